From an optimization exercise on the open Yosys and OpenROAD flow, aimed at small area; shortcuts taken in it are not production practice.
RTL that was checked went through simulation tests only; none was proved equivalent to the original.
Runs are listed by start time; runs that overlapped did not see each other's results, and the first one shown may already differ from the original design.
Some runs may be left out. An edit can pass the tests and still lose a function that they never use.
For runs 3 to 6, only the layout was checked, not whether the RTL still works.
The flow treats the clock pin as an ideal source, which a real chip does not have.
Power figures rest on the tool's default switching activity, not on a simulated workload.

==> flow/design.v <==
`timescale 1ns / 1ps
module task2 (clock, reset_neg, PS2_clock, PS2_data, finish_flag, neg_edge, overflow, bit_counter, output_data, output_data_2, Seven_Segment_display, Seven_Segment_display_1);
input clock, reset_neg, PS2_clock, PS2_data;
output logic finish_flag, neg_edge, overflow; output logic [3:0] bit_counter; output logic [6:0] Seven_Segment_display, Seven_Segment_display_1; output logic [7:0] output_data, output_data_2;
logic PS2_clock_delay, packet_detect, filter_PS2_clock_current, filter_PS2_clock_next, first_digit_detect, second_digit_detect, enter_detect_1, enter_detect_2, sum_detected; 
logic [1:0] current_state, next_state; 
logic [7:0] filter_current, filter_next, first_digit_temp, second_digit_temp, first_digit, second_digit, first_digit_converted, second_digit_converted, decimal_0_output, 
decimal_1_output, final_sum;
logic [10:0] current_register, next_register;
parameter IDLE_STATE = 2'b00; parameter RX_STATE = 2'b01;
always_ff @ (posedge clock, negedge reset_neg)
begin
if (!reset_neg)
begin
filter_current <= 8'b0;
filter_PS2_clock_current <= 1'b0;
end
else
begin
filter_current <= filter_next;
filter_PS2_clock_current <= filter_PS2_clock_next;
end
end
assign filter_next = {PS2_clock, filter_current[7:1]};
assign filter_PS2_clock_next = (filter_current == 8'b11111111) ? 1'b1 : ((filter_current == 8'b00000000) ? 1'b0 : filter_PS2_clock_current);
assign neg_edge = (~filter_PS2_clock_next) & (filter_PS2_clock_current);
always_ff @ (posedge clock, negedge reset_neg)
begin
if (!reset_neg)
bit_counter <= 4'b0;
else if (bit_counter == 4'b1010)
bit_counter <= 4'b0;
else if ((current_state == RX_STATE) & (neg_edge))
bit_counter <= bit_counter + 4'b1;
end
assign overflow = (bit_counter == 4'b1010) ? 1'b1 : 1'b0;
always_ff @ (posedge clock, negedge reset_neg)
begin
if (!reset_neg)
begin
current_state <= IDLE_STATE;
current_register <= 11'b0;
end
else
begin
current_state <= next_state;
current_register <= next_register;
end
end
always_comb
begin
next_state = current_state;
next_register = current_register;
finish_flag = 1'b0;
case (current_state)
IDLE_STATE:
if (neg_edge)
begin
next_state = RX_STATE;
end
RX_STATE:
begin
if (neg_edge)
begin
next_register = {PS2_data, current_register[10:1]};
end
if (overflow)
begin
finish_flag = 1'b1;
next_state = IDLE_STATE;
end
end
endcase
end
always_ff @ (posedge clock, negedge reset_neg)
begin
if (!reset_neg)
begin
output_data <= 8'b0;
output_data_2 <= 8'b0;
packet_detect <= 1'b0;
first_digit_detect <= 1'b0;
second_digit_detect <= 1'b0;
first_digit_temp <= 8'b0;
second_digit_temp <= 8'b0;
first_digit <= 8'b0;
second_digit <= 8'b0;
enter_detect_1 <= 1'b0;
enter_detect_2 <= 1'b0;
sum_detected <= 1'b0;
final_sum <= 8'b0;
end
else if ((overflow) & (current_register[8:1] == 8'hF0))
begin
packet_detect <= 1'b1;
sum_detected <= 1'b0;
end
else if ((overflow) & ((current_register[8:1] == 8'h45) || (current_register[8:1] == 8'h16) || (current_register[8:1] == 8'h1E) || (current_register[8:1] == 8'h26) ||
(current_register[8:1] == 8'h25) || (current_register[8:1] == 8'h2E) || (current_register[8:1] == 8'h36) || (current_register[8:1] == 8'h3D) || (current_register[8:1] == 8'h3E) ||
(current_register[8:1] == 8'h46)) & (packet_detect) & (!second_digit_detect) & (!enter_detect_1) & (!enter_detect_2))
begin
output_data <= current_register[8:1];
packet_detect <= 1'b0;
first_digit_detect <= 1'b1;
first_digit_temp <= current_register[8:1];
sum_detected <= 1'b0;
output_data_2 <= 8'h45;
end
else if ((overflow) & (current_register[8:1] == 8'h5A) & (packet_detect) & (first_digit_detect) & (!second_digit_detect) & (!enter_detect_2))
begin
packet_detect <= 1'b0;
first_digit_detect <= 1'b0;
first_digit <= first_digit_temp;
enter_detect_1 <= 1'b1;
sum_detected <= 1'b0;
end
else if ((overflow) & ((current_register[8:1] == 8'h45) || (current_register[8:1] == 8'h16) || (current_register[8:1] == 8'h1E) || (current_register[8:1] == 8'h26) ||
(current_register[8:1] == 8'h25) || (current_register[8:1] == 8'h2E) || (current_register[8:1] == 8'h36) || (current_register[8:1] == 8'h3D) || (current_register[8:1] == 8'h3E) ||
(current_register[8:1] == 8'h46)) & (packet_detect) & (!first_digit_detect) & (enter_detect_1) & (!enter_detect_2))
begin
output_data <= current_register[8:1];
packet_detect <= 1'b0;
second_digit_detect <= 1'b1;
second_digit_temp <= current_register[8:1];
enter_detect_1 <= 1'b0;
sum_detected <= 1'b0;
output_data_2 <= 8'h45;
end
else if ((overflow) & (current_register[8:1] == 8'h5A) & (packet_detect) & (!first_digit_detect) & (second_digit_detect) & (!enter_detect_1))
begin
packet_detect <= 1'b0;
second_digit_detect <= 1'b0;
second_digit <= second_digit_temp;
enter_detect_2 <= 1'b1;
sum_detected <= 1'b0;
end
else if (enter_detect_2)
begin
enter_detect_2 <= 1'b0;
sum_detected <= 1'b1;
end
else if (sum_detected)
begin
final_sum <= first_digit_converted + second_digit_converted;
output_data <= decimal_0_output;
output_data_2 <= decimal_1_output;
end
end
Seven_Segment_display digit (.output_data (output_data), .Seven_Segment_display_output (Seven_Segment_display), .sum_detected_flag (sum_detected));
Seven_Segment_display digit_1 (.output_data (output_data_2), .Seven_Segment_display_output (Seven_Segment_display_1), .sum_detected_flag (sum_detected));
PS2_Binary sum_digit_1 (.output_data_conversion (first_digit), .binary_output (first_digit_converted));
PS2_Binary sum_digit_2 (.output_data_conversion (second_digit), .binary_output (second_digit_converted));
Binary_Decimal sum_to_digits (.sum_input (final_sum), .decimal_0 (decimal_0_output), .decimal_1 (decimal_1_output));
endmodule
module Seven_Segment_display (output_data, Seven_Segment_display_output, sum_detected_flag);
input logic sum_detected_flag; input logic [7:0] output_data;
output logic [6:0] Seven_Segment_display_output;
always_comb
begin
if (sum_detected_flag)
begin
case (output_data)
8'd0: Seven_Segment_display_output = 7'b1000000;
8'd1: Seven_Segment_display_output = 7'b1111001;
8'd2: Seven_Segment_display_output = 7'b0100100;
8'd3: Seven_Segment_display_output = 7'b0110000;
8'd4: Seven_Segment_display_output = 7'b0011001;
8'd5: Seven_Segment_display_output = 7'b0010010;
8'd6: Seven_Segment_display_output = 7'b0000010;
8'd7: Seven_Segment_display_output = 7'b1111000;
8'd8: Seven_Segment_display_output = 7'b0000000;
8'd9: Seven_Segment_display_output = 7'b0010000;
default: Seven_Segment_display_output = 7'b1000000;
endcase
end
else 
begin
case (output_data)
8'h45: Seven_Segment_display_output = 7'b1000000;
8'h16: Seven_Segment_display_output = 7'b1111001;
8'h1E: Seven_Segment_display_output = 7'b0100100;
8'h26: Seven_Segment_display_output = 7'b0110000;
8'h25: Seven_Segment_display_output = 7'b0011001;
8'h2E: Seven_Segment_display_output = 7'b0010010;
8'h36: Seven_Segment_display_output = 7'b0000010;
8'h3D: Seven_Segment_display_output = 7'b1111000;
8'h3E: Seven_Segment_display_output = 7'b0000000;
8'h46: Seven_Segment_display_output = 7'b0010000;
default: Seven_Segment_display_output = 7'b1000000;
endcase
end
end
endmodule
module PS2_Binary (output_data_conversion, binary_output);
input logic [7:0] output_data_conversion;
output logic [7:0] binary_output;
always_comb
begin
case (output_data_conversion)
8'h45: binary_output = 8'b00000000;
8'h16: binary_output = 8'b00000001;
8'h1E: binary_output = 8'b00000010;
8'h26: binary_output = 8'b00000011;
8'h25: binary_output = 8'b00000100;
8'h2E: binary_output = 8'b00000101;
8'h36: binary_output = 8'b00000110;
8'h3D: binary_output = 8'b00000111;
8'h3E: binary_output = 8'b00001000;
8'h46: binary_output = 8'b00001001;
default: binary_output = 8'b11111111;
endcase
end
endmodule
module Binary_Decimal (sum_input, decimal_0, decimal_1);
input logic [7:0] sum_input;
output logic [7:0] decimal_0, decimal_1;
always_comb
begin
case (sum_input)
8'b00000000:
begin
decimal_0 = 8'd0;
decimal_1 = 8'd0;
end
8'b00000001:
begin
decimal_0 = 8'd1;
decimal_1 = 8'd0;
end
8'b00000010:
begin
decimal_0 = 8'd2;
decimal_1 = 8'd0;
end
8'b00000011:
begin
decimal_0 = 8'd3;
decimal_1 = 8'd0;
end
8'b00000100:
begin
decimal_0 = 8'd4;
decimal_1 = 8'd0;
end
8'b00000101:
begin
decimal_0 = 8'd5;
decimal_1 = 8'd0;
end
8'b00000110:
begin
decimal_0 = 8'd6;
decimal_1 = 8'd0;
end
8'b00000111:
begin
decimal_0 = 8'd7;
decimal_1 = 8'd0;
end
8'b00001000:
begin
decimal_0 = 8'd8;
decimal_1 = 8'd0;
end
8'b00001001:
begin
decimal_0 = 8'd9;
decimal_1 = 8'd0;
end
8'b00001010:
begin
decimal_0 = 8'd0;
decimal_1 = 8'd1;
end
8'b00001011:
begin
decimal_0 = 8'd1;
decimal_1 = 8'd1;
end
8'b00001100:
begin
decimal_0 = 8'd2;
decimal_1 = 8'd1;
end
8'b00001101:
begin
decimal_0 = 8'd3;
decimal_1 = 8'd1;
end
8'b00001110:
begin
decimal_0 = 8'd4;
decimal_1 = 8'd1;
end
8'b00001111:
begin
decimal_0 = 8'd5;
decimal_1 = 8'd1;
end
8'b00010000:
begin
decimal_0 = 8'd6;
decimal_1 = 8'd1;
end
8'b00010001:
begin
decimal_0 = 8'd7;
decimal_1 = 8'd1;
end
8'b00010010:
begin
decimal_0 = 8'd8;
decimal_1 = 8'd1;
end
default: 
begin
decimal_0 = 8'd0;
decimal_1 = 8'd0;
end
endcase
end
endmodule
==> flow/run.sh <==
#!/bin/bash
# synth_recipe.tcl (not shown) runs the flow's synth.tcl, then flattens the netlist and writes it again
# the make line also repeats each setting of config.mk as NAME=value (left out here)
make -C /OpenROAD-flow-scripts/flow DESIGN_CONFIG=/design/flow/config.mk WORK_HOME=/design/flow/orfs CLKGATE_MAP_FILE= SYNTH_SCRIPT=/design/flow/synth_recipe.tcl finish
==> flow/config.mk <==
export PLATFORM = sky130hd
export DESIGN_NAME = task2
export DESIGN_NICKNAME = task2
export VERILOG_FILES = /design/flow/design.v
export SDC_FILE = /design/flow/constraint.sdc
export NUM_CORES = 4
export LEC_CHECK = 0
export CAP_MARGIN = 20
export CORE_MARGIN = 2
export CORE_UTILIZATION = 40
export SLEW_MARGIN = 20
==> flow/constraint.sdc <==
create_clock -name core_clock -period 10.0 [get_ports {clock}]
set_input_delay 2.0000 -clock core_clock [delete_from_list [all_inputs] [get_ports {clock}]]
set_output_delay 2.0000 -clock core_clock [all_outputs]
set_load 0.01 [all_outputs]
==> flow_summary.ini, run 1 <==
[timing]
setup_viol = 0
max_freq_mhz = 223
min_period_ps = 4470
hold_violations = 0
fin_setup_tns_ps = 0
tightestPinTransition_ps = 1070
rsz0062_at_grt = false
slew_viol_final = 0
final.period_utilization = 0.447
skew_ps = 7.83
slew_headroom = 0.276

[synth]
yosysSeqAreaShare = 0.431
synth-seq-cells = 80
synth_largest_area_cell = dfrtp_1
synth_top_area_frac = 0.431
synth-edff-count = 0
synth_warnings = 4
syn_area_per_cell_um2 = 10.4
synth_area_leaders = dfrtp_1 43%, mux2_1 4.6%, mux2_2 3.9%, ha_1 2.7%, mux2_4 2.6%
synthArstFlopShare = 1.00
netlist_area_um2 = 4640
synth_cells = 444
ys.flop_type = dfrtp_1
yosysUniqueCellTypes = 73

[detailed_routing]
vias_per_cell = 5.37
vias = 3264
wl_per_cell_um = 15.2
drt_pass1_iterations = 4
routed_wl_um = 9260
drc = 0
drt_iter0_drc = 226
antenna_left = 0

[critical_path]
cp_num_buf_inv = 3
cp_slowest_cell = clkdlybuf4s50_1
reg2reg_from = first_digit[3]
worst-setup-path-type = register to output pin
crit_path_start_kind = register
cp_cell_sequence = inv_1 -> ha_1 -> inv_1 -> nor3_1 -> a31o_2 -> a31oi_1 -> a21oi_1 -> clkdlybuf4s50_1
crit_family = buffers and inverters
slowest_delay_ps = 550
cpMostUsedCell = inv_1
arrival_ps = 2470
worstSetupEndpointType = output pin
worst_ep_required_time_ps = 8000
worst-r2r-setup-slack_ps = 6210
reg2reg_to = final_sum[4]
ff2ff_path_depth = 13
worstPathMaxFanout = 6

[power_and_ir_drop]
combPwrFrac = 0.017
intPower_mw = 0.549
netSwitchingPower_mw = 0.143
clkPwrFrac = 0.510
ir_worst_vdd_v = 0.0000950
p_leak_nw = 2.30
power.density_nw_per_um2 = 130
switching_share = 0.206
seq_power_share = 0.473

[grt]
grt.met1_usage = 0.200
grt_overflow = 0
antenna_found_initial = 0
grt_usage = 0.154
use_met2 = 0.253
grt_max_degree = 81
grt_pass1_vias = 3148
grt-busiest-layer = met2
grt_use_met3 = 0.0414
grt_pass1_wl_um = 15500

[placement]
place_area_um2 = 4950
hpwlAfterDp_um = 6330
place.gp.congestion = 0.846
dp_cells = 591
portBuffers = 32

[final_layout]
stdcell_area_um2 = 5300
fillers = 1074
fin_nets = 475
multiInputGateArea_um2 = 2350
seqCellArea_um2 = 2000
drive_above_1_share = 0.125
diodes = 0
syn2layout_area_growth_pct = 14.3
fin_cells = 608

[min_path]
hold_end = filter_current[0]
hold_depth = 0
hp-class = register to register
min_from = filter_current[1]

[floorplan]
top_level_ports = 41
core_um2 = 11400
fp-row-count = 39
start_util = 0.408
die_x_um = 112
die_h_um = 112
die_area_um2 = 12500

[clock_network]
path_clk_slew_ps = 60
clock_sinks = 80
clkLatencyLatePin_ps = 340
ctsHoldBuffers = 0
post_cts_buffers = 0
cts-resized-gates = 0
cts_tree = yes
numCtsBuffers = 9
clockBufferDepth = 2
htree_levels = 3
ctsRootBufferMaster = clkbuf_16

[run_status]
status = complete, no violations

[flow_run]
drv_cap = 0
-- registers in the layout, indices dropped and copies added, names as in the netlist --
| signal | count |
|---|---|
| first_digit_temp | 8 |
| second_digit_detect | 1 |
| current_state | 1 |
| filter_current | 8 |
| first_digit | 8 |
| final_sum | 8 |
| enter_detect_2 | 1 |
| bit_counter | 4 |
| sum_detected | 1 |
| output_data | 8 |
| packet_detect | 1 |
| filter_PS2_clock_current | 1 |
| second_digit_temp | 8 |
| current_register | 10 |
| enter_detect_1 | 1 |
| second_digit | 8 |
| output_data_2 | 2 |
| first_digit_detect | 1 |
-- Yosys cell counts, drive strengths merged (3+ instances only) --
| library cell | count |
|---|---|
| a21oi | 22 |
| dfrtp | 80 |
| o32ai | 3 |
| nor2b | 16 |
| nand2b | 6 |
| o21ai | 19 |
| nand3b | 4 |
| a22o | 5 |
| a31oi | 7 |
| nor3 | 7 |
| xnor2 | 9 |
| or3 | 7 |
| inv | 25 |
| and2 | 8 |
| mux2i | 10 |
| nor2 | 27 |
| nor3b | 5 |
| ha | 10 |
| nand4 | 8 |
| or3b | 3 |
| xor2 | 3 |
| o2bb2ai | 3 |
| nand2 | 21 |
| nand3 | 5 |
| o31ai | 3 |
| clkbuf | 13 |
| a21boi | 4 |
| mux2 | 43 |
| or4 | 4 |
| buf | 22 |
-- area by class of cell --
type / instances / area share
Clock buffer: 10 / 0.0432
Clock inverter: 6 / 0.0175
Inverter: 25 / 0.0177
Multi-Input combinational cell: 310 / 0.444
Sequential cell: 80 / 0.377
Tap cell: 143 / 0.0337
Timing Repair Buffer: 34 / 0.0665
-- cell families after synthesis --
| group | count (synthesis) | share of synthesized area |
|---|---|---|
| and+or+nand+nor | 138 | 0.179 |
| AOI/OAI and AO/OA | 88 | 0.135 |
| DFF | 80 | 0.431 |
| buffers and inverters | 60 | 0.0658 |
| muxes | 53 | 0.132 |
| xor gates and xnor gates | 12 | 0.0227 |
| adders and majority gates | 11 | 0.0313 |
| other | 2 | 0.00162 |
-- routing by layer --
layer  share of wire  vias to the layer above  wire length (um)
li1                -                     1604                 -
met1            0.47                     1579              4350
met2            0.48                       70              4460
met3           0.037                       11               341
met4           0.012                        0               108
met5               0                        -                 0
-- power groups by stage --
stage | Combinational (mW) | Sequential, mW | Clock [mW]
2_1_floorplan | 0.00502 | 0.333 | 0
3_3_place_gp | 0.0103 | 0.333 | 0
3_5_place_dp | 0.0107 | 0.334 | 0
4_1_cts | 0.0107 | 0.328 | 0.362
5_1_grt | 0.0132 | 0.328 | 0.377
6_report | 0.0115 | 0.328 | 0.353
-- worst register-to-register path, stage by stage (launching register included) --
cell and delay, ps:
dfrtp_1 560, nor4b_1 130, and2_1 190, and2_1 170
nor4b_1 920, a311o_1 280, ha_1 180, inv_1 50
fa_1 390, nor2b_1 140, o21ai_0 100, nor2b_1 150
xnor2_1 110, mux2_1 280
-- how the worst max path moves through the flow --
stage | startpoint | end | slack [ps] | cells after the start
after floorplan | output_data[0] | Seven_Segment_display[6] | 6470 | 7
after global placement | output_data[0] | Seven_Segment_display[6] | 5970 | 8
after detailed placement | output_data[0] | Seven_Segment_display[6] | 5900 | 8
after CTS | output_data[1] | Seven_Segment_display[4] | 5530 | 8
after global routing | output_data[0] | Seven_Segment_display[6] | 5350 | 8
final | output_data[0] | Seven_Segment_display[6] | 5530 | 8
-- stage by stage --
step | power, mW | hold slack [ps] | util | worst slack, ps
6_report | 0.692 | 392 | 0.466 | 5530
5_1_grt | 0.718 | 418 | 0.466 | 5350
4_1_cts | 0.701 | 397 | 0.464 | 5530
3_5_place_dp | 0.344 | 388 | 0.436 | 5900
3_3_place_gp | 0.344 | 375 | 0.436 | 5970
2_1_floorplan | 0.338 | 366 | - | 6470
-- cells in the final DEF (no fill, tap or decap), types with 6 or more instances in the layout --
| cell | n |
|---|---|
| dfrtp_1 | 80 |
| clkdlybuf4s50_1 | 31 |
| nor2_1 | 26 |
| inv_1 | 25 |
| a21oi_1 | 22 |
| nand2_1 | 20 |
| mux2_1 | 19 |
| o21ai_0 | 17 |
| nor2b_1 | 16 |
| mux2_2 | 16 |
| mux2i_1 | 10 |
| ha_1 | 10 |
| xnor2_1 | 9 |
| clkbuf_16 | 9 |
| and2_1 | 8 |
| nand4_1 | 8 |
| mux2_4 | 8 |
| conb_1 | 8 |
| or3_1 | 7 |
| nand2b_1 | 6 |
| nor3_1 | 6 |
| a31oi_1 | 6 |
==> inputs of run 2 (changes only) <==
==> flow/design.v (replaced) <==
`timescale 1ns / 1ps
module task2 (clock, reset_neg, PS2_clock, PS2_data, finish_flag, neg_edge, overflow, bit_counter, output_data, output_data_2, Seven_Segment_display, Seven_Segment_display_1);
input clock, reset_neg, PS2_clock, PS2_data;
output logic finish_flag, neg_edge, overflow;
output logic [3:0] bit_counter;
output logic [6:0] Seven_Segment_display, Seven_Segment_display_1;
output logic [7:0] output_data, output_data_2;
logic filt;
logic [3:0] run;
logic run_inc;
assign run_inc = PS2_clock ^ filt ^ run[3];
always_ff @(posedge clock, negedge reset_neg)
if (!reset_neg) begin
  filt <= 1'b0;
  run <= 4'd0;
end else begin
  filt <= filt ^ run[3];
  run[2:0] <= run_inc ? run[2:0] + 3'd1 : 3'd0;
  run[3] <= run_inc & (&run[2:0]);
end
assign neg_edge = filt & run[3];
localparam [3:0] CS_IDLE = 4'b1100;
logic [3:0] cs;
logic idle;
assign idle = cs[3] & cs[2];
assign bit_counter = {cs[3] & ~cs[2], cs[2] & ~cs[3], cs[1:0]};
assign overflow = cs[3] & ~cs[2] & cs[1] & ~cs[0];
assign finish_flag = overflow;
always_ff @(posedge clock, negedge reset_neg)
if (!reset_neg)
  cs <= CS_IDLE;
else if (overflow)
  cs <= CS_IDLE;
else if (neg_edge)
  cs <= idle ? 4'd0 : cs + 4'd1;
logic [7:0] rx;
always_ff @(posedge clock)
if (neg_edge & ~cs[3])
  rx <= {PS2_data, rx[7:1]};
logic is_f0, is_5a, is_dig;
logic [3:0] dig;
always_comb begin
  is_dig = 1'b1;
  dig = 4'd0;
  case (rx)
    8'h45: dig = 4'd0;
    8'h16: dig = 4'd1;
    8'h1E: dig = 4'd2;
    8'h26: dig = 4'd3;
    8'h25: dig = 4'd4;
    8'h2E: dig = 4'd5;
    8'h36: dig = 4'd6;
    8'h3D: dig = 4'd7;
    8'h3E: dig = 4'd8;
    8'h46: dig = 4'd9;
    default: begin is_dig = 1'b0; dig = 4'bxxxx; end
  endcase
end
assign is_f0 = rx == 8'hF0;
assign is_5a = rx == 8'h5A;
localparam [2:0] ST_N  = 3'd0;   
localparam [2:0] ST_F1 = 3'd1;   
localparam [2:0] ST_E1 = 3'd2;   
localparam [2:0] ST_F2 = 3'd3;   
localparam [2:0] ST_E2 = 3'd4;   
localparam [2:0] ST_S1 = 3'd5;   
localparam [2:0] ST_S2 = 3'd6;   
localparam [2:0] ST_S3 = 3'd7;   
logic [2:0] st;
logic pd;
logic [3:0] d1, d2;
logic [3:0] ones;
logic tens;
logic sd;
assign sd = (st == ST_S1) | (st == ST_S2) | (st == ST_S3);
logic [4:0] bsum;
logic [3:0] s_ones;
logic s_tens;
assign bsum = d1 + d2;
assign s_tens = bsum >= 5'd10;
assign s_ones = s_tens ? bsum[3:0] - 4'd10 : bsum[3:0];
always_ff @(posedge clock, negedge reset_neg)
if (!reset_neg) begin
  st <= ST_N;
  pd <= 1'b0;
  ones <= 4'd0;
  tens <= 1'b0;
end else if (overflow & is_f0) begin
  pd <= 1'b1;
  if (sd) st <= ST_N;
end else if (overflow & is_dig & pd & ((st == ST_N) | (st == ST_F1) | sd)) begin
  pd <= 1'b0;
  st <= ST_F1;
end else if (overflow & is_5a & pd & (st == ST_F1)) begin
  pd <= 1'b0;
  st <= ST_E1;
end else if (overflow & is_dig & pd & (st == ST_E1)) begin
  pd <= 1'b0;
  st <= ST_F2;
end else if (overflow & is_5a & pd & (st == ST_F2)) begin
  pd <= 1'b0;
  st <= ST_E2;
end else if (st == ST_E2) begin
  st <= ST_S1;
end else if (st == ST_S1) begin
  st <= ST_S2;
end else if (st == ST_S2) begin
  st <= ST_S3;
  ones <= s_ones;
  tens <= s_tens;
end
always_ff @(posedge clock)
if (overflow & ~is_f0 & is_dig & pd & ((st == ST_N) | (st == ST_F1) | sd))
  d1 <= dig;
always_ff @(posedge clock)
if (overflow & ~is_f0 & is_dig & pd & (st == ST_E1))
  d2 <= dig;
logic show1, show2, showsum;
assign show1 = (st == ST_F1) | (st == ST_E1);
assign show2 = (st == ST_F2) | (st == ST_E2) | (st == ST_S1);
assign showsum = (st == ST_S2) | (st == ST_S3);
logic [3:0] dsel;
assign dsel = show1 ? d1 : d2;
logic [7:0] scan;
always_comb
case (dsel)
  4'd0: scan = 8'h45;
  4'd1: scan = 8'h16;
  4'd2: scan = 8'h1E;
  4'd3: scan = 8'h26;
  4'd4: scan = 8'h25;
  4'd5: scan = 8'h2E;
  4'd6: scan = 8'h36;
  4'd7: scan = 8'h3D;
  4'd8: scan = 8'h3E;
  4'd9: scan = 8'h46;
  default: scan = 8'hxx;
endcase
assign output_data = (show1 | show2) ? scan : {4'd0, ones};
assign output_data_2 = (show1 | show2) ? 8'h45 : {7'd0, tens};
logic [3:0] segv;
assign segv = (show1 | (show2 & ~sd)) ? dsel : showsum ? ones : 4'd0;
always_comb
case (segv)
  4'd0: Seven_Segment_display = 7'b1000000;
  4'd1: Seven_Segment_display = 7'b1111001;
  4'd2: Seven_Segment_display = 7'b0100100;
  4'd3: Seven_Segment_display = 7'b0110000;
  4'd4: Seven_Segment_display = 7'b0011001;
  4'd5: Seven_Segment_display = 7'b0010010;
  4'd6: Seven_Segment_display = 7'b0000010;
  4'd7: Seven_Segment_display = 7'b1111000;
  4'd8: Seven_Segment_display = 7'b0000000;
  4'd9: Seven_Segment_display = 7'b0010000;
  default: Seven_Segment_display = 7'bxxxxxxx;
endcase
assign Seven_Segment_display_1 = (showsum & tens) ? 7'b1111001 : 7'b1000000;
endmodule
==> run 2 against run 1 <==
Compared with the run above: still clean on timing, DRC and antenna; clock-buffer cell count down 2; final cell count decreased by 38%; sequential share of layout area shrank 6.4 points; area after synthesis down 43%; sequential cell count fell by 46; worst setup slack worse by 770 ps; utilization about the same; register-to-register slack gained 1100 ps; sequential power down 52%; die area down 42%; critical path type unchanged; highest routed layer unchanged.
==> flow_summary.ini, run 2 <==
[min_path]
hp-class = register to register
hold_depth = 1
min_from = run[0]

[power_and_ir_drop]
clkPwrFrac = 0.369
power.density_nw_per_um2 = 92.3
ir_worst_vdd_v = 0.0000825
combPwrFrac = 0.064
p_leak_nw = 1.22
netSwitchingPower_mw = 0.0586
seq_power_share = 0.567
intPower_mw = 0.217
switching_share = 0.213

[synth]
yosysMostFrequentCell = nand2_1
netlist_area_um2 = 2650
yosysSeqAreaShare = 0.352
synth-edff-count = 16
synth_area_leaders = edfxtp_1 18%, dfrtp_1 15%, ha_1 8.5%, buf_4 4.5%, nand2_1 3.5%
ys.flop_type = edfxtp_1
synth_cells = 280
syn_area_per_cell_um2 = 9.47
synth_common_cells = 25 x nand2_1, 18 x ha_1, 17 x a21oi_1
yosysUniqueCellTypes = 65
synth_top_area_frac = 0.181
synth_largest_area_cell = edfxtp_1
synthArstFlopShare = 0.529
synth-seq-cells = 34
synth_warnings = 1

[critical_path]
slowest_delay_ps = 710
worst-r2r-setup-slack_ps = 7300
crit_path_start_kind = register
cp-startpoint = st[1]
arrival_ps = 3250
reg2reg_from = d1[0]
worst-setup-path-type = register to output pin
crit_family = compound AO/OA/AOI/OAI gates
worstPathMaxFanout = 19
cp_cell_sequence = xor2_1 -> a21boi_0 -> a21oi_1 -> o22a_1 -> ha_1 -> a211oi_1 -> clkdlybuf4s50_1
cp_num_buf_inv = 1
ff2ff_path_depth = 9
worstSetupEndpointType = output pin
worst_ep_required_time_ps = 8000
crit_cells = 7
cp_slowest_cell = dfrtp_1

[floorplan]
die_h_um = 85.4
core_um2 = 6390
top_level_ports = 41
fp-row-count = 29
start_util = 0.415
die_area_um2 = 7300
die_x_um = 85.4

[grt]
grt_overflow = 0
grt_max_degree = 20
grt_pass1_vias = 2012
grt_pass1_wl_um = 9220
grt_usage = 0.153
antenna_found_initial = 0

[clock_network]
clock_sinks = 34
clkLatencyLatePin_ps = 280
path_clk_slew_ps = 60
post_cts_buffers = 0
numCtsBuffers = 5
cts-resized-gates = 0
htree_levels = 2
clockBufferDepth = 2
ctsRootBufferMaster = clkbuf_8
ctsHoldBuffers = 0
cts_tree = yes

[final_layout]
syn2layout_area_growth_pct = 12.4
diodes = 0
mostFrequentLayoutCells = 31 x clkdlybuf4s50_1, 25 x nand2_1, 18 x ha_1
fin_util = 0.467
largest_register_ffs = 8
drive_above_1_share = 0.0833
final_common_cell = clkdlybuf4s50_1
fin_cells = 377
fin_nets = 322
largest_register = rx

[timing]
hold_violations = 0
tightestPinTransition_ps = 778
skew_ps = 4.18
slew_viol_final = 0
slew_headroom = 0.479
final.period_utilization = 0.525
rsz0062_at_grt = false
hold_ws_ps = 444
max_freq_mhz = 191
fin_setup_tns_ps = 0
min_period_ps = 5250
setup_viol = 0

[detailed_routing]
drt_iter0_drc = 93
vias_per_cell = 5.49
antenna_left = 0
wl_per_cell_um = 13.9
vias = 2068
routed_wl_um = 5230
drc = 0
drt_pass1_iterations = 4

[placement]
place.gp.congestion = 0.870
portBuffers = 31
hpwlAfterDp_um = 3960
dp_cells = 369

[run_status]
status = complete, no violations

[flow_run]
drv_cap = 0
run 2: metrics by stage:
step / setup slack, ps / area [um2] / power [mW]
6_report: 4750 / 2980 / 0.275
5_1_grt: 4480 / 2980 / 0.288
4_1_cts: 4760 / 2980 / 0.279
3_5_place_dp: 5080 / 2890 / 0.177
3_3_place_gp: 5160 / 2890 / 0.177
2_1_floorplan: 5800 / 2680 / 0.174
run 2: kinds of logic (layout without fill, tap and decap cells):
group / count (synthesis) / count (layout) / share of synthesized area
buffers and inverters: 42 / 55 / 0.0958
adder cells (fa/ha/maj): 19 / 19 / 0.0925
multiplexers: 16 / 16 / 0.0698
other: 2 / 9 / 0.00283
AND/OR/NAND/NOR: 96 / 96 / 0.201
AO/OA/AOI/OAI: 63 / 63 / 0.160
XOR/XNOR: 8 / 8 / 0.0264
flip-flops: 34 / 34 / 0.352
run 2: area by class of cell:
class	count	area [um2]
Fill cell	651	3410
Multi-Input combinational cell	211	1490
Sequential cell	34	933
Timing Repair Buffer	31	310
Tap cell	77	96.3
Clock buffer	8	90.1
Inverter	16	60.1
run 2: final timing paths:
check                                           endpoint
worst min register to register                    run[0]
worst min-delay path                              run[0]
worst max-delay path            Seven_Segment_display[3]
worst max register to register                   ones[2]
min in group asynchronous                         run[2]
max in group asynchronous                          st[0]
run 2: metal layers:
layer / up-vias / track usage / share of wire
met3: 16 / 0.0243 / 0.038
met4: 0 / 0.0592 / 0.028
met1: 972 / 0.205 / 0.48
met2: 59 / 0.248 / 0.46
met5: - / 0 / 0
li1: 1021 / - / -
run 2: power by group through the flow:
stage | Clock [mW] | Sequential [mW] | Combinational, mW
finish | 0.102 | 0.156 | 0.0175
global route | 0.110 | 0.157 | 0.0206
CTS | 0.105 | 0.156 | 0.0181
detailed placement | 0 | 0.159 | 0.0180
global placement | 0 | 0.159 | 0.0179
floorplan | 0 | 0.158 | 0.0157
==> inputs of run 3 (changes only) <==
==> flow/design.v (replaced) <==
`timescale 1ns / 1ps
module task2 (clock, reset_neg, PS2_clock, PS2_data, finish_flag, neg_edge, overflow, bit_counter, output_data, output_data_2, Seven_Segment_display, Seven_Segment_display_1);
input clock, reset_neg, PS2_clock, PS2_data;
output logic finish_flag, neg_edge, overflow;
output logic [3:0] bit_counter;
output logic [6:0] Seven_Segment_display, Seven_Segment_display_1;
output logic [7:0] output_data, output_data_2;
logic filt;
logic [3:0] run;
logic run_inc;
assign run_inc = PS2_clock ^ filt ^ run[3];
always_ff @(posedge clock, negedge reset_neg)
if (!reset_neg) begin
  filt <= 1'b0;
  run <= 4'd0;
end else begin
  filt <= filt ^ run[3];
  run[0] <= run_inc & ~run[0];
  run[1] <= run_inc & (run[1] ^ run[0]);
  run[2] <= run_inc & (run[2] ^ (run[1] & run[0]));
  run[3] <= run_inc & run[2] & run[1] & run[0];
end
assign neg_edge = filt & run[3];
logic [3:0] cs;
logic idle;
assign idle = cs[3] & cs[2];
assign bit_counter = {cs[3] & ~cs[2], cs[2] & ~cs[3], cs[1:0]};
assign overflow = cs[3] & cs[1];
assign finish_flag = overflow;
always_ff @(posedge clock, negedge reset_neg)
if (!reset_neg)
  cs <= 4'b1100;
else if (overflow)
  cs <= 4'b1100;
else if (neg_edge)
  cs <= idle ? 4'd0 : cs + 4'd1;
logic [7:0] rx;
always_ff @(posedge clock)
if (neg_edge & ~cs[3])
  rx <= {PS2_data, rx[7:1]};
logic is_f0, is_5a, is_dig;
logic [3:0] dig;
assign is_f0 = rx == 8'hF0;
assign is_5a = rx == 8'h5A;
assign is_dig = (rx == 8'h45) | (rx == 8'h16) | (rx == 8'h1E) | (rx == 8'h26) | (rx == 8'h25) |
                (rx == 8'h2E) | (rx == 8'h36) | (rx == 8'h3D) | (rx == 8'h3E) | (rx == 8'h46);
localparam [2:0] ST_N  = 3'b000;   
localparam [2:0] ST_S1 = 3'b001;   
localparam [2:0] ST_S2 = 3'b010;   
localparam [2:0] ST_S3 = 3'b011;   
localparam [2:0] ST_F2 = 3'b100;   
localparam [2:0] ST_E2 = 3'b101;   
localparam [2:0] ST_F1 = 3'b110;   
localparam [2:0] ST_E1 = 3'b111;   
logic [2:0] st;
logic pd;
logic [3:0] d1, d2;
logic [3:0] ones;
logic tens;
logic ev_f0, ev_dig, ev_5a;
assign ev_f0 = overflow & is_f0;
assign ev_dig = overflow & pd & is_dig;
assign ev_5a = overflow & pd & is_5a;
logic ld1, ld2;
assign ld1 = ev_dig & ((st == ST_N) | (st == ST_F1));
assign ld2 = ev_dig & (st == ST_E1);
logic [4:0] bsum;
logic s_c;
logic [3:0] s_ones;
assign bsum = d1 + d2;
assign s_c = bsum[4] | (bsum[3] & (bsum[2] | bsum[1]));
assign s_ones = {(bsum[3] & ~s_c) | (bsum[4] & bsum[1]), bsum[2] ^ (s_c & ~bsum[1]), bsum[1] ^ s_c, bsum[0]};
always_ff @(posedge clock, negedge reset_neg)
if (!reset_neg) begin
  st <= ST_N;
  pd <= 1'b0;
end else begin
  if (ev_f0)
    pd <= 1'b1;
  else if (ld1 | ld2 | (ev_5a & ((st == ST_F1) | (st == ST_F2))))
    pd <= 1'b0;
  case (st)
    ST_N:  if (ev_dig) st <= ST_F1;
    ST_F1: if (ev_5a) st <= ST_E1;
    ST_E1: if (ev_dig) st <= ST_F2;
    ST_F2: if (ev_5a) st <= ST_E2;
    ST_E2: st <= ST_S1;
    ST_S1: st <= ST_S2;
    ST_S2: st <= ST_S3;
    ST_S3: if (ev_f0) st <= ST_N;
  endcase
end
always_ff @(posedge clock, negedge reset_neg)
if (!reset_neg) begin
  ones <= 4'd0;
  tens <= 1'b0;
end else if (st == ST_S2) begin
  ones <= s_ones;
  tens <= s_c;
end
always_ff @(posedge clock)
if (ld1)
  d1 <= dig;
always_ff @(posedge clock)
if (ld2)
  d2 <= dig;
logic scanmode, showsum;
assign scanmode = st[2] | (~st[1] & st[0]);
assign showsum = ~st[2] & st[1];
logic [3:0] dsel, segv;
logic [6:0] scan, seg;
assign dsel = st[1] ? d1 : d2;
assign segv = st[2] ? dsel : (st[1] ? ones : 4'd0);
assign output_data = scanmode ? {1'b0, scan} : {4'd0, ones};
assign output_data_2 = {1'b0, scanmode, 3'b000, scanmode, 1'b0, scanmode | tens};
assign Seven_Segment_display = seg;
assign Seven_Segment_display_1 = {1'b1, {3{showsum & tens}}, 2'b00, showsum & tens};
assign dig[0] = (~rx[4] & rx[1]) | (rx[4] & rx[0]) | (~rx[5] & ~rx[3] & rx[1]);
assign dig[1] = (~rx[5] & rx[3]) | (rx[5] & ~rx[3] & rx[1]) | (rx[4] & rx[0]);
assign dig[2] = (rx[5] & rx[4] & ~rx[3]) | (~rx[4] & rx[3]) | (rx[5] & rx[0]);
assign dig[3] = (rx[6] & rx[1]) | (rx[5] & rx[4] & rx[3] & rx[1]);
assign scan[0] = (~dsel[3] & ~dsel[1] & ~dsel[0]) | (dsel[2] & dsel[1] & dsel[0]);
assign scan[1] = ~((~dsel[3] & ~dsel[1] & ~dsel[0]) | (dsel[2] & dsel[1] & dsel[0]));
assign scan[2] = 1'b1;
assign scan[3] = (dsel[3] & ~dsel[0]) | (~dsel[2] & dsel[1] & ~dsel[0]) | (dsel[2] & dsel[0]);
assign scan[4] = (~dsel[3] & ~dsel[2] & ~dsel[1] & dsel[0]) | (dsel[3] & ~dsel[0]) | (dsel[1] & ~dsel[0]) | (dsel[2] & dsel[1]);
assign scan[5] = (dsel[1] & dsel[0]) | (dsel[3] & ~dsel[0]) | (dsel[2]);
assign scan[6] = (~dsel[3] & ~dsel[2] & ~dsel[1] & ~dsel[0]) | (dsel[3] & dsel[0]);
assign seg[0] = (~segv[3] & ~segv[2] & ~segv[1] & segv[0]) | (segv[2] & ~segv[1] & ~segv[0]);
assign seg[1] = (segv[2] & ~segv[1] & segv[0]) | (segv[2] & segv[1] & ~segv[0]);
assign seg[2] = (~segv[2] & segv[1] & ~segv[0]);
assign seg[3] = (~segv[3] & ~segv[2] & ~segv[1] & segv[0]) | (segv[2] & ~segv[1] & ~segv[0]) | (segv[2] & segv[1] & segv[0]);
assign seg[4] = (segv[0]) | (segv[2] & ~segv[1]);
assign seg[5] = (~segv[3] & ~segv[2] & segv[0]) | (~segv[2] & segv[1]) | (segv[1] & segv[0]);
assign seg[6] = (~segv[3] & ~segv[2] & ~segv[1]) | (segv[2] & segv[1] & segv[0]);
endmodule
==> run 3 against run 2 <==
Compared with the run above: fmax increased by 11%; combinational power grew 47%; highest routed layer unchanged; largest cell class unchanged; area after synthesis shrank 16%.
==> flow_summary.ini, run 3 <==
[run_status]
status = complete, no violations

[grt]
grt_pass1_vias = 1535
grt_overflow = 0
grt_pass1_wl_um = 7110
grt_max_degree = 20
grt_usage = 0.144
antenna_found_initial = 0

[timing]
final.period_utilization = 0.474
slew_headroom = 0.476
setup_viol = 0
slew_viol_final = 0
skew_ps = 5.05
min_period_ps = 4740
max_freq_mhz = 211
tightestPinTransition_ps = 784
hold_violations = 0
fin_setup_tns_ps = 0
rsz0062_at_grt = false

[critical_path]
ff2ff_path_depth = 8
crit_path_start_kind = register
worst-r2r-setup-slack_ps = 7760
worst-setup-path-type = register to output pin
worstSetupEndpointType = output pin
reg2reg_from = d1[0]
cp_num_buf_inv = 1
arrival_ps = 2740
crit_family = flip-flops
worstPathMaxFanout = 19
worst_ep_required_time_ps = 8000
reg2reg_to = ones[2]
cp_slowest_cell = dfrtp_1
cp_cell_sequence = mux2_2 -> a22o_1 -> nand3b_1 -> a21boi_1 -> clkdlybuf4s50_1
slowest_delay_ps = 730

[floorplan]
core_um2 = 5470
fp-row-count = 27
top_level_ports = 41
start_util = 0.409
die_h_um = 78.8
die_x_um = 78.8
die_area_um2 = 6210

[final_layout]
drive_above_1_share = 0.109
largest_register_ffs = 8
largest_register = rx
final_common_cell = clkdlybuf4s50_1
fillers = 540
fin_cells = 320
syn2layout_area_growth_pct = 15.7
fin_nets = 260
multiInputGateArea_um2 = 1120
seqCellArea_um2 = 933
mostFrequentLayoutCells = 31 x clkdlybuf4s50_1, 19 x nor2_1, 16 x a21oi_1, 16 x dfrtp_1, 16 x edfxtp_1
diodes = 0

[synth]
synth-seq-cells = 34
synth-edff-count = 16
yosysUniqueCellTypes = 57
yosysSeqAreaShare = 0.417
synthArstFlopShare = 0.529
synth_largest_area_cell = edfxtp_1
syn_area_per_cell_um2 = 9.82
synth_area_leaders = edfxtp_1 21%, dfrtp_1 18%, buf_4 5.7%, ha_1 4.5%, a21oi_1 3.6%
netlist_area_um2 = 2240
synth_top_area_frac = 0.215
synth_common_cells = 19 x nor2_1, 17 x buf_4, 16 x a21oi_1, 16 x dfrtp_1, 16 x edfxtp_1
ys.flop_type = edfxtp_1
synth_warnings = 1
synth_cells = 228
yosysMostFrequentCell = nor2_1

[detailed_routing]
drc = 0
vias_per_cell = 5.09
drt_iter0_drc = 41
drt_pass1_iterations = 4
wl_per_cell_um = 12.9
antenna_left = 0
vias = 1629
routed_wl_um = 4110

[clock_network]
clkLatencyLatePin_ps = 280
post_cts_buffers = 0
ctsHoldBuffers = 0
clockBufferDepth = 2
cts-resized-gates = 0
path_clk_slew_ps = 60
htree_levels = 2
clock_sinks = 34
cts_tree = yes
numCtsBuffers = 5
ctsRootBufferMaster = clkbuf_8

[power_and_ir_drop]
ir_worst_vdd_v = 0.0000833
p_leak_nw = 1.03
power.density_nw_per_um2 = 111

[min_path]
min_from = run[0]
hp-class = register to register
hold_end = run[0]
hold_depth = 1

[placement]
portBuffers = 31
dp_cells = 312
hpwlAfterDp_um = 3130
place.gp.congestion = 0.774

[flow_run]
drv_cap = 0
==> run 3: power by group <==
part / switching, mW / total [mW] / leakage, nW / internal (mW)
Clock: 0.0437 / 0.0992 / 0.0482 / 0.0554
Sequential: 0.00774 / 0.162 / 0.383 / 0.154
Combinational: 0.0125 / 0.0257 / 0.602 / 0.0132
Total: 0.0640 / 0.287 / 1.03 / 0.223
==> run 3: worst max path at each step <==
stage	startpoint	to	slack, ps	cells after the start
5_1_grt	st[2]	Seven_Segment_display[3]	5070	5
2_1_floorplan	st[1]	Seven_Segment_display[3]	6330	5
4_1_cts	st[1]	Seven_Segment_display[3]	5270	5
3_3_place_gp	st[1]	Seven_Segment_display[3]	5640	5
6_report	st[1]	Seven_Segment_display[3]	5260	5
3_5_place_dp	st[1]	Seven_Segment_display[3]	5580	5
==> run 3: area by class of cell <==
cell class / instances / share of cell area
clock buffer: 7 / 0.0333
sequential: 34 / 0.360
multi-input combinational: 164 / 0.434
timing repair buffer: 31 / 0.120
clock inverter: 1 / 0.00193
tap: 72 / 0.0348
inverter: 11 / 0.0159
==> run 3: cells by family (layout without fill, tap and decap cells) <==
| group | after synthesis | in the layout | share of synthesized area |
|---|---|---|---|
| xor gates and xnor gates | 10 | 10 | 0.0391 |
| and+or+nand+nor | 65 | 65 | 0.160 |
| buffers and inverters | 37 | 50 | 0.0927 |
| muxes | 9 | 9 | 0.0436 |
| adders and majority gates | 9 | 9 | 0.0536 |
| AOI/OAI and AO/OA | 62 | 62 | 0.191 |
| DFF | 34 | 34 | 0.417 |
| other | 2 | 9 | 0.00335 |
==> run 3: per-layer routing <==
| metal | GRT usage | up-vias | share of wire |
|---|---|---|---|
| li1 | - | 831 | - |
| met1 | 0.187 | 753 | 0.48 |
| met2 | 0.233 | 39 | 0.46 |
| met3 | 0.0375 | 6 | 0.046 |
| met4 | 0.0466 | 0 | 0.012 |
| met5 | 0 | - | 0 |
==> run 3: through the flow <==
stage / total power, mW / instance area, um2 / util / hold slack [ps] / setup slack (ps)
finish: 0.287 / 2590 / 0.473 / 466 / 5260
global route: 0.305 / 2590 / 0.473 / 499 / 5070
CTS: 0.292 / 2590 / 0.473 / 470 / 5270
detailed placement: 0.191 / 2500 / 0.457 / 461 / 5580
global placement: 0.190 / 2500 / 0.457 / 456 / 5640
floorplan: 0.186 / 2270 / - / 421 / 6330
==> inputs of run 4 (changes only) <==
==> flow/flow/run.sh (new file) <==
#!/bin/bash
set -o pipefail
cp standard.sh standard.sh.txt 2>/dev/null
export BUFFER_PORTS_ARGS="-buffer_cell sky130_fd_sc_hd__buf_1"
bash standard.sh > standard.log 2>&1
==> flow/standard.sh (new file) <==
#!/bin/bash
# synth_recipe.tcl (not shown) runs the flow's synth.tcl, then flattens the netlist and writes it again
# the make line also repeats each setting of config.mk as NAME=value (left out here)
make -C /OpenROAD-flow-scripts/flow DESIGN_CONFIG=/design/flow/config.mk WORK_HOME=/design/flow/orfs CLKGATE_MAP_FILE= SYNTH_SCRIPT=/design/flow/synth_recipe.tcl "${@:-finish}"
removed: flow/run.sh
==> run 4 against run 3 <==
Compared with the run above: clock skew grew 0.75 ps; fmax increased by 9.5%; still clean on timing, DRC and antenna; highest routed layer unchanged; power increased by 16%; wire length fell by 0.19%; first-iteration DRC count up 56%; synthesized cell count unchanged; worst setup slack better by 410 ps; largest power group unchanged.
==> flow_summary.ini, run 4 <==
[run_status]
status = complete, no violations

[synth]
synth_warnings = 1
synth_common_cells = 19 x nor2_1, 17 x buf_4, 16 x a21oi_1, 16 x dfrtp_1, 16 x edfxtp_1
synth_cells = 228
synth_top_area_frac = 0.215
yosysMostFrequentCell = nor2_1
yosysUniqueCellTypes = 57
synth-seq-cells = 34
synth-edff-count = 16
syn_area_per_cell_um2 = 9.82
synth_area_leaders = edfxtp_1 21%, dfrtp_1 18%, buf_4 5.7%, ha_1 4.5%, a21oi_1 3.6%
synth_largest_area_cell = edfxtp_1
ys.flop_type = edfxtp_1
netlist_area_um2 = 2240
yosysSeqAreaShare = 0.417
synthArstFlopShare = 0.529

[placement]
place.gp.congestion = 0.760
place_area_um2 = 2310
hpwlAfterDp_um = 3060
portBuffers = 31

[critical_path]
reg2reg_to = ones[2]
cp_slowest_cell = dfrtp_1
arrival_ps = 2330
cp_cell_sequence = mux2_2 -> a22o_1 -> nand3b_1 -> a21boi_1 -> buf_1
cp-startpoint = st[1]
ff2ff_path_depth = 8
reg2reg_from = d1[0]
crit_family = flip-flops
worst-setup-path-type = register to output pin
worst_ep_required_time_ps = 8000
cp_num_buf_inv = 1
crit_path_start_kind = register
worst-r2r-setup-slack_ps = 7740
slowest_delay_ps = 710
worstPathMaxFanout = 19
worstSetupEndpointType = output pin

[grt]
grt_pass1_vias = 1465
grt_max_degree = 20
grt_overflow = 0
antenna_found_initial = 0
grt_usage = 0.139
grt_pass1_wl_um = 6850

[power_and_ir_drop]
fin_total_pwr_mw = 0.333
switching_share = 0.208
intPower_mw = 0.263
ir_worst_vdd_v = 0.0000780
p_leak_nw = 0.980
netSwitchingPower_mw = 0.0693
clkPwrFrac = 0.445
seq_power_share = 0.486
power.density_nw_per_um2 = 136
combPwrFrac = 0.069

[timing]
hold_violations = 0
skew_ps = 5.80
max_freq_mhz = 231
final.period_utilization = 0.433
tightestPinTransition_ps = 955
slew_headroom = 0.364
fin_setup_tns_ps = 0
rsz0062_at_grt = false
setup_viol = 0
min_period_ps = 4330
slew_viol_final = 0

[final_layout]
largest_register = rx
mostFrequentLayoutCells = 31 x buf_1, 19 x nor2_1, 16 x a21oi_1, 16 x dfrtp_1, 16 x edfxtp_1
fin_nets = 260
stdcell_area_um2 = 2440
syn2layout_area_growth_pct = 8.88
fin_util = 0.446
diodes = 0
largest_register_ffs = 8
final_common_cell = buf_1
drive_above_1_share = 0.109

[floorplan]
die_area_um2 = 6210
start_util = 0.409
fp-row-count = 27
core_um2 = 5470
die_x_um = 78.8
die_h_um = 78.8
top_level_ports = 41

[clock_network]
ctsHoldBuffers = 0
cts-resized-gates = 0
clkLatencyLatePin_ps = 280
ctsRootBufferMaster = clkbuf_8
cts_tree = yes
htree_levels = 2
numCtsBuffers = 5
post_cts_buffers = 0
clockBufferDepth = 2
path_clk_slew_ps = 70
clock_sinks = 34

[detailed_routing]
antenna_left = 0
drc = 0
routed_wl_um = 4100
wl_per_cell_um = 12.8
vias = 1636
drt_iter0_drc = 64
vias_per_cell = 5.11
drt_pass1_iterations = 4

[min_path]
hold_depth = 1
hold_end = run[0]
min_from = run[0]
hp-class = register to register

[flow_run]
drv_cap = 0
==> run 4: worst reg2reg max path, stage by stage, from the launching register on <==
cell and delay, ps:
edfxtp_1 420, ha_1 250, fa_1 410, a21o_1 190
a21oi_1 300, o21ai_0 150, ha_1 210, xnor2_1 150
o21ai_1 70
==> run 4: kinds of logic after synthesis <==
group           synth area share
compound gates             0.191
xor+xnor                  0.0391
fa+ha+maj                 0.0536
buf+inv                   0.0927
flops                      0.417
mux                       0.0436
other cells              0.00335
simple gates               0.160
==> run 4: worst max-delay path by stage <==
stage	end	slack (ps)	cells after the start
detailed placement	Seven_Segment_display[3]	5990	5
CTS	Seven_Segment_display[3]	5680	5
floorplan	Seven_Segment_display[3]	6330	5
global route	Seven_Segment_display[3]	5490	5
global placement	Seven_Segment_display[3]	6040	5
finish	Seven_Segment_display[3]	5670	5
==> run 4: power groups by stage <==
stage	clock network [mW]	registers (mW)	logic, mW
CTS	0.151	0.162	0.0233
global placement	0	0.164	0.0228
finish	0.148	0.162	0.0229
floorplan	0	0.163	0.0230
global route	0.158	0.164	0.0263
detailed placement	0	0.165	0.0231
==> run 4: routing by layer <==
| layer | track usage | part of all wire | up-vias |
|---|---|---|---|
| li1 | - | - | 837 |
| met2 | 0.233 | 0.45 | 46 |
| met4 | 0.0414 | 0.011 | 0 |
| met3 | 0.0318 | 0.061 | 6 |
| met5 | 0 | 0 | - |
| met1 | 0.179 | 0.48 | 747 |
==> run 4: area by class of cell <==
cell class / instances / area, um2
fill: 533 / 3030
multi-input combinational: 164 / 1120
sequential: 34 / 933
timing repair buffer: 31 / 116
tap: 72 / 90.1
clock buffer: 5 / 68.8
clock inverter: 3 / 63.8
inverter: 11 / 41.3
==> run 4: stage by stage <==
step                      hold slack (ps)  cells  worst slack (ps)
after floorplan                       421    235              6330
after global routing                  505    320              5490
after CTS                             463    320              5680
after global placement                455    312              6040
final                                 459    320              5670
after detailed placement              452    312              5990
==> inputs of run 5 (changes only) <==
==> flow/flow/run.sh (replaced) <==
#!/bin/bash
set -o pipefail
export BUFFER_PORTS_ARGS="-buffer_cell sky130_fd_sc_hd__buf_1"
export CTS_ARGS="-sink_clustering_enable -repair_clock_nets -dont_use_dummy_load -buf_list sky130_fd_sc_hd__clkbuf_4 -sink_clustering_size 40 -sink_clustering_max_diameter 300"
bash standard.sh > standard.log 2>&1
==> run 5 against run 4 <==
Compared with the run above: final area decreased by 3.9%; synthesized cell count is the same; still clean; die area did not move; sequential share of layout area rose by 1.6 points; critical path type unchanged; worst setup slack worse by 74 ps; clock skew up 12 ps; critical endpoint unchanged; utilization shrank 1.7 points; first-iteration DRC count shrank 9.4%; fmax fell by 1.7%.
==> flow_summary.ini, run 5 <==
[run_status]
status = complete, no violations

[detailed_routing]
routed_wl_um = 4060
drt_pass1_iterations = 4
drt-met1-wl_um = 1990
wl_met3_um = 232
antenna_left = 0
top_layer_used = met4
drc = 0
vias_per_cell = 5.09
drt_iter0_drc = 58
dr_wl_met2_um = 1780
vias = 1613
wl_per_cell_um = 12.8

[critical_path]
worstSetupEndpointType = output pin
arrival_ps = 2400
worst_ep_required_time_ps = 8000
worstPathMaxFanout = 19
worst-setup-path-type = register to output pin
crit_path_start_kind = register

[synth]
synth-edff-count = 16
yosysSeqAreaShare = 0.417
synth_largest_area_cell = edfxtp_1
syn_area_per_cell_um2 = 9.82
synth_top_area_frac = 0.215
yosysMostFrequentCell = nor2_1
synth_warnings = 1
ys.flop_type = edfxtp_1
synth_area_leaders = edfxtp_1 21%, dfrtp_1 18%, buf_4 5.7%, ha_1 4.5%, a21oi_1 3.6%
yosysUniqueCellTypes = 57
synth_common_cells = 19 x nor2_1, 17 x buf_4, 16 x a21oi_1, 16 x dfrtp_1, 16 x edfxtp_1
synthArstFlopShare = 0.529
synth_cells = 228
netlist_area_um2 = 2240
synth-seq-cells = 34

[clock_network]
clkLatencyLatePin_ps = 330
post_cts_buffers = 0
clockBufferDepth = 2
ctsRootBufferMaster = clkbuf_4
ctsHoldBuffers = 0
clock_sinks = 34
path_clk_slew_ps = 90
cts-resized-gates = 0
cts_tree = yes
numCtsBuffers = 5
htree_levels = 2

[timing]
tightestPinTransition_ps = 960
slew_headroom = 0.360
setup_viol = 0
slew_viol_final = 0
final.period_utilization = 0.440
hold_ws_ps = 462
fin_setup_tns_ps = 0
hold_violations = 0
max_freq_mhz = 227
min_period_ps = 4400
fin_ws_ps = 5600
skew_ps = 17.5
rsz0062_at_grt = false

[final_layout]
largest_register_ffs = 8
fin_nets = 260
mostFrequentLayoutCells = 31 x buf_1, 19 x nor2_1, 16 x a21oi_1, 16 x dfrtp_1, 16 x edfxtp_1
largest_register = rx
diodes = 0
fin_util = 0.428
syn2layout_area_growth_pct = 4.64
final_common_cell = buf_1
drive_above_1_share = 0.102

[floorplan]
fp-row-count = 27
top_level_ports = 41
die_x_um = 78.8
core_um2 = 5470
start_util = 0.409
die_h_um = 78.8
die_area_um2 = 6210

[min_path]
hp-class = register to register

[placement]
pre_cts_slack_ps = 5990
portBuffers = 31
place.gp.congestion = 0.760
hpwlAfterDp_um = 3060

[grt]
grt_overflow = 0
grt_max_degree = 20
grt_usage = 0.137
antenna_found_initial = 0
grt_pass1_wl_um = 6750
grt_pass1_vias = 1451

[power_and_ir_drop]
power.density_nw_per_um2 = 106
ir_worst_vdd_v = 0.0000713
p_leak_nw = 0.937

[flow_run]
drv_cap = 0
## run 5: cell count changes in the layout (fill, tap and decap cells not counted), sizes merged
cell,change
bufinv,-2
clkinv,-1
## run 5: critical path, stage by stage, from the launching register on
cell and delay, ps:
dfrtp_1 740, mux2_2 460, a22o_1 340, nand3b_1 220, a21boi_1 150, buf_1 160
## run 5: area by class of cell
class / count / area (um2)
well taps: 72 / 90.1
multi-input cells: 164 / 1120
flip-flops and latches: 34 / 933
repair buffers: 31 / 116
clock buffers: 5 / 37.5
fillers: 539 / 3130
inverters: 11 / 41.3
## run 5: cell families after synthesis
family          after synthesis  synth area share
simple gates                 65             0.160
buf+inv                      37            0.0927
flops                        34             0.417
compound gates               62             0.191
mux                           9            0.0436
xor+xnor                     10            0.0391
other cells                   2           0.00335
fa+ha+maj                     9            0.0536
## run 5: stage by stage
| step | power (mW) | cells | instance area (um2) |
|---|---|---|---|
| after floorplan | 0.186 | 235 | 2270 |
| final | 0.249 | 317 | 2340 |
| after global placement | 0.187 | 312 | 2310 |
| after CTS | 0.252 | 317 | 2340 |
| after detailed placement | 0.188 | 312 | 2310 |
| after global routing | 0.263 | 317 | 2340 |
## run 5: final timing paths
kind / from / end / slack, ps / cells past startpoint
setup / recovery: st[1] / Seven_Segment_display[3] / 5600 / 5
hold / removal: run[0] / run[0] / 460 / 1
setup reg to reg: d1[0] / ones[2] / 7740 / 8
hold reg to reg: run[0] / run[0] / 460 / 1
max in group asynchronous: reset_neg / st[1] / 7620 / 1
min in group asynchronous: reset_neg / cs[1] / 1780 / 1
## run 5: where the power goes
part / internal, mW / total (mW) / switching, mW
sequential: 0.154 / 0.162 / 0.00729
clock: 0.0235 / 0.0644 / 0.0409
combinational: 0.0103 / 0.0229 / 0.0126
total: 0.188 / 0.249 / 0.0608
## run 5: layer usage
layer	vias to the layer above	global-route usage
li1	836	-
met1	724	0.177
met2	45	0.229
met3	8	0.0284
met4	0	0.0466
met5	-	0
==> inputs of run 6 (changes only) <==
==> flow/flow/run.sh (replaced) <==
#!/bin/bash
set -o pipefail
export BUFFER_PORTS_ARGS="-buffer_cell sky130_fd_sc_hd__buf_1"
export CTS_ARGS="-sink_clustering_enable -repair_clock_nets -dont_use_dummy_load -buf_list sky130_fd_sc_hd__clkbuf_8"
bash standard.sh > standard.log 2>&1
==> run 6 against run 5 <==
Compared with the run above: via count grew 0.74%; sequential cell count did not move; area after synthesis stayed put; largest cell class unchanged; still clean on timing, DRC and antenna; non-clock buffer count is the same.
==> flow_summary.ini, run 6 <==
[run_status]
status = complete, no violations

[timing]
max_freq_mhz = 230
tightestPinTransition_ps = 961
slew_headroom = 0.359
fin_setup_tns_ps = 0
skew_ps = 13.9
final.period_utilization = 0.434
hold_violations = 0
slew_viol_final = 0
min_period_ps = 4340
setup_viol = 0
rsz0062_at_grt = false

[grt]
grt-busiest-layer = met2
grt.met1_usage = 0.176
grt_pass1_wl_um = 6780
grt_max_degree = 20
grt_use_met3 = 0.0352
use_met2 = 0.231
antenna_found_initial = 0
grt_pass1_vias = 1450
grt_overflow = 0
grt_usage = 0.139

[clock_network]
cts-resized-gates = 0
numCtsBuffers = 5
ctsHoldBuffers = 0
path_clk_slew_ps = 60
ctsRootBufferMaster = clkbuf_8
cts_tree = yes
clock_sinks = 34
htree_levels = 2
clkLatencyLatePin_ps = 280
post_cts_buffers = 0
clockBufferDepth = 2

[floorplan]
die_x_um = 78.8
die_area_um2 = 6210
core_um2 = 5470
die_h_um = 78.8
start_util = 0.409
fp-row-count = 27
top_level_ports = 41

[power_and_ir_drop]
p_leak_nw = 0.950
ir_worst_vdd_v = 0.0000723
power.density_nw_per_um2 = 114

[critical_path]
arrival_ps = 2340
ff2ff_path_depth = 8
worst-setup-path-type = register to output pin
slowest_delay_ps = 730
reg2reg_to = ones[2]
worst-r2r-setup-slack_ps = 7750
cp_slowest_cell = dfrtp_1
crit_family = flip-flops
worstSetupEndpointType = output pin
reg2reg_from = d1[0]
cp_num_buf_inv = 1
cp_cell_sequence = mux2_2 -> a22o_1 -> nand3b_1 -> a21boi_1 -> buf_1
crit_path_start_kind = register
worstPathMaxFanout = 19
worst_ep_required_time_ps = 8000

[final_layout]
final_common_cell = buf_1
drive_above_1_share = 0.102
fin_cells = 317
largest_register_ffs = 8
fin_nets = 260
mostFrequentLayoutCells = 31 x buf_1, 19 x nor2_1, 16 x a21oi_1, 16 x dfrtp_1, 16 x edfxtp_1
syn2layout_area_growth_pct = 6.03
largest_register = rx
diodes = 0

[synth]
syn_area_per_cell_um2 = 9.82
yosysSeqAreaShare = 0.417
synth_top_area_frac = 0.215
synth_common_cells = 19 x nor2_1, 17 x buf_4, 16 x a21oi_1, 16 x dfrtp_1, 16 x edfxtp_1
ys.flop_type = edfxtp_1
synth-edff-count = 16
synth_largest_area_cell = edfxtp_1
yosysUniqueCellTypes = 57
netlist_area_um2 = 2240
synth_cells = 228
synth_area_leaders = edfxtp_1 21%, dfrtp_1 18%, buf_4 5.7%, ha_1 4.5%, a21oi_1 3.6%
yosysMostFrequentCell = nor2_1
synth-seq-cells = 34
synthArstFlopShare = 0.529
synth_warnings = 1

[placement]
dp_cells = 312
place.gp.congestion = 0.760
hpwlAfterDp_um = 3060
portBuffers = 31

[min_path]
min_from = run[0]
hold_depth = 1
hp-class = register to register
hold_end = run[0]

[detailed_routing]
drc = 0
vias = 1625
routed_wl_um = 4090
drt_iter0_drc = 52
drt_pass1_iterations = 4
vias_per_cell = 5.13
wl_per_cell_um = 12.9
antenna_left = 0

[flow_run]
drv_cap = 0
## run 6: final cells by class
| type | instances | area (um2) |
|---|---|---|
| fillers | 539 | 3100 |
| multi-input cells | 164 | 1120 |
| flip-flops and latches | 34 | 933 |
| repair buffers | 31 | 116 |
| well taps | 72 | 90.1 |
| clock buffers | 5 | 68.8 |
| inverters | 11 | 41.3 |
## run 6: layer usage
metal	part of all wire	up-vias
li1	-	838
met1	0.48	739
met2	0.45	41
met3	0.050	7
met4	0.017	0
met5	0	-
## run 6: metrics by stage
step	cell area, um2	power, mW	setup WS, ps	hold WS [ps]	util
2_1_floorplan	2270	0.186	6330	421	-
3_3_place_gp	2310	0.187	6040	455	0.421
3_5_place_dp	2310	0.188	5990	452	0.421
4_1_cts	2370	0.277	5680	462	0.434
5_1_grt	2370	0.288	5500	503	0.434
6_report	2370	0.272	5660	457	0.434
## run 6: kinds of logic after synthesis
group                    count (synthesis)  share of synthesized area
XOR/XNOR                                10                     0.0391
flip-flops                              34                      0.417
AND/OR/NAND/NOR                         65                      0.160
buffers and inverters                   37                     0.0927
multiplexers                             9                     0.0436
other                                    2                    0.00335
adder cells (fa/ha/maj)                  9                     0.0536
AO/OA/AOI/OAI                           62                      0.191
## run 6: where the power goes
part	internal [mW]	total [mW]	switching (mW)
Clock	0.0447	0.0871	0.0424
Sequential	0.155	0.162	0.00731
Combinational	0.0103	0.0229	0.0126
## run 6: worst max-delay path by stage
stage	startpoint	to	slack [ps]	cells past startpoint
floorplan	st[1]	Seven_Segment_display[3]	6330	5
global placement	st[1]	Seven_Segment_display[3]	6040	5
detailed placement	st[1]	Seven_Segment_display[3]	5990	5
CTS	st[1]	Seven_Segment_display[3]	5680	5
global route	st[1]	Seven_Segment_display[3]	5500	5
finish	st[1]	Seven_Segment_display[3]	5660	5
==> inputs of run 7 (changes only) <==
--- a/flow/design.v
+++ b/flow/design.v
@@ -54,7 +54,7 @@
 localparam [2:0] ST_E1 = 3'b111;   
 logic [2:0] st;
 logic pd;
-logic [3:0] d1, d2;
+logic [3:0] ds, dp;   
 logic [3:0] ones;
 logic tens;
 logic ev_f0, ev_dig, ev_5a;
@@ -67,7 +67,7 @@
 logic [4:0] bsum;
 logic s_c;
 logic [3:0] s_ones;
-assign bsum = d1 + d2;
+assign bsum = ds + dp;
 assign s_c = bsum[4] | (bsum[3] & (bsum[2] | bsum[1]));
 assign s_ones = {(bsum[3] & ~s_c) | (bsum[4] & bsum[1]), bsum[2] ^ (s_c & ~bsum[1]), bsum[1] ^ s_c, bsum[0]};
 always_ff @(posedge clock, negedge reset_neg)
@@ -99,17 +99,17 @@
   tens <= s_c;
 end
 always_ff @(posedge clock)
-if (ld1)
-  d1 <= dig;
+if (ld1 | ld2)
+  ds <= dig;
 always_ff @(posedge clock)
 if (ld2)
-  d2 <= dig;
+  dp <= ds;
 logic scanmode, showsum;
 assign scanmode = st[2] | (~st[1] & st[0]);
 assign showsum = ~st[2] & st[1];
 logic [3:0] dsel, segv;
 logic [6:0] scan, seg;
-assign dsel = st[1] ? d1 : d2;
+assign dsel = ds;
 assign segv = st[2] ? dsel : (st[1] ? ones : 4'd0);
 assign output_data = scanmode ? {1'b0, scan} : {4'd0, ones};
 assign output_data_2 = {1'b0, scanmode, 3'b000, scanmode, 1'b0, scanmode | tens};
==> flow/flow/run.sh (replaced) <==
#!/bin/bash
set -o pipefail
export BUFFER_PORTS_ARGS="-buffer_cell sky130_fd_sc_hd__buf_1"
export CTS_ARGS="-sink_clustering_enable -repair_clock_nets -dont_use_dummy_load -buf_list sky130_fd_sc_hd__clkbuf_4 -sink_clustering_size 40 -sink_clustering_max_diameter 300"
bash standard.sh > standard.log 2>&1
==> run 7 against run 6 <==
Compared with the run above: clock power decreased by 27%; combinational power about the same; global-route usage decreased by 0.37 points; final area decreased by 6.2%; area after synthesis decreased by 4.8%; non-clock buffer count unchanged; final cell count decreased by 6.6%; synthesized cell count decreased by 7.9%; largest power group unchanged; sequential cell count unchanged; hold slack improved by 9.4 ps.
==> flow_summary.ini, run 7 <==
[run_status]
status = complete, no violations

[floorplan]
start_util = 0.415
die_area_um2 = 5930
die_h_um = 77.0
die_x_um = 77.0
fp-row-count = 26
core_um2 = 5140
top_level_ports = 41

[synth]
synth_cells = 210
yosysSeqAreaShare = 0.438
netlist_area_um2 = 2130
syn_area_per_cell_um2 = 10.2
synth-edff-count = 16
synth_common_cells = 17 x buf_4, 16 x dfrtp_1, 16 x edfxtp_1, 13 x a21oi_1, 12 x nor2_1
synth_largest_area_cell = edfxtp_1
yosysMostFrequentCell = buf_4
yosysUniqueCellTypes = 57
synth_area_leaders = edfxtp_1 23%, dfrtp_1 19%, buf_4 6.0%, ha_1 4.7%, a21oi_1 3.1%
synth-seq-cells = 34
synth_warnings = 1
ys.flop_type = edfxtp_1
synthArstFlopShare = 0.529
synth_top_area_frac = 0.225

[clock_network]
numCtsBuffers = 5
ctsHoldBuffers = 0
htree_levels = 2
cts_tree = yes
path_clk_slew_ps = 90
clkLatencyLatePin_ps = 320
post_cts_buffers = 0
ctsRootBufferMaster = clkbuf_4
clockBufferDepth = 2
cts-resized-gates = 0
clock_sinks = 34

[final_layout]
fin_cells = 296
fin_nets = 241
diodes = 0
syn2layout_area_growth_pct = 4.52
fillers = 527
largest_register_ffs = 8
mostFrequentLayoutCells = 31 x buf_1, 16 x dfrtp_1, 16 x edfxtp_1
fin_util = 0.434
drive_above_1_share = 0.0708
final_common_cell = buf_1
largest_register = rx
stdcell_area_um2 = 2230

[power_and_ir_drop]
clkPwrFrac = 0.256
power.density_nw_per_um2 = 111
seq_power_share = 0.650
combPwrFrac = 0.093
netSwitchingPower_mw = 0.0605
p_leak_nw = 0.890
fin_total_pwr_mw = 0.248
intPower_mw = 0.188
ir_worst_vdd_v = 0.0000727
switching_share = 0.244

[timing]
min_period_ps = 4220
tightestPinTransition_ps = 1010
fin_setup_tns_ps = 0
fin_ws_ps = 5780
max_freq_mhz = 237
slew_headroom = 0.329
slew_viol_final = 0
final.period_utilization = 0.422
rsz0062_at_grt = false
hold_violations = 0
skew_ps = 5.30
setup_viol = 0
hold_ws_ps = 467

[detailed_routing]
wl_per_cell_um = 13.0
vias = 1557
antenna_left = 0
drt_iter0_drc = 47
drt_pass1_iterations = 4
drc = 0
vias_per_cell = 5.26
routed_wl_um = 3860

[placement]
place.gp.congestion = 0.792
hpwlAfterDp_um = 2830
portBuffers = 31
pre_cts_slack_ps = 6150
place_area_um2 = 2190
dp_cells = 291

[grt]
grt_overflow = 0
antenna_found_initial = 0
grt_usage = 0.135
grt_pass1_vias = 1433
grt_pass1_wl_um = 6470
grt_max_degree = 19

[critical_path]
worstSetupEndpointType = output pin
worstPathMaxFanout = 15
arrival_ps = 2220
crit_path_start_kind = register
worst-setup-path-type = register to output pin
worst_ep_required_time_ps = 8000

[min_path]
hp-class = register to register

[flow_run]
drv_cap = 0
==> run 7: power by group through the flow <==
stage | clock [mW] | combinational [mW] | sequential, mW
3_5_place_dp | 0 | 0.0238 | 0.164
2_1_floorplan | 0 | 0.0227 | 0.163
6_report | 0.0636 | 0.0231 | 0.161
3_3_place_gp | 0 | 0.0229 | 0.164
4_1_cts | 0.0672 | 0.0237 | 0.162
5_1_grt | 0.0733 | 0.0265 | 0.163
==> run 7: routing by layer <==
metal	track usage	wire [um]	vias up
met5	0	0	-
met4	0.0518	40	0
met3	0.0329	161	4
met2	0.221	1830	35
met1	0.174	1830	744
li1	-	-	774
==> run 7: cell families (layout without fill, tap and decap cells) <==
kind of cell	Yosys count	in the layout	share of synthesized area
mux	7	7	0.0346
simple gates	61	61	0.158
buf+inv	36	45	0.0986
compound gates	54	54	0.182
flops	34	34	0.438
other cells	2	9	0.00352
fa+ha+maj	9	9	0.0563
xor+xnor	7	7	0.0288
==> run 7: worst max-delay path, cell delays in order, from the launching register on <==
cell     delay (ps)
dfrtp_1         560
nor2b_1         480
a22oi_2         230
and3_1          240
o31a_1          270
buf_1           120
==> run 7: layout make-up <==
class	instances	area, um2	share of cell area
inverter	9	33.8	0.0152
tap	70	87.6	0.0393
clock buffer	5	37.5	0.0168
sequential	34	933	0.419
multi-input combinational	147	1020	0.458
timing repair buffer	31	116	0.0522
==> run 7: worst paths after layout <==
check,start,endpoint,slack [ps],cells after the start
worst max-delay path,st[2],Seven_Segment_display[3],5780,5
worst min-delay path,run[0],run[0],470,1
worst max register to register,ds[0],ones[2],7470,8
worst min register to register,run[0],run[0],470,1
max in group asynchronous,reset_neg,ones[2],7570,1
min in group asynchronous,reset_neg,run[3],1820,1
==> inputs of run 8 (changes only) <==
==> flow/flow/run.sh (replaced) <==
#!/bin/bash
# Layout flow: the standard synthesis, then the combinational logic is
# re-mapped for area by ABC (flip-flops untouched), then the standard
# layout with the port buffers made from buf_1 and a clock tree without
# dummy loads. Each tool writes its own log in this folder.
set -euo pipefail
here=$(pwd)
res=$here/orfs/results/$FLOW_PLATFORM/task2/base
export BUFFER_PORTS_ARGS="-buffer_cell sky130_fd_sc_hd__buf_1"
export CTS_ARGS="-sink_clustering_enable -repair_clock_nets -dont_use_dummy_load -buf_list sky130_fd_sc_hd__clkbuf_4"
bash standard.sh $res/1_2_yosys.v > standard_synth.log 2>&1
cp $res/1_2_yosys.v $here/synth_standard.v
REOPT_LIB=$FLOW_HOME/platforms/sky130hd/lib/sky130_fd_sc_hd__tt_025C_1v80.lib \
REOPT_IN=$here/synth_standard.v REOPT_OUT=$here/synth_reopt.v REOPT_TOP=$FLOW_TOP \
REOPT_SCRIPT=$here/flow/area.abc \
  $FLOW_HOME/../tools/install/yosys/bin/yosys -c $here/flow/reopt.tcl > reopt.log 2>&1
cp $here/synth_reopt.v $res/1_2_yosys.v
bash standard.sh finish > standard_finish.log 2>&1
==> flow/flow/area.abc (new file) <==
strash
&get -n
&deepsyn -T 30
&put
amap
topo
==> flow/flow/reopt.tcl (new file) <==
# Re-map the combinational logic of the standard synthesis for area.
# Flip-flops are kept as they are (same instances, names and cell types).
yosys -import
set lib $::env(REOPT_LIB)
set dont_use {sky130_fd_sc_hd__fill_1 sky130_fd_sc_hd__fill_2 sky130_fd_sc_hd__fill_4 sky130_fd_sc_hd__fill_8 sky130_fd_sc_hd__lpflow_bleeder_1 sky130_fd_sc_hd__lpflow_clkbufkapwr_1 sky130_fd_sc_hd__lpflow_clkbufkapwr_16 sky130_fd_sc_hd__lpflow_clkbufkapwr_2 sky130_fd_sc_hd__lpflow_clkbufkapwr_4 sky130_fd_sc_hd__lpflow_clkbufkapwr_8 sky130_fd_sc_hd__lpflow_clkinvkapwr_1 sky130_fd_sc_hd__lpflow_clkinvkapwr_16 sky130_fd_sc_hd__lpflow_clkinvkapwr_2 sky130_fd_sc_hd__lpflow_clkinvkapwr_4 sky130_fd_sc_hd__lpflow_clkinvkapwr_8 sky130_fd_sc_hd__lpflow_decapkapwr_12 sky130_fd_sc_hd__lpflow_decapkapwr_3 sky130_fd_sc_hd__lpflow_decapkapwr_4 sky130_fd_sc_hd__lpflow_decapkapwr_6 sky130_fd_sc_hd__lpflow_decapkapwr_8 sky130_fd_sc_hd__lpflow_inputiso0n_1 sky130_fd_sc_hd__lpflow_inputiso0p_1 sky130_fd_sc_hd__lpflow_inputiso1n_1 sky130_fd_sc_hd__lpflow_inputiso1p_1 sky130_fd_sc_hd__lpflow_inputisolatch_1 sky130_fd_sc_hd__lpflow_isobufsrc_1 sky130_fd_sc_hd__lpflow_isobufsrc_16 sky130_fd_sc_hd__lpflow_isobufsrc_2 sky130_fd_sc_hd__lpflow_isobufsrc_4 sky130_fd_sc_hd__lpflow_isobufsrc_8 sky130_fd_sc_hd__lpflow_isobufsrckapwr_16 sky130_fd_sc_hd__lpflow_lsbuf_lh_hl_isowell_tap_1 sky130_fd_sc_hd__lpflow_lsbuf_lh_hl_isowell_tap_2 sky130_fd_sc_hd__lpflow_lsbuf_lh_hl_isowell_tap_4 sky130_fd_sc_hd__lpflow_lsbuf_lh_isowell_4 sky130_fd_sc_hd__lpflow_lsbuf_lh_isowell_tap_1 sky130_fd_sc_hd__lpflow_lsbuf_lh_isowell_tap_2 sky130_fd_sc_hd__lpflow_lsbuf_lh_isowell_tap_4 sky130_fd_sc_hd__probe_p_8 sky130_fd_sc_hd__probec_p_8 }
set du_args {}
foreach c $dont_use { lappend du_args -dont_use $c }
read_liberty -ignore_miss_func $lib
read_verilog $::env(REOPT_IN)
hierarchy -top $::env(REOPT_TOP)
setattr -mod -set keep_hierarchy 1 sky130_fd_sc_hd__df* sky130_fd_sc_hd__edf* sky130_fd_sc_hd__sdf* sky130_fd_sc_hd__conb*
flatten
delete {t:$scopeinfo}
opt_clean -purge
select -module $::env(REOPT_TOP)
tee -o $::env(REOPT_OUT).before_stat.txt stat -liberty $lib
select -clear
abc -liberty $lib {*}$du_args -script $::env(REOPT_SCRIPT)
opt_clean -purge
splitnets
opt_clean -purge
hilomap -singleton -hicell sky130_fd_sc_hd__conb_1 HI -locell sky130_fd_sc_hd__conb_1 LO
insbuf -buf sky130_fd_sc_hd__buf_4 A X
opt_clean -purge
select -module $::env(REOPT_TOP)
tee -o $::env(REOPT_OUT).after_stat.txt stat -liberty $lib
write_verilog -noattr -nohex -nodec -selected $::env(REOPT_OUT)
==> run 8 against run 7 <==
Compared with the run above: final area is 11% lower; first-iteration DRC count is 51% higher; final cell count is 1.7% lower; combinational power is 58% lower; via count is 3.8% lower; largest cell class is now registers.
==> flow_summary.ini, run 8 <==
[final_layout]
diodes = 0
multiInputGateArea_um2 = 721
fin_util = 0.449
fin_nets = 245
mostFrequentLayoutCells = 41 x nor2_1, 30 x buf_1, 29 x clkinv_1
largest_register = rx
seqCellArea_um2 = 933
fillers = 435
final_common_cell = nor2_1
largest_register_ffs = 8
drive_above_1_share = 0.0335
syn2layout_area_growth_pct = 6.81

[detailed_routing]
antenna_left = 0
routed_wl_um = 3560
vias = 1498
drt_iter0_drc = 71
drc = 0
vias_per_cell = 5.15
wl_per_cell_um = 12.2
drt_pass1_iterations = 4

[timing]
rsz0062_at_grt = false
hold_violations = 0
fin_ws_ps = 5880
setup_viol = 0
fin_setup_tns_ps = 0
skew_ps = 17.4
slew_viol_final = 0
final.period_utilization = 0.412
min_period_ps = 4120
max_freq_mhz = 243
slew_headroom = 0.574
tightestPinTransition_ps = 636

[floorplan]
fp-row-count = 24
top_level_ports = 41
die_h_um = 72.1
die_area_um2 = 5200
die_x_um = 72.1
core_um2 = 4410
start_util = 0.421

[clock_network]
clkLatencyLatePin_ps = 330
clockBufferDepth = 2
cts-resized-gates = 0
path_clk_slew_ps = 90
post_cts_buffers = 0
numCtsBuffers = 5
ctsRootBufferMaster = clkbuf_4
cts_tree = yes
ctsHoldBuffers = 0
clock_sinks = 34
htree_levels = 2

[synth]
syn_area_per_cell_um2 = 8.76
synth_cells = 212
synth_warnings = 1
netlist_area_um2 = 1860

[power_and_ir_drop]
power.density_nw_per_um2 = 113
ir_worst_vdd_v = 0.0000744
p_leak_nw = 0.752

[flow_run]
drv_cap = 0

[placement]
place.gp.congestion = 0.906
hpwlAfterDp_um = 2710
portBuffers = 31
pre_cts_slack_ps = 6220

[critical_path]
worst-setup-path-type = register to output pin
worstSetupEndpointType = output pin
crit_path_start_kind = register
worst_ep_required_time_ps = 8000
arrival_ps = 2120
worstPathMaxFanout = 10

[min_path]
hp-class = register to register

[grt]
grt_pass1_vias = 1334
antenna_found_initial = 0
grt_overflow = 0
grt_pass1_wl_um = 6110
grt_max_degree = 19
grt_usage = 0.152

[run_status]
status = complete, no violations
run 8: worst paths after layout:
check                      startpoint                  endpoint  slack, ps  depth (start not counted)
setup / recovery                st[2]  Seven_Segment_display[3]       5880                          9
hold / removal                 run[0]                    run[0]        450                          1
setup reg to reg                cs[3]                     dp[1]       7390                          7
hold reg to reg                run[0]                    run[0]        450                          1
max in group asynchronous   reset_neg                     cs[3]       8070                          1
min in group asynchronous   reset_neg                        pd       1600                          1
run 8: layout make-up:
class	instances	share of cell area
Inverter	29	0.0549
Timing Repair Buffer	31	0.0593
Clock buffer	5	0.0189
Tap cell	52	0.0328
Sequential cell	34	0.471
Multi-Input combinational cell	140	0.363
run 8: power by group:
group / total (mW) / switching, mW / leakage (nW) / internal [mW]
clock network: 0.0636 / 0.0401 / 0.0230 / 0.0235
logic: 0.00963 / 0.00702 / 0.346 / 0.00261
registers: 0.151 / 0.00189 / 0.383 / 0.149
run 8: worst max-delay path, cell delays in order (launching register included):
cell      delay [ps]
dfrtp_1          500
clkinv_1         170
o22ai_1          250
clkinv_1         120
nor2_1           140
nor3_1            80
clkinv_1          70
nor2_1            40
or3_1            300
buf_1            130
run 8: per-layer routing:
layer	global-route usage	vias to the layer above	routed length [um]
met5	0	-	0
met4	0.0755	0	83
met3	0.0403	8	279
met2	0.228	59	1540
met1	0.205	666	1650
li1	-	765	-
run 8: through the flow:
stage / cells / cell area (um2) / power [mW] / hold slack, ps
after floorplan: 219 / 1880 / 0.163 / 420
after global placement: 286 / 1940 / 0.163 / 435
after detailed placement: 286 / 1940 / 0.164 / 439
after CTS: 291 / 1980 / 0.227 / 453
after global routing: 291 / 1980 / 0.235 / 476
final: 291 / 1980 / 0.224 / 450
==> inputs of run 9 (changes only) <==
--- a/flow/design.v
+++ b/flow/design.v
@@ -44,32 +44,31 @@
 assign is_5a = rx == 8'h5A;
 assign is_dig = (rx == 8'h45) | (rx == 8'h16) | (rx == 8'h1E) | (rx == 8'h26) | (rx == 8'h25) |
                 (rx == 8'h2E) | (rx == 8'h36) | (rx == 8'h3D) | (rx == 8'h3E) | (rx == 8'h46);
-localparam [2:0] ST_N  = 3'b000;   
-localparam [2:0] ST_S1 = 3'b001;   
-localparam [2:0] ST_S2 = 3'b010;   
-localparam [2:0] ST_S3 = 3'b011;   
-localparam [2:0] ST_F2 = 3'b100;   
-localparam [2:0] ST_E2 = 3'b101;   
-localparam [2:0] ST_F1 = 3'b110;   
-localparam [2:0] ST_E1 = 3'b111;   
+assign dig[0] = (~rx[4] & rx[1]) | (rx[4] & rx[0]) | (~rx[5] & ~rx[3] & rx[1]);
+assign dig[1] = (~rx[5] & rx[3]) | (rx[5] & ~rx[3] & rx[1]) | (rx[4] & rx[0]);
+assign dig[2] = (rx[5] & rx[4] & ~rx[3]) | (~rx[4] & rx[3]) | (rx[5] & rx[0]);
+assign dig[3] = (rx[6] & rx[1]) | (rx[5] & rx[4] & rx[3] & rx[1]);
+localparam [2:0] ST_N = 3'd0;
+localparam [2:0] ST_S1 = 3'd1;
+localparam [2:0] ST_S2 = 3'd3;
+localparam [2:0] ST_S3 = 3'd4;
+localparam [2:0] ST_F2 = 3'd7;
+localparam [2:0] ST_E2 = 3'd5;
+localparam [2:0] ST_F1 = 3'd6;
+localparam [2:0] ST_E1 = 3'd2;
 logic [2:0] st;
 logic pd;
-logic [3:0] ds, dp;   
+logic [3:0] ds, dp;
 logic [3:0] ones;
 logic tens;
 logic ev_f0, ev_dig, ev_5a;
 assign ev_f0 = overflow & is_f0;
 assign ev_dig = overflow & pd & is_dig;
 assign ev_5a = overflow & pd & is_5a;
-logic ld1, ld2;
+logic ld1, ld2, ldsum;
 assign ld1 = ev_dig & ((st == ST_N) | (st == ST_F1));
 assign ld2 = ev_dig & (st == ST_E1);
-logic [4:0] bsum;
-logic s_c;
-logic [3:0] s_ones;
-assign bsum = ds + dp;
-assign s_c = bsum[4] | (bsum[3] & (bsum[2] | bsum[1]));
-assign s_ones = {(bsum[3] & ~s_c) | (bsum[4] & bsum[1]), bsum[2] ^ (s_c & ~bsum[1]), bsum[1] ^ s_c, bsum[0]};
+assign ldsum = st == ST_S2;
 always_ff @(posedge clock, negedge reset_neg)
 if (!reset_neg) begin
   st <= ST_N;
@@ -90,42 +89,47 @@
     ST_S3: if (ev_f0) st <= ST_N;
   endcase
 end
-always_ff @(posedge clock, negedge reset_neg)
-if (!reset_neg) begin
-  ones <= 4'd0;
-  tens <= 1'b0;
-end else if (st == ST_S2) begin
-  ones <= s_ones;
-  tens <= s_c;
-end
 always_ff @(posedge clock)
 if (ld1 | ld2)
   ds <= dig;
 always_ff @(posedge clock)
 if (ld2)
   dp <= ds;
-logic scanmode, showsum;
-assign scanmode = st[2] | (~st[1] & st[0]);
-assign showsum = ~st[2] & st[1];
-logic [3:0] dsel, segv;
+logic [3:0] vs, vp;
+assign vs = ds;
+assign vp = dp;
+logic [4:0] bsum;
+logic s_c;
+logic [3:0] s_ones;
+assign bsum = vs + vp;
+assign s_c = bsum[4] | (bsum[3] & (bsum[2] | bsum[1]));
+assign s_ones = {(bsum[3] & ~s_c) | (bsum[4] & bsum[1]), bsum[2] ^ (s_c & ~bsum[1]), bsum[1] ^ s_c, bsum[0]};
+always_ff @(posedge clock, negedge reset_neg)
+if (!reset_neg) begin
+  ones <= 4'd0;
+  tens <= 1'b0;
+end else if (ldsum) begin
+  ones <= s_ones;
+  tens <= s_c;
+end
+logic scanmode, showdig, showsum;
+assign scanmode = (st == ST_F1) | (st == ST_E1) | (st == ST_F2) | (st == ST_E2) | (st == ST_S1);
+assign showdig = (st == ST_F1) | (st == ST_E1) | (st == ST_F2) | (st == ST_E2);
+assign showsum = (st == ST_S2) | (st == ST_S3);
 logic [6:0] scan, seg;
-assign dsel = ds;
-assign segv = st[2] ? dsel : (st[1] ? ones : 4'd0);
+logic [3:0] segv;
+assign scan[0] = (~ds[3] & ~ds[1] & ~ds[0]) | (ds[2] & ds[1] & ds[0]);
+assign scan[1] = ~((~ds[3] & ~ds[1] & ~ds[0]) | (ds[2] & ds[1] & ds[0]));
+assign scan[2] = 1'b1;
+assign scan[3] = (ds[3] & ~ds[0]) | (~ds[2] & ds[1] & ~ds[0]) | (ds[2] & ds[0]);
+assign scan[4] = (~ds[3] & ~ds[2] & ~ds[1] & ds[0]) | (ds[3] & ~ds[0]) | (ds[1] & ~ds[0]) | (ds[2] & ds[1]);
+assign scan[5] = (ds[1] & ds[0]) | (ds[3] & ~ds[0]) | (ds[2]);
+assign scan[6] = (~ds[3] & ~ds[2] & ~ds[1] & ~ds[0]) | (ds[3] & ds[0]);
+assign segv = showdig ? vs : (showsum ? ones : 4'd0);
 assign output_data = scanmode ? {1'b0, scan} : {4'd0, ones};
 assign output_data_2 = {1'b0, scanmode, 3'b000, scanmode, 1'b0, scanmode | tens};
 assign Seven_Segment_display = seg;
 assign Seven_Segment_display_1 = {1'b1, {3{showsum & tens}}, 2'b00, showsum & tens};
-assign dig[0] = (~rx[4] & rx[1]) | (rx[4] & rx[0]) | (~rx[5] & ~rx[3] & rx[1]);
-assign dig[1] = (~rx[5] & rx[3]) | (rx[5] & ~rx[3] & rx[1]) | (rx[4] & rx[0]);
-assign dig[2] = (rx[5] & rx[4] & ~rx[3]) | (~rx[4] & rx[3]) | (rx[5] & rx[0]);
-assign dig[3] = (rx[6] & rx[1]) | (rx[5] & rx[4] & rx[3] & rx[1]);
-assign scan[0] = (~dsel[3] & ~dsel[1] & ~dsel[0]) | (dsel[2] & dsel[1] & dsel[0]);
-assign scan[1] = ~((~dsel[3] & ~dsel[1] & ~dsel[0]) | (dsel[2] & dsel[1] & dsel[0]));
-assign scan[2] = 1'b1;
-assign scan[3] = (dsel[3] & ~dsel[0]) | (~dsel[2] & dsel[1] & ~dsel[0]) | (dsel[2] & dsel[0]);
-assign scan[4] = (~dsel[3] & ~dsel[2] & ~dsel[1] & dsel[0]) | (dsel[3] & ~dsel[0]) | (dsel[1] & ~dsel[0]) | (dsel[2] & dsel[1]);
-assign scan[5] = (dsel[1] & dsel[0]) | (dsel[3] & ~dsel[0]) | (dsel[2]);
-assign scan[6] = (~dsel[3] & ~dsel[2] & ~dsel[1] & ~dsel[0]) | (dsel[3] & dsel[0]);
 assign seg[0] = (~segv[3] & ~segv[2] & ~segv[1] & segv[0]) | (segv[2] & ~segv[1] & ~segv[0]);
 assign seg[1] = (segv[2] & ~segv[1] & segv[0]) | (segv[2] & segv[1] & ~segv[0]);
 assign seg[2] = (~segv[2] & segv[1] & ~segv[0]);
==> run 9 against run 8 <==
Compared with the run above: worst setup slack got worse by 1000 ps; synthesized cell count grew 8.0%; sequential share of layout area is 1.4 points lower; critical path type unchanged; critical endpoint is now Seven_Segment_display[5]; highest routed layer unchanged; sequential power about the same.
==> flow_summary.ini, run 9 <==
[placement]
dp_cells = 305
portBuffers = 31
pre_cts_slack_ps = 5220
hpwlAfterDp_um = 2910
place.gp.congestion = 0.826

[clock_network]
ctsRootBufferMaster = clkbuf_4
ctsHoldBuffers = 0
clockBufferDepth = 2
clkLatencyLatePin_ps = 330
post_cts_buffers = 0
path_clk_slew_ps = 100
htree_levels = 2
clock_sinks = 34
cts-resized-gates = 0
numCtsBuffers = 5
cts_tree = yes

[grt]
grt_max_degree = 19
grt_usage = 0.158
grt_pass1_wl_um = 6530
grt_overflow = 0
antenna_found_initial = 0
grt_pass1_vias = 1510

[power_and_ir_drop]
fin_total_pwr_mw = 0.225
ir_worst_vdd_v = 0.0000585
power.density_nw_per_um2 = 110
p_leak_nw = 0.753

[critical_path]
ff2ff_path_depth = 8
reg2reg_to = dp[1]
worst_ep_required_time_ps = 8000
crit_path_start_kind = register
cp_num_buf_inv = 4
slowest_delay_ps = 490
worst-setup-path-type = register to output pin
cp_slowest_cell = nor2_1
crit_cells = 11
critical_path.endpoint = Seven_Segment_display[5]
cp-startpoint = st[1]
worstPathMaxFanout = 10
crit_family = simple AND/OR/NAND/NOR gates
worst-r2r-setup-slack_ps = 7450
cpMostUsedCell = nor2_1
arrival_ps = 3160
cp_cell_sequence = clkinv_1 -> nor2_1 -> clkinv_1 -> nor2_1 -> nor2_1 -> clkinv_1 -> o32a_1 -> o21ai_0 -> nor2_1 -> or3_1 -> buf_1
worstSetupEndpointType = output pin
reg2reg_from = rx[4]

[timing]
skew_ps = 27.2
min_period_ps = 5160
tightestPinTransition_ps = 614
fin_ws_ps = 4840
fin_setup_tns_ps = 0
hold_violations = 0
max_freq_mhz = 194
setup_viol = 0
slew_viol_final = 0
final.period_utilization = 0.516
rsz0062_at_grt = false
slew_headroom = 0.589

[final_layout]
largest_register = rx
fin_cells = 310
largest_register_ffs = 8
diodes = 0
fin_nets = 262
final_common_cell = nor2_1
mostFrequentLayoutCells = 46 x nor2_1, 39 x clkinv_1, 30 x buf_1
multiInputGateArea_um2 = 741
seqCellArea_um2 = 933
syn2layout_area_growth_pct = 6.73
drive_above_1_share = 0.0313
fillers = 479

[floorplan]
top_level_ports = 41
die_x_um = 73.2
die_area_um2 = 5360
fp-row-count = 25
start_util = 0.411
core_um2 = 4660
die_h_um = 73.2

[synth]
netlist_area_um2 = 1910
synth_warnings = 1
synth_cells = 229
syn_area_per_cell_um2 = 8.36

[detailed_routing]
routed_wl_um = 3750
wl_per_cell_um = 12.1
antenna_left = 0
vias = 1571
drc = 0
vias_per_cell = 5.07
drt_pass1_iterations = 4
drt_iter0_drc = 75

[run_status]
status = complete, no violations

[min_path]
hp-class = register to register

[flow_run]
drv_cap = 0
run 9: worst min path at each step:
stage,from,cells past startpoint,slack [ps],to
after CTS,run[0],1,450,run[0]
after floorplan,run[0],1,420,run[0]
after detailed placement,run[0],1,440,run[0]
after global routing,run[0],1,470,run[0]
final,run[0],1,450,run[0]
after global placement,run[0],1,430,run[0]
run 9: cell type report:
type,instances,area share
flip-flops and latches,34,0.457
multi-input cells,147,0.363
inverters,39,0.0716
repair buffers,31,0.0576
well taps,54,0.0331
clock buffers,5,0.0184
run 9: metrics by stage:
| stage | instance area [um2] | utilization | hold WS (ps) |
|---|---|---|---|
| 5_1_grt | 2040 | 0.438 | 473 |
| 4_1_cts | 2040 | 0.438 | 450 |
| 3_5_place_dp | 2010 | 0.430 | 436 |
| 6_report | 2040 | 0.438 | 448 |
| 2_1_floorplan | 1940 | - | 420 |
| 3_3_place_gp | 2000 | 0.430 | 434 |
run 9: report_power, final:
group / switching [mW] / leakage, nW / internal, mW
Sequential: 0.00194 / 0.383 / 0.149
Clock: 0.0406 / 0.0230 / 0.0235
Combinational: 0.00695 / 0.346 / 0.00262
run 9: worst reg2reg max path: cells and delay by family (launching register included):
| family | cells | cell delay, ps |
|---|---|---|
| buffers and inverters | 2 | 350 |
| and+or+nand+nor | 5 | 1050 |
| AOI/OAI and AO/OA | 1 | 330 |
| DFF | 1 | 470 |
run 9: per-layer routing:
layer	vias up	GRT usage	part of all wire
met2	46	0.260	0.48
met5	-	0	0
met3	5	0.0373	0.047
met4	0	0.0720	0.011
met1	701	0.196	0.46
li1	819	-	-
==> inputs of run 10 (changes only) <==
--- a/flow/flow/run.sh
+++ b/flow/flow/run.sh
@@ -7,6 +7,7 @@
 here=$(pwd)
 res=$here/orfs/results/$FLOW_PLATFORM/task2/base
 export BUFFER_PORTS_ARGS="-buffer_cell sky130_fd_sc_hd__buf_1"
+export SKIP_REPAIR_TIE_FANOUT=1
 export CTS_ARGS="-sink_clustering_enable -repair_clock_nets -dont_use_dummy_load -buf_list sky130_fd_sc_hd__clkbuf_4"
 bash standard.sh $res/1_2_yosys.v > standard_synth.log 2>&1
 cp $res/1_2_yosys.v $here/synth_standard.v
==> run 10 against run 9 <==
Compared with the run above: first-iteration DRC count is 20% lower; die area is the same; critical path depth unchanged; still clean on timing, DRC and antenna; critical path type unchanged; combinational power up 0.4%; hold slack better by 6.6 ps.
==> flow_summary.ini, run 10 <==
[final_layout]
drive_above_1_share = 0.0321
final_common_cell = nor2_1
diodes = 0
fillers = 485
fin_nets = 255
largest_register = rx
fin_cells = 303
largest_register_ffs = 8
mostFrequentLayoutCells = 46 x nor2_1, 39 x clkinv_1, 30 x buf_1
syn2layout_area_growth_pct = 5.36

[critical_path]
worst_ep_required_time_ps = 8000
cp_num_buf_inv = 4
crit_family = simple AND/OR/NAND/NOR gates
worst-setup-path-type = register to output pin
worstPathMaxFanout = 10
arrival_ps = 3180
cp_cell_sequence = clkinv_1 -> nor2_1 -> clkinv_1 -> nor2_1 -> nor2_1 -> clkinv_1 -> o32a_1 -> o21ai_0 -> nor2_1 -> or3_1 -> buf_1
slowest_delay_ps = 510
cp_slowest_cell = nor2_1
crit_path_start_kind = register
worst-r2r-setup-slack_ps = 7510
cpMostUsedCell = nor2_1
worstSetupEndpointType = output pin

[run_status]
status = complete, no violations

[detailed_routing]
drt_pass1_iterations = 4
drc = 0
vias = 1537
drt_iter0_drc = 60
routed_wl_um = 3770
wl_per_cell_um = 12.4
vias_per_cell = 5.07
antenna_left = 0

[clock_network]
post_cts_buffers = 0
path_clk_slew_ps = 90
clkLatencyLatePin_ps = 330
ctsHoldBuffers = 0
cts-resized-gates = 0
clockBufferDepth = 2
numCtsBuffers = 5
ctsRootBufferMaster = clkbuf_4
clock_sinks = 34
htree_levels = 2
cts_tree = yes

[power_and_ir_drop]
ir_worst_vdd_v = 0.0000737
intPower_mw = 0.175
seq_power_share = 0.667
netSwitchingPower_mw = 0.0511
clkPwrFrac = 0.290
p_leak_nw = 0.730
combPwrFrac = 0.042
power.density_nw_per_um2 = 112
switching_share = 0.226

[grt]
grt_usage = 0.154
antenna_found_initial = 0
grt_pass1_wl_um = 6280
grt_pass1_vias = 1379
grt_overflow = 0
grt_max_degree = 19

[placement]
dp_cells = 298
hpwlAfterDp_um = 2910
place.gp.congestion = 0.862
portBuffers = 31
pre_cts_slack_ps = 5200

[floorplan]
die_x_um = 73.2
die_h_um = 73.2
core_um2 = 4660
fp-row-count = 25
start_util = 0.411
die_area_um2 = 5360
top_level_ports = 41

[timing]
fin_ws_ps = 4820
hold_violations = 0
final.period_utilization = 0.518
skew_ps = 14.7
hold_ws_ps = 454
setup_viol = 0
tightestPinTransition_ps = 615
slew_headroom = 0.588
slew_viol_final = 0
fin_setup_tns_ps = 0
max_freq_mhz = 193
rsz0062_at_grt = false
min_period_ps = 5180

[min_path]
hp-class = register to register

[synth]
synth_cells = 229
syn_area_per_cell_um2 = 8.36
synth_warnings = 1
netlist_area_um2 = 1910

[flow_run]
drv_cap = 0
[run 10: final timing paths]
check,from,endpoint,cells after the start
setup reg to reg,rx[4],dp[0],8
min in group asynchronous,reset_neg,cs[0],1
hold reg to reg,run[0],run[0],1
hold / removal,run[0],run[0],1
setup / recovery,st[1],Seven_Segment_display[5],11
max in group asynchronous,reset_neg,cs[2],1
[run 10: area by class of cell]
cell class,count,area (um2),share of cell area
Sequential cell,34,933,0.463
Inverter,39,146,0.0726
Multi-Input combinational cell,140,714,0.354
Timing Repair Buffer,31,118,0.0583
Tap cell,54,67.6,0.0335
Clock buffer,5,37.5,0.0186
[run 10: power groups by stage]
stage | clock [mW] | combinational [mW] | sequential (mW)
5_1_grt | 0.0738 | 0.0115 | 0.151
2_1_floorplan | 0 | 0.00981 | 0.153
3_5_place_dp | 0 | 0.00971 | 0.154
3_3_place_gp | 0 | 0.00958 | 0.154
4_1_cts | 0.0681 | 0.00978 | 0.151
6_report | 0.0656 | 0.00961 | 0.151
[run 10: per-stage QoR]
stage	instance area, um2	util	power, mW
floorplan	1910	-	0.163
global placement	1980	0.424	0.163
detailed placement	1980	0.424	0.164
CTS	2020	0.432	0.229
global route	2020	0.433	0.237
finish	2020	0.433	0.226
[run 10: per-layer routing]
metal,wire (um),vias up,share of wire,track usage
met1,1740,693,0.46,0.186
met2,1850,30,0.49,0.258
met5,0,-,0,0
met4,54,0,0.014,0.0679
met3,129,5,0.034,0.0387
li1,-,809,-,-
[run 10: worst reg2reg max path: cells and delay by family (launching register included)]
kind,cells,cell delay (ps)
and+or+nand+nor,5,1030
buffers and inverters,2,340
AOI/OAI and AO/OA,1,320
DFF,1,480
==> inputs of run 11 (changes only) <==
==> flow/flow/run.sh (replaced) <==
#!/bin/bash
# Layout flow.
#  1. the standard synthesis (kept as synth_standard.v for reference).
#  2. Our own synthesis of the same design (own_synth.tcl): the same front end
#     (flattened, no fsm/share passes, registers named after the wires they
#     drive), no adder extraction and an area-oriented ABC mapping. It is used
#     only if its registers (names and cell types) are exactly those of the
#     standard synthesis; otherwise the standard netlist's logic is re-mapped
#     for area with its flip-flops untouched (reopt.tcl).
#  3. the standard layout of that netlist, with port buffers made from
#     buf_1, tie cells shared between constant outputs, and a clock tree of
#     clkbuf_4 without dummy loads.
# Each tool writes its own log in this folder.
set -euo pipefail
here=$(pwd)
res=$here/orfs/results/$FLOW_PLATFORM/task2/base
lib=$FLOW_HOME/platforms/sky130hd/lib/sky130_fd_sc_hd__tt_025C_1v80.lib
yosys=$FLOW_HOME/../tools/install/yosys/bin/yosys
export BUFFER_PORTS_ARGS="-buffer_cell sky130_fd_sc_hd__buf_1"
export SKIP_REPAIR_TIE_FANOUT=1
export CTS_ARGS="-sink_clustering_enable -repair_clock_nets -dont_use_dummy_load -buf_list sky130_fd_sc_hd__clkbuf_4"

bash standard.sh $res/1_2_yosys.v > standard_synth.log 2>&1
cp $res/1_2_yosys.v $here/synth_standard.v

flops() { grep -E '^ *sky130_fd_sc_hd__[a-z0-9_]+ ' "$1" | awk '{print $2, $1}' | grep -E ' sky130_fd_sc_hd__(df|edf|sdf|dl)' | sort; }

OS_LIB=$lib OS_IN=$here/design.v OS_TOP=$FLOW_TOP OS_OUT=$here/synth_own.v OS_SCRIPT=$here/flow/area.abc \
  $yosys -c $here/flow/own_synth.tcl > own_synth.log 2>&1 || true
if [[ -s $here/synth_own.v ]] && [[ "$(flops $here/synth_own.v)" == "$(flops $here/synth_standard.v)" ]]; then
  echo "using own synthesis" > synth_choice.txt
  cp $here/synth_own.v $res/1_2_yosys.v
else
  echo "registers differ: re-mapping the standard netlist" > synth_choice.txt
  REOPT_LIB=$lib REOPT_IN=$here/synth_standard.v REOPT_OUT=$here/synth_reopt.v REOPT_TOP=$FLOW_TOP \
  REOPT_SCRIPT=$here/flow/area.abc $yosys -c $here/flow/reopt.tcl > reopt.log 2>&1
  cp $here/synth_reopt.v $res/1_2_yosys.v
fi
flops $res/1_2_yosys.v > registers_used.txt
flops $here/synth_standard.v > registers_standard.txt

bash standard.sh finish > standard_finish.log 2>&1
==> flow/flow/own_synth.tcl (new file) <==
# Synthesis of the design for area: the same front end as the standard
# synthesis (flattened, no fsm/share passes, registers named after the wires
# they drive), no adder extraction, and an area-oriented ABC mapping.
yosys -import
set lib $::env(OS_LIB)
set dont_use {sky130_fd_sc_hd__fill_1 sky130_fd_sc_hd__fill_2 sky130_fd_sc_hd__fill_4 sky130_fd_sc_hd__fill_8 sky130_fd_sc_hd__lpflow_bleeder_1 sky130_fd_sc_hd__lpflow_clkbufkapwr_1 sky130_fd_sc_hd__lpflow_clkbufkapwr_16 sky130_fd_sc_hd__lpflow_clkbufkapwr_2 sky130_fd_sc_hd__lpflow_clkbufkapwr_4 sky130_fd_sc_hd__lpflow_clkbufkapwr_8 sky130_fd_sc_hd__lpflow_clkinvkapwr_1 sky130_fd_sc_hd__lpflow_clkinvkapwr_16 sky130_fd_sc_hd__lpflow_clkinvkapwr_2 sky130_fd_sc_hd__lpflow_clkinvkapwr_4 sky130_fd_sc_hd__lpflow_clkinvkapwr_8 sky130_fd_sc_hd__lpflow_decapkapwr_12 sky130_fd_sc_hd__lpflow_decapkapwr_3 sky130_fd_sc_hd__lpflow_decapkapwr_4 sky130_fd_sc_hd__lpflow_decapkapwr_6 sky130_fd_sc_hd__lpflow_decapkapwr_8 sky130_fd_sc_hd__lpflow_inputiso0n_1 sky130_fd_sc_hd__lpflow_inputiso0p_1 sky130_fd_sc_hd__lpflow_inputiso1n_1 sky130_fd_sc_hd__lpflow_inputiso1p_1 sky130_fd_sc_hd__lpflow_inputisolatch_1 sky130_fd_sc_hd__lpflow_isobufsrc_1 sky130_fd_sc_hd__lpflow_isobufsrc_16 sky130_fd_sc_hd__lpflow_isobufsrc_2 sky130_fd_sc_hd__lpflow_isobufsrc_4 sky130_fd_sc_hd__lpflow_isobufsrc_8 sky130_fd_sc_hd__lpflow_isobufsrckapwr_16 sky130_fd_sc_hd__lpflow_lsbuf_lh_hl_isowell_tap_1 sky130_fd_sc_hd__lpflow_lsbuf_lh_hl_isowell_tap_2 sky130_fd_sc_hd__lpflow_lsbuf_lh_hl_isowell_tap_4 sky130_fd_sc_hd__lpflow_lsbuf_lh_isowell_4 sky130_fd_sc_hd__lpflow_lsbuf_lh_isowell_tap_1 sky130_fd_sc_hd__lpflow_lsbuf_lh_isowell_tap_2 sky130_fd_sc_hd__lpflow_lsbuf_lh_isowell_tap_4 sky130_fd_sc_hd__probe_p_8 sky130_fd_sc_hd__probec_p_8 }
set du_args {}
foreach c $dont_use { lappend du_args -dont_use $c }
read_liberty -lib $lib
read_verilog -sv $::env(OS_IN)
synth -flatten -top $::env(OS_TOP) -nofsm -noshare
yosys rename -wire
opt -purge
dfflibmap -liberty $lib {*}$du_args
opt
setundef -zero
abc -liberty $lib {*}$du_args -script $::env(OS_SCRIPT)
splitnets
opt_clean -purge
hilomap -singleton -hicell sky130_fd_sc_hd__conb_1 HI -locell sky130_fd_sc_hd__conb_1 LO
insbuf -buf sky130_fd_sc_hd__buf_4 A X
# left out here: clean up, hide names made inside functions
tee -o $::env(OS_OUT).stat.txt stat -liberty $lib
check -assert -mapped
write_verilog -noattr -nohex -nodec $::env(OS_OUT)
==> run 11 against run 10 <==
Compared with the run above: critical path depth up 3; fmax down 14%; sequential cell count unchanged.
==> flow_summary.ini, run 11 <==
[final_layout]
mostFrequentLayoutCells = 36 x nor2_1, 33 x clkinv_1, 31 x buf_1
fin_util = 0.439
syn2layout_area_growth_pct = 4.95
diodes = 0
drive_above_1_share = 0.0302
largest_register_ffs = 8
seqCellArea_um2 = 933
fillers = 456
multiInputGateArea_um2 = 662
largest_register = rx
fin_nets = 238
final_common_cell = nor2_1

[floorplan]
die_h_um = 71.9
fp-row-count = 24
die_x_um = 71.9
top_level_ports = 41
die_area_um2 = 5180
core_um2 = 4410
start_util = 0.418

[detailed_routing]
vias = 1484
drt_pass1_iterations = 4
wl_per_cell_um = 11.5
drc = 0
drt_iter0_drc = 81
routed_wl_um = 3270
vias_per_cell = 5.23
antenna_left = 0

[grt]
grt_overflow = 0
grt_pass1_wl_um = 5430
grt_max_degree = 19
antenna_found_initial = 0
grt_usage = 0.135
grt_pass1_vias = 1274

[synth]
synth_warnings = 1
netlist_area_um2 = 1850
synth_cells = 213
syn_area_per_cell_um2 = 8.67

[clock_network]
post_cts_buffers = 0
clockBufferDepth = 2
cts-resized-gates = 0
clkLatencyLatePin_ps = 330
ctsRootBufferMaster = clkbuf_4
clock_sinks = 34
htree_levels = 2
ctsHoldBuffers = 0
path_clk_slew_ps = 110
cts_tree = yes
numCtsBuffers = 5

[critical_path]
worstSetupEndpointType = output pin
worst_ep_required_time_ps = 8000
cpMostUsedCell = clkinv_1
cp_slowest_cell = clkinv_1
crit_path_start_kind = register
slowest_delay_ps = 470
worstPathMaxFanout = 10
arrival_ps = 4000
worst-setup-path-type = register to output pin
cp_cell_sequence = clkinv_1 -> nor2_1 -> clkinv_1 -> nor2_1 -> clkinv_1 -> o21ai_0 -> clkinv_1 -> o22ai_1 -> clkinv_1 -> o21ai_0 -> o21a_1 -> o21ai_0 -> o21ai_0 -> buf_1

[timing]
tightestPinTransition_ps = 958
rsz0062_at_grt = false
min_period_ps = 6000
setup_viol = 0
max_freq_mhz = 167
skew_ps = 30.0
slew_viol_final = 0
fin_setup_tns_ps = 0
hold_violations = 0
slew_headroom = 0.355
final.period_utilization = 0.600

[power_and_ir_drop]
ir_worst_vdd_v = 0.0000848
power.density_nw_per_um2 = 115
p_leak_nw = 0.697

[placement]
hpwlAfterDp_um = 2530
portBuffers = 31
place.gp.congestion = 0.824

[min_path]
hp-class = register to register

[run_status]
status = complete, no violations

[flow_run]
drv_cap = 0
run 11: report_power, final:
group	leakage [nW]	total, mW	internal [mW]	switching, mW
sequential	0.383	0.151	0.149	0.00203
combinational	0.291	0.00924	0.00248	0.00676
clock	0.0230	0.0624	0.0235	0.0389
run 11: routing by layer:
| metal | up-vias | track usage | routed length, um |
|---|---|---|---|
| met5 | - | 0 | 0 |
| met1 | 677 | 0.169 | 1530 |
| met4 | 0 | 0.0608 | 51 |
| met2 | 35 | 0.219 | 1520 |
| li1 | 766 | - | - |
| met3 | 6 | 0.0389 | 160 |
run 11: critical path, delay by kind of cell, from the launching register on:
family,cells,cell delay (ps)
buffers and inverters,6,1260
AOI/OAI and AO/OA,6,1490
and+or+nand+nor,2,500
DFF,1,420
run 11: path summary, 6_finish.rpt:
| check | from | to | slack, ps | cells past startpoint |
|---|---|---|---|---|
| min | run[0] | run[0] | 450 | 1 |
| min in group asynchronous | reset_neg | run[1] | 1770 | 1 |
| max in group asynchronous | reset_neg | run[0] | 7660 | 1 |
| min reg2reg | run[0] | run[0] | 450 | 1 |
| max reg2reg | cs[3] | ds[3] | 7340 | 8 |
| max | st[1] | Seven_Segment_display[5] | 4000 | 14 |
run 11: area by class of cell:
cell class	instances	share of cell area
repair buffers	31	0.0600
clock buffers	5	0.0194
flip-flops and latches	34	0.482
multi-input cells	129	0.342
well taps	52	0.0336
inverters	33	0.0639
run 11: per-stage QoR:
stage                     total power, mW  instances  setup WS [ps]  cell area, um2  hold slack, ps
after floorplan                     0.163        213           4850            1850             420
after global placement              0.163        279           4560            1900             437
after detailed placement            0.163        279           4390            1900             442
after CTS                           0.226        284           4010            1940             455
after global routing                0.235        284           3530            1940             477
final                               0.223        284           4000            1940             451
==> inputs of run 12 (changes only) <==
--- a/flow/flow/run.sh
+++ b/flow/flow/run.sh
@@ -8,7 +8,7 @@
 #     standard synthesis; otherwise the standard netlist's logic is re-mapped
 #     for area with its flip-flops untouched (reopt.tcl).
 #  3. the standard layout of that netlist, with port buffers made from
-#     buf_1, tie cells shared between constant outputs, and a clock tree of
+#     buf_1, and a clock tree of
 #     clkbuf_4 without dummy loads.
 # Each tool writes its own log in this folder.
 set -euo pipefail
@@ -17,7 +17,6 @@
 lib=$FLOW_HOME/platforms/sky130hd/lib/sky130_fd_sc_hd__tt_025C_1v80.lib
 yosys=$FLOW_HOME/../tools/install/yosys/bin/yosys
 export BUFFER_PORTS_ARGS="-buffer_cell sky130_fd_sc_hd__buf_1"
-export SKIP_REPAIR_TIE_FANOUT=1
 export CTS_ARGS="-sink_clustering_enable -repair_clock_nets -dont_use_dummy_load -buf_list sky130_fd_sc_hd__clkbuf_4"
 
 bash standard.sh $res/1_2_yosys.v > standard_synth.log 2>&1
==> run 12 against run 11 <==
Compared with the run above: clock-buffer cell count stayed put; largest cell class unchanged; wire length grew 1.2%; worst setup slack lost 15 ps; die area stayed put; still clean.
==> flow_summary.ini, run 12 <==
[critical_path]
worstSetupEndpointType = output pin
cp_cell_sequence = clkinv_1 -> nor2_1 -> clkinv_1 -> nor2_1 -> clkinv_1 -> o21ai_0 -> clkinv_1 -> o22ai_1 -> clkinv_1 -> o21ai_0 -> o21a_1 -> o21ai_0 -> o21ai_0 -> buf_1
slowest_delay_ps = 470
crit_family = compound AO/OA/AOI/OAI gates
cp_num_buf_inv = 6
cpMostUsedCell = clkinv_1
worst_ep_required_time_ps = 8000
worst-setup-path-type = register to output pin
crit_path_start_kind = register
arrival_ps = 4020
cp_slowest_cell = clkinv_1
worstPathMaxFanout = 10

[timing]
max_freq_mhz = 166
setup_viol = 0
min_period_ps = 6020
tightestPinTransition_ps = 958
fin_setup_tns_ps = 0
slew_headroom = 0.355
final.period_utilization = 0.602
skew_ps = 38.3
rsz0062_at_grt = false
slew_viol_final = 0
hold_violations = 0
hold_ws_ps = 462

[detailed_routing]
dr_wl_met2_um = 1490
wl_per_cell_um = 11.4
drt-met1-wl_um = 1570
vias = 1458
drt_pass1_iterations = 4
vias_per_cell = 5.01
drt_iter0_drc = 69
wl_met3_um = 192
drc = 0
routed_wl_um = 3310
antenna_left = 0
top_layer_used = met4

[placement]
hpwlAfterDp_um = 2590
portBuffers = 31
place.gp.congestion = 0.832
dp_cells = 286

[floorplan]
fp-row-count = 24
start_util = 0.418
die_h_um = 71.9
top_level_ports = 41
core_um2 = 4410
die_area_um2 = 5180
die_x_um = 71.9

[run_status]
status = complete, no violations

[final_layout]
fin_cells = 291
fin_nets = 245
syn2layout_area_growth_pct = 6.37
diodes = 0
largest_register = rx
largest_register_ffs = 8
final_common_cell = nor2_1
drive_above_1_share = 0.0293
mostFrequentLayoutCells = 36 x nor2_1, 33 x clkinv_1, 31 x buf_1

[clock_network]
ctsHoldBuffers = 0
ctsRootBufferMaster = clkbuf_4
htree_levels = 2
numCtsBuffers = 5
cts-resized-gates = 0
clockBufferDepth = 2
cts_tree = yes
clock_sinks = 34
post_cts_buffers = 0
clkLatencyLatePin_ps = 330
path_clk_slew_ps = 110

[synth]
netlist_area_um2 = 1850
synth_cells = 213
synth_warnings = 1
syn_area_per_cell_um2 = 8.67

[flow_run]
drv_cap = 0

[grt]
grt_max_degree = 19
antenna_found_initial = 0
grt_overflow = 0
grt_usage = 0.135
grt_pass1_vias = 1285
grt_pass1_wl_um = 5480

[min_path]
hp-class = register to register

[power_and_ir_drop]
power.density_nw_per_um2 = 112
p_leak_nw = 0.720
ir_worst_vdd_v = 0.0000790
==> run 12: cell count changes in the layout (fill, tap and decap cells not counted) <==
cell,delta
conb_1,+7
==> run 12: stage by stage <==
stage | utilization | setup slack, ps | power [mW] | area, um2
final | 0.445 | 3980 | 0.221 | 1960
after global routing | 0.445 | 3450 | 0.233 | 1960
after CTS | 0.445 | 4020 | 0.224 | 1960
after detailed placement | 0.437 | 4400 | 0.163 | 1930
after global placement | 0.437 | 4560 | 0.163 | 1930
after floorplan | - | 4850 | 0.163 | 1870
==> run 12: power breakdown <==
group,internal [mW],switching [mW],total [mW]
clock network,0.0234,0.0370,0.0604
registers,0.149,0.00190,0.151
logic,0.00249,0.00685,0.00934
==> run 12: layer usage <==
metal	vias to the layer above	GRT usage
li1	762	-
met1	645	0.168
met2	44	0.218
met3	7	0.0375
met4	0	0.0629
met5	-	0
==> run 12: cell type report <==
class / count / area (um2)
Inverter: 33 / 124
Fill cell: 437 / 2450
Sequential cell: 34 / 933
Timing Repair Buffer: 31 / 116
Multi-Input combinational cell: 136 / 688
Tap cell: 52 / 65.1
Clock buffer: 5 / 37.5
==> run 12: path summary, 6_finish.rpt <==
path	start	endpoint	slack (ps)	depth (start not counted)
max	st[1]	Seven_Segment_display[5]	3980	14
min	run[0]	run[0]	460	1
max reg2reg	cs[3]	ds[2]	7360	8
min reg2reg	run[0]	run[0]	460	1
max in group asynchronous	reset_neg	pd	7660	1
min in group asynchronous	reset_neg	st[2]	1760	1
==> inputs of run 13 (changes only) <==
--- a/flow/flow/run.sh
+++ b/flow/flow/run.sh
@@ -8,7 +8,7 @@
 #     standard synthesis; otherwise the standard netlist's logic is re-mapped
 #     for area with its flip-flops untouched (reopt.tcl).
 #  3. the standard layout of that netlist, with port buffers made from
-#     buf_1, and a clock tree of
+#     buf_1, tie cells shared between constant outputs, and a clock tree of
 #     clkbuf_4 without dummy loads.
 # Each tool writes its own log in this folder.
 set -euo pipefail
@@ -17,7 +17,8 @@
 lib=$FLOW_HOME/platforms/sky130hd/lib/sky130_fd_sc_hd__tt_025C_1v80.lib
 yosys=$FLOW_HOME/../tools/install/yosys/bin/yosys
 export BUFFER_PORTS_ARGS="-buffer_cell sky130_fd_sc_hd__buf_1"
-export CTS_ARGS="-sink_clustering_enable -repair_clock_nets -dont_use_dummy_load -buf_list sky130_fd_sc_hd__clkbuf_4"
+export SKIP_REPAIR_TIE_FANOUT=1
+export CTS_ARGS="-sink_clustering_enable -repair_clock_nets -dont_use_dummy_load -buf_list sky130_fd_sc_hd__clkbuf_8 -sink_clustering_size 34 -sink_clustering_max_diameter 1000 -sink_clustering_levels 1"
 
 bash standard.sh $res/1_2_yosys.v > standard_synth.log 2>&1
 cp $res/1_2_yosys.v $here/synth_standard.v
==> run 13 against run 12 <==
Compared with the run above: power is 12% higher; final area increased by 0.26%; clock power rose by 42%; clock skew is 16 ps lower; utilization grew 0.11 points; die area is the same; highest routed layer unchanged; first-iteration DRC count shrank 16%; largest cell class unchanged.
==> flow_summary.ini, run 13 <==
[run_status]
status = complete, no violations

[final_layout]
diodes = 0
largest_register_ffs = 8
mostFrequentLayoutCells = 36 x nor2_1, 33 x clkinv_1, 31 x buf_1
syn2layout_area_growth_pct = 6.64
largest_register = rx
fin_cells = 284
final_common_cell = nor2_1
fin_nets = 238
drive_above_1_share = 0.0302
fin_util = 0.446
stdcell_area_um2 = 1970

[critical_path]
worst_ep_required_time_ps = 8000
cp_slowest_cell = clkinv_1
cp_cell_sequence = clkinv_1 -> nor2_1 -> clkinv_1 -> nor2_1 -> clkinv_1 -> o21ai_0 -> clkinv_1 -> o22ai_1 -> clkinv_1 -> o21ai_0 -> o21a_1 -> o21ai_0 -> o21ai_0 -> buf_1
cpMostUsedCell = clkinv_1
arrival_ps = 3930
worstSetupEndpointType = output pin
crit_path_start_kind = register
slowest_delay_ps = 480
worstPathMaxFanout = 10
worst-setup-path-type = register to output pin

[timing]
hold_violations = 0
fin_setup_tns_ps = 0
slew_headroom = 0.354
max_freq_mhz = 169
final.period_utilization = 0.593
tightestPinTransition_ps = 959
setup_viol = 0
slew_viol_final = 0
min_period_ps = 5930
skew_ps = 22.3
rsz0062_at_grt = false

[grt]
grt_pass1_wl_um = 5400
antenna_found_initial = 0
grt_max_degree = 19
grt_pass1_vias = 1275
grt_overflow = 0
grt_usage = 0.134

[detailed_routing]
drc = 0
drt_iter0_drc = 58
vias = 1479
vias_per_cell = 5.21
routed_wl_um = 3230
antenna_left = 0
wl_per_cell_um = 11.4
drt_pass1_iterations = 4

[floorplan]
core_um2 = 4410
top_level_ports = 41
die_x_um = 71.9
die_h_um = 71.9
start_util = 0.418
fp-row-count = 24
die_area_um2 = 5180

[placement]
portBuffers = 31
hpwlAfterDp_um = 2530
place_area_um2 = 1900
place.gp.congestion = 0.824
dp_cells = 279

[clock_network]
clock_sinks = 34
htree_levels = 2
numCtsBuffers = 5
cts-resized-gates = 0
clkLatencyLatePin_ps = 280
post_cts_buffers = 0
cts_tree = yes
ctsHoldBuffers = 0
ctsRootBufferMaster = clkbuf_8
path_clk_slew_ps = 70
clockBufferDepth = 2

[synth]
syn_area_per_cell_um2 = 8.67
synth_warnings = 1
synth_cells = 213
netlist_area_um2 = 1850

[power_and_ir_drop]
fin_total_pwr_mw = 0.247
ir_worst_vdd_v = 0.0000837
power.density_nw_per_um2 = 125
p_leak_nw = 0.710

[min_path]
hp-class = register to register

[flow_run]
drv_cap = 0
-- run 13: final timing paths --
path	from	to	slack (ps)	cells after the start
setup reg to reg	cs[3]	ds[1]	7340	8
hold reg to reg	run[0]	run[0]	450	1
min in group asynchronous	reset_neg	st[2]	1830	1
setup / recovery	st[1]	Seven_Segment_display[5]	4070	14
max in group asynchronous	reset_neg	run[0]	7600	1
hold / removal	run[0]	run[0]	450	1
-- run 13: through the flow --
step           setup slack [ps]  hold slack [ps]
6_report                   4070              446
5_1_grt                    3620              472
4_1_cts                    4090              451
3_5_place_dp               4390              442
3_3_place_gp               4560              437
2_1_floorplan              4850              420
-- run 13: area by class of cell --
type / count / area [um2]
timing repair buffer: 31 / 116
multi-input combinational: 129 / 662
inverter: 33 / 124
sequential: 34 / 933
fill: 456 / 2440
clock buffer: 5 / 68.8
tap: 52 / 65.1
-- run 13: worst max-delay path: cells and delay by family, from the launching register on --
family,cells,cell delay (ps)
compound gates,6,1490
buf+inv,6,1270
simple gates,2,500
flops,1,400
-- run 13: per-layer routing --
metal  global-route usage  share of wire  wire length, um  up-vias
met1                0.167           0.47             1520      679
met3               0.0389          0.050              162        2
li1                     -              -                -      761
met2                0.221           0.47             1520       37
met4               0.0482         0.0065               21        0
met5                    0              0                0        -
-- run 13: power by group --
group / leakage [nW] / switching, mW / internal [mW]
logic: 0.291 / 0.00681 / 0.00249
registers: 0.383 / 0.00200 / 0.149
clock network: 0.0359 / 0.0413 / 0.0447
total: 0.710 / 0.0502 / 0.196
==> inputs of run 14 (changes only) <==
--- a/flow/flow/run.sh
+++ b/flow/flow/run.sh
@@ -8,8 +8,8 @@
 #     standard synthesis; otherwise the standard netlist's logic is re-mapped
 #     for area with its flip-flops untouched (reopt.tcl).
 #  3. the standard layout of that netlist, with port buffers made from
-#     buf_1, tie cells shared between constant outputs, and a clock tree of
-#     clkbuf_4 without dummy loads.
+#     buf_1, tie cells shared between constant outputs, and the clock
+#     driven to all registers by one clkbuf_16.
 # Each tool writes its own log in this folder.
 set -euo pipefail
 here=$(pwd)
@@ -18,7 +18,10 @@
 yosys=$FLOW_HOME/../tools/install/yosys/bin/yosys
 export BUFFER_PORTS_ARGS="-buffer_cell sky130_fd_sc_hd__buf_1"
 export SKIP_REPAIR_TIE_FANOUT=1
-export CTS_ARGS="-sink_clustering_enable -repair_clock_nets -dont_use_dummy_load -buf_list sky130_fd_sc_hd__clkbuf_8 -sink_clustering_size 34 -sink_clustering_max_diameter 1000 -sink_clustering_levels 1"
+# The clock tree is one clkbuf_16 at the centre of the registers, inserted by
+# flow/pre_cts.tcl; CTS then finds no net left to buffer.
+export PRE_CTS_TCL=$(pwd)/flow/pre_cts.tcl
+export CTS_ARGS="-clk_nets clock -dont_use_dummy_load -buf_list sky130_fd_sc_hd__clkbuf_4"
 
 bash standard.sh $res/1_2_yosys.v > standard_synth.log 2>&1
 cp $res/1_2_yosys.v $here/synth_standard.v
==> flow/flow/pre_cts.tcl (new file) <==
# Drive all register clock pins from one clock buffer placed at their centre.
set block [ord::get_db_block]
set clk_net [$block findNet clock]
set sinks {}
set xs 0; set ys 0
foreach it [$clk_net getITerms] {
  lappend sinks $it
  set bb [[$it getInst] getBBox]
  set xs [expr {$xs + ([$bb xMin] + [$bb xMax]) / 2}]
  set ys [expr {$ys + ([$bb yMin] + [$bb yMax]) / 2}]
}
set n [llength $sinks]
puts "clock sinks: $n"
set master [[ord::get_db] findMaster sky130_fd_sc_hd__clkbuf_16]
set inst [odb::dbInst_create $block $master clkroot_buf]
set net [odb::dbNet_create $block clkroot_net]
$net setSigType CLOCK
foreach it $sinks { $it disconnect; $it connect $net }
[$inst findITerm A] connect $clk_net
[$inst findITerm X] connect $net
$inst setLocation [expr {$xs / $n}] [expr {$ys / $n}]
$inst setPlacementStatus PLACED
==> run 14 against run 13 <==
Compared with the run above: first-iteration DRC count increased by 6.9%; largest power group unchanged; clock skew decreased by 15 ps; still clean; area after synthesis unchanged; combinational power decreased by 1%; utilization decreased by 0.99 points; die area unchanged; sequential power about the same; final cell count decreased by 1.4%; final area decreased by 2.2%; critical path type unchanged; wire length decreased by 2.8%; sequential share of layout area increased by 1.1 points.
==> flow_summary.ini, run 14 <==
[detailed_routing]
antenna_left = 0
drc = 0
vias_per_cell = 5.19
drt_iter0_drc = 62
vias = 1454
routed_wl_um = 3140
wl_per_cell_um = 11.2
drt_pass1_iterations = 4

[min_path]
hold_end = run[0]
min_from = run[0]
hold_depth = 1
hp-class = register to register

[final_layout]
largest_register_ffs = 8
mostFrequentLayoutCells = 36 x nor2_1, 33 x clkinv_1, 31 x buf_1
fillers = 460
seqCellArea_um2 = 933
fin_util = 0.436
diodes = 0
syn2layout_area_growth_pct = 4.27
multiInputGateArea_um2 = 662
final_common_cell = nor2_1
largest_register = rx
fin_nets = 234
drive_above_1_share = 0.0132

[synth]
netlist_area_um2 = 1850
syn_area_per_cell_um2 = 8.67
synth_warnings = 1
synth_cells = 213

[power_and_ir_drop]
ir_worst_vdd_v = 0.0000737
power.density_nw_per_um2 = 109
fin_total_pwr_mw = 0.210
p_leak_nw = 0.686

[timing]
hold_violations = 0
skew_ps = 7.16
final.period_utilization = 0.583
slew_viol_final = 0
setup_viol = 0
tightestPinTransition_ps = 929
max_freq_mhz = 172
fin_setup_tns_ps = 0
min_period_ps = 5830
rsz0062_at_grt = false
slew_headroom = 0.374

[flow_run]
drv_cap = 0

[run_status]
status = complete, no violations

[floorplan]
core_um2 = 4410
fp-row-count = 24
die_x_um = 71.9
die_h_um = 71.9
die_area_um2 = 5180
start_util = 0.418
top_level_ports = 41

[placement]
hpwlAfterDp_um = 2530
place.gp.congestion = 0.824
portBuffers = 31

[clock_network]
path_clk_slew_ps = 110
cts-resized-gates = 0
post_cts_buffers = 0
ctsHoldBuffers = 0
clkLatencyLatePin_ps = 170

[critical_path]
cp-startpoint = st[1]
worstPathMaxFanout = 10
arrival_ps = 3830
worstSetupEndpointType = output pin
worst_ep_required_time_ps = 8000
crit_path_start_kind = register
worst-r2r-setup-slack_ps = 7360
reg2reg_from = cs[3]
worst-setup-path-type = register to output pin
ff2ff_path_depth = 8
reg2reg_to = ds[0]

[grt]
grt_pass1_wl_um = 5320
grt_overflow = 0
antenna_found_initial = 0
grt_pass1_vias = 1257
grt_usage = 0.122
grt_max_degree = 35
## run 14: cell type report
cell class,instances,share of cell area
buffer,1,0.0130
inverter,33,0.0643
multi-input combinational,129,0.344
sequential,34,0.485
tap,52,0.0338
timing repair buffer,31,0.0604
## run 14: power by group
group / internal [mW] / switching, mW / leakage [nW]
Sequential: 0.149 / 0.00197 / 0.383
Combinational: 0.00248 / 0.00672 / 0.291
Clock: 0.0187 / 0.0312 / 0.0123
Total: 0.170 / 0.0399 / 0.686
## run 14: metrics by stage
step	std cells	setup slack (ps)	hold WS [ps]	cell area, um2
floorplan	213	4850	420	1850
global placement	279	4560	437	1900
detailed placement	279	4390	442	1900
CTS	280	4400	442	1930
global route	280	3710	480	1930
finish	280	4170	452	1930
## run 14: worst max-delay path by stage
stage	endpoint	slack, ps	cells past startpoint
3_5_place_dp	Seven_Segment_display[5]	4390	14
2_1_floorplan	Seven_Segment_display[5]	4850	13
4_1_cts	Seven_Segment_display[5]	4400	14
5_1_grt	Seven_Segment_display[5]	3710	14
6_report	Seven_Segment_display[5]	4170	14
3_3_place_gp	Seven_Segment_display[5]	4560	14
## run 14: metal layers
layer  vias to the layer above  share of wire  GRT usage  wire length [um]
li1                        755              -          -                 -
met1                       661           0.47      0.166              1470
met2                        36           0.49      0.224              1520
met3                         2          0.041    0.00694               130
met4                         0         0.0048    0.00839                15
met5                         -              0          0                 0
## run 14: critical path, cell delays in order (launching register included)
cell and delay, ps:
dfrtp_1 420, clkinv_1 110, nor2_1 150, clkinv_1 110
nor2_1 350, clkinv_1 230, o21ai_0 400, clkinv_1 470
o22ai_1 370, clkinv_1 170, o21ai_0 250, o21a_1 180
o21ai_0 120, o21ai_0 160, buf_1 170
==> inputs of run 15 (changes only) <==
--- a/flow/design.v
+++ b/flow/design.v
@@ -44,18 +44,15 @@
 assign is_5a = rx == 8'h5A;
 assign is_dig = (rx == 8'h45) | (rx == 8'h16) | (rx == 8'h1E) | (rx == 8'h26) | (rx == 8'h25) |
                 (rx == 8'h2E) | (rx == 8'h36) | (rx == 8'h3D) | (rx == 8'h3E) | (rx == 8'h46);
-assign dig[0] = (~rx[4] & rx[1]) | (rx[4] & rx[0]) | (~rx[5] & ~rx[3] & rx[1]);
-assign dig[1] = (~rx[5] & rx[3]) | (rx[5] & ~rx[3] & rx[1]) | (rx[4] & rx[0]);
-assign dig[2] = (rx[5] & rx[4] & ~rx[3]) | (~rx[4] & rx[3]) | (rx[5] & rx[0]);
-assign dig[3] = (rx[6] & rx[1]) | (rx[5] & rx[4] & rx[3] & rx[1]);
+assign dig = {rx[5], rx[4], rx[3], rx[0]};
 localparam [2:0] ST_N = 3'd0;
 localparam [2:0] ST_S1 = 3'd1;
-localparam [2:0] ST_S2 = 3'd3;
+localparam [2:0] ST_S2 = 3'd2;
 localparam [2:0] ST_S3 = 3'd4;
-localparam [2:0] ST_F2 = 3'd7;
+localparam [2:0] ST_F2 = 3'd3;
 localparam [2:0] ST_E2 = 3'd5;
 localparam [2:0] ST_F1 = 3'd6;
-localparam [2:0] ST_E1 = 3'd2;
+localparam [2:0] ST_E1 = 3'd7;
 logic [2:0] st;
 logic pd;
 logic [3:0] ds, dp;
@@ -94,10 +91,13 @@
   ds <= dig;
 always_ff @(posedge clock)
 if (ld2)
-  dp <= ds;
+  dp <= vs;
 logic [3:0] vs, vp;
-assign vs = ds;
-assign vp = dp;
+assign vs[0] = (~ds[2] & ~ds[0]) | (ds[2] & ds[0]) | (~ds[3] & ~ds[1] & ~ds[0]);
+assign vs[1] = (ds[3] & ~ds[1] & ~ds[0]) | (~ds[3] & ds[1]) | (ds[2] & ds[0]);
+assign vs[2] = (ds[3] & ds[0]) | (~ds[2] & ds[1]) | (ds[3] & ds[2] & ~ds[1]);
+assign vs[3] = (~ds[3] & ~ds[2] & ~ds[0]) | (ds[3] & ds[2] & ds[1] & ~ds[0]);
+assign vp = dp;   
 logic [4:0] bsum;
 logic s_c;
 logic [3:0] s_ones;
@@ -118,13 +118,13 @@
 assign showsum = (st == ST_S2) | (st == ST_S3);
 logic [6:0] scan, seg;
 logic [3:0] segv;
-assign scan[0] = (~ds[3] & ~ds[1] & ~ds[0]) | (ds[2] & ds[1] & ds[0]);
-assign scan[1] = ~((~ds[3] & ~ds[1] & ~ds[0]) | (ds[2] & ds[1] & ds[0]));
+assign scan[0] = (ds[0]);
+assign scan[1] = (~ds[0]);
 assign scan[2] = 1'b1;
-assign scan[3] = (ds[3] & ~ds[0]) | (~ds[2] & ds[1] & ~ds[0]) | (ds[2] & ds[0]);
-assign scan[4] = (~ds[3] & ~ds[2] & ~ds[1] & ds[0]) | (ds[3] & ~ds[0]) | (ds[1] & ~ds[0]) | (ds[2] & ds[1]);
-assign scan[5] = (ds[1] & ds[0]) | (ds[3] & ~ds[0]) | (ds[2]);
-assign scan[6] = (~ds[3] & ~ds[2] & ~ds[1] & ~ds[0]) | (ds[3] & ds[0]);
+assign scan[3] = (ds[1]);
+assign scan[4] = (ds[2]);
+assign scan[5] = (ds[3]);
+assign scan[6] = (~ds[3] & ~ds[2]);
 assign segv = showdig ? vs : (showsum ? ones : 4'd0);
 assign output_data = scanmode ? {1'b0, scan} : {4'd0, ones};
 assign output_data_2 = {1'b0, scanmode, 3'b000, scanmode, 1'b0, scanmode | tens};
==> run 15 against run 14 <==
Compared with the run above: still clean; sequential cell count unchanged; power increased by 13%; utilization decreased by 0.20 points; fmax grew 9.4%; clock skew about the same; combinational power grew 150%; hold slack gained 2.1 ps; global-route usage increased by 0.80 points; die area fell by 1.9%; synthesized cell count decreased by 4.2%; critical path type unchanged; largest power group unchanged.
==> flow_summary.ini, run 15 <==
[critical_path]
worstPathMaxFanout = 13
slowest_delay_ps = 580
worst-r2r-setup-slack_ps = 7140
arrival_ps = 3330
cp_slowest_cell = nor2_1
worst_ep_required_time_ps = 8000
worstSetupEndpointType = output pin
worst-setup-path-type = register to output pin
ff2ff_path_depth = 12
reg2reg_to = ones[2]
crit_path_start_kind = register
cp_cell_sequence = nand2_1 -> clkinv_1 -> nor2_1 -> clkinv_1 -> or2_0 -> o21ai_0 -> or2_0 -> o32ai_1 -> o21bai_1 -> nor2b_1 -> nor2b_1 -> buf_1
reg2reg_from = ds[2]

[grt]
antenna_found_initial = 0
grt_use_met3 = 0.00703
use_met2 = 0.220
grt_max_degree = 35
grt_overflow = 0
grt-busiest-layer = met2
grt.met1_usage = 0.190
grt_pass1_wl_um = 5570
grt_pass1_vias = 1252
grt_usage = 0.130

[synth]
syn_area_per_cell_um2 = 8.87
netlist_area_um2 = 1810
synth_cells = 204
synth_warnings = 1

[final_layout]
fin_util = 0.434
drive_above_1_share = 0.0183
fin_cells = 271
stdcell_area_um2 = 1890
largest_register = rx
fillers = 454
mostFrequentLayoutCells = 32 x nor2_1, 30 x buf_1, 24 x clkinv_1
syn2layout_area_growth_pct = 4.42
diodes = 0
largest_register_ffs = 8
final_common_cell = nor2_1
fin_nets = 225

[clock_network]
cts-resized-gates = 0
path_clk_slew_ps = 120
post_cts_buffers = 0
ctsHoldBuffers = 0
clkLatencyLatePin_ps = 180

[timing]
skew_ps = 6.94
rsz0062_at_grt = false
max_freq_mhz = 188
fin_setup_tns_ps = 0
slew_headroom = 0.491
fin_ws_ps = 4670
hold_violations = 0
hold_ws_ps = 454
slew_viol_final = 0
tightestPinTransition_ps = 760
setup_viol = 0
min_period_ps = 5330
final.period_utilization = 0.533

[power_and_ir_drop]
p_leak_nw = 0.702
fin_total_pwr_mw = 0.236
power.density_nw_per_um2 = 125
ir_worst_vdd_v = 0.0000811

[placement]
dp_cells = 270
pre_cts_slack_ps = 4910
hpwlAfterDp_um = 2590
portBuffers = 31
place.gp.congestion = 0.883
place_area_um2 = 1860

[detailed_routing]
antenna_left = 0
wl_per_cell_um = 12.1
drc = 0
drt_pass1_iterations = 4
vias = 1387
drt_iter0_drc = 50
routed_wl_um = 3270
vias_per_cell = 5.12

[floorplan]
die_x_um = 71.3
die_h_um = 71.3
die_area_um2 = 5080
fp-row-count = 24
start_util = 0.416
core_um2 = 4350
top_level_ports = 41

[min_path]
hold_depth = 1
min_from = run[0]
hp-class = register to register
hold_end = run[0]

[run_status]
status = complete, no violations

[flow_run]
drv_cap = 0
run 15: critical path, delay by kind of cell (launching register included):
family / cells / cell delay, ps
simple gates: 6 / 1590
compound gates: 3 / 510
flops: 1 / 440
buf+inv: 3 / 610
run 15: cell type report:
cell class                 count  area [um2]  area share
inverter                      24        90.1      0.0477
buffer                         1        25.0      0.0132
tap                           52        65.1      0.0344
timing repair buffer          31         118      0.0622
multi-input combinational    129         659       0.349
sequential                    34         933       0.494
run 15: worst max path at each step:
stage           from                  endpoint  slack (ps)  cells past startpoint
3_5_place_dp   st[2]  Seven_Segment_display[0]        4910                     12
2_1_floorplan  st[2]  Seven_Segment_display[0]        5160                     11
6_report       st[2]  Seven_Segment_display[0]        4670                     12
4_1_cts        st[2]  Seven_Segment_display[0]        4910                     12
3_3_place_gp   st[2]  Seven_Segment_display[0]        5070                     12
5_1_grt        st[2]  Seven_Segment_display[0]        4280                     12
run 15: power breakdown:
group | internal (mW) | total [mW] | switching, mW
registers | 0.156 | 0.162 | 0.00587
logic | 0.00757 | 0.0228 | 0.0152
clock network | 0.0188 | 0.0514 | 0.0327
total | 0.183 | 0.236 | 0.0538
run 15: metal layers:
metal / vias to the layer above / wire length [um]
met3: 4 / 161
li1: 714 / -
met4: 0 / 36
met5: - / 0
met2: 38 / 1410
met1: 631 / 1660

==> static timing again, ports no longer ideal <==
The results above use ideal ports. As a check the final layouts listed here were re-extracted and re-timed, cells and wires unchanged.
Step 1 assumes that a clkbuf_16 drives the clock port and a buf_2 every other input.
Step 2 times the ports against the registers' clock, not the clock port: input delays grow and output delays shrink by t, the midpoint of the rising clock arrivals with the driver on.
a / b / c = ideal / step 1 / step 2; a / b = the first two.
run	shift t [ns]	slack for setup (ns)	worst setup path at the end	latest minus earliest clock arrival (ns)	slew at the worst register clock pin (ns)
run 1	0.370	5.526 / 5.489 / 5.859	register to output	0.008 / 0.008	0.06 / 0.06
run 2	0.301	4.753 / 4.729 / 5.030	register to output	0.005 / 0.004	0.07 / 0.07
run 3	0.299	5.264 / 5.238 / 5.537	register to output	0.005 / 0.005	0.06 / 0.06
run 4	0.309	5.674 / 5.646 / 5.955	register to output	0.005 / 0.006	0.07 / 0.07
run 5	0.350	5.601 / 5.576 / 5.925	register to output	0.018 / 0.017	0.10 / 0.10
run 6	0.305	5.659 / 5.630 / 5.935	register to output	0.014 / 0.014	0.07 / 0.07
run 7	0.339	5.778 / 5.753 / 6.092	register to output	0.005 / 0.005	0.09 / 0.09
run 8	0.345	5.882 / 5.860 / 6.204	register to output	0.018 / 0.017	0.10 / 0.10
run 9	0.337	4.838 / 4.814 / 5.151	register to output	0.027 / 0.028	0.10 / 0.10
run 10	0.347	4.820 / 4.797 / 5.143	register to output	0.014 / 0.015	0.10 / 0.10
run 11	0.342	3.996 / 3.972 / 4.314	register to output	0.030 / 0.030	0.11 / 0.11
run 12	0.336	3.981 / 3.959 / 4.295	register to output	0.038 / 0.038	0.11 / 0.11
run 13	0.295	4.066 / 4.041 / 4.336	register to output	0.022 / 0.022	0.07 / 0.07
run 14	0.199	4.170 / 4.141 / 4.340	register to output	0.008 / 0.008	0.11 / 0.11
run 15	0.201	4.672 / 4.644 / 4.845	register to output	0.007 / 0.006	0.12 / 0.12
After both steps every run listed still meets setup and hold.
